From an optimization exercise on the open Yosys and OpenROAD flow, aimed at small area, a short achievable clock period and few clock cycles; shortcuts taken in it are not production practice.
At most, simulation tests tie the RTL to the original design; equivalence was not proved.
The runs stand in the order in which they began. Some may have run side by side, so a run need not build on the results above it, and the first need not be the original design.
The series may have gaps, and a smaller design here may also do less where the tests do not look.
For runs 2 and 3, only the layout was checked, not whether the RTL still works.

<file path="design/flow/run.sh">
#!/bin/bash
# synth_recipe.tcl (not shown) runs the flow's synth.tcl, then flattens the netlist and writes it again
# the make line also repeats each setting of config.mk as NAME=value (left out here)
make -C /OpenROAD-flow-scripts/flow DESIGN_CONFIG=/design/flow/config.mk WORK_HOME=/design/flow/orfs CLKGATE_MAP_FILE= SYNTH_SCRIPT=/design/flow/synth_recipe.tcl finish
</file>
<file path="design/flow/config.mk">
export PLATFORM = sky130hd
export DESIGN_NAME = rs_dec_kes
export DESIGN_NICKNAME = rs_dec_kes
export VERILOG_FILES = /design/flow/design.v
export SDC_FILE = /design/flow/constraint.sdc
export NUM_CORES = 8
export LEC_CHECK = 0
export CAP_MARGIN = 35
export CORE_MARGIN = 2
export CORE_UTILIZATION = 40
export SLEW_MARGIN = 35
</file>
<file path="design/flow/constraint.sdc">
create_clock -name core_clock -period 9.0 [get_ports {clk}]
set_input_delay 1.8000 -clock core_clock [delete_from_list [all_inputs] [get_ports {clk}]]
set_output_delay 1.8000 -clock core_clock [all_outputs]
set_load 0.01 [all_outputs]
</file>
<file path="design/flow/design.v">
module gf_mul (
    input  logic [9:0] a,
    input  logic [9:0] b,
    output logic [9:0] y
);
    assign y[0] = (a[0] & b[0]) ^ (a[1] & b[9]) ^ (a[2] & b[8]) ^ (a[3] & b[7]) ^ (a[4] & b[6]) ^ (a[5] & b[5]) ^ (a[6] & b[4]) ^ (a[7] & b[3]) ^ (a[8] & b[2]) ^ (a[8] & b[9]) ^ (a[9] & b[1]) ^ (a[9] & b[8]);
    assign y[1] = (a[0] & b[1]) ^ (a[1] & b[0]) ^ (a[2] & b[9]) ^ (a[3] & b[8]) ^ (a[4] & b[7]) ^ (a[5] & b[6]) ^ (a[6] & b[5]) ^ (a[7] & b[4]) ^ (a[8] & b[3]) ^ (a[9] & b[2]) ^ (a[9] & b[9]);
    assign y[2] = (a[0] & b[2]) ^ (a[1] & b[1]) ^ (a[2] & b[0]) ^ (a[3] & b[9]) ^ (a[4] & b[8]) ^ (a[5] & b[7]) ^ (a[6] & b[6]) ^ (a[7] & b[5]) ^ (a[8] & b[4]) ^ (a[9] & b[3]);
    assign y[3] = (a[0] & b[3]) ^ (a[1] & b[2]) ^ (a[1] & b[9]) ^ (a[2] & b[1]) ^ (a[2] & b[8]) ^ (a[3] & b[0]) ^ (a[3] & b[7]) ^ (a[4] & b[6]) ^ (a[4] & b[9]) ^ (a[5] & b[5]) ^ (a[5] & b[8]) ^ (a[6] & b[4]) ^ (a[6] & b[7]) ^ (a[7] & b[3]) ^ (a[7] & b[6]) ^ (a[8] & b[2]) ^ (a[8] & b[5]) ^ (a[8] & b[9]) ^ (a[9] & b[1]) ^ (a[9] & b[4]) ^ (a[9] & b[8]);
    assign y[4] = (a[0] & b[4]) ^ (a[1] & b[3]) ^ (a[2] & b[2]) ^ (a[2] & b[9]) ^ (a[3] & b[1]) ^ (a[3] & b[8]) ^ (a[4] & b[0]) ^ (a[4] & b[7]) ^ (a[5] & b[6]) ^ (a[5] & b[9]) ^ (a[6] & b[5]) ^ (a[6] & b[8]) ^ (a[7] & b[4]) ^ (a[7] & b[7]) ^ (a[8] & b[3]) ^ (a[8] & b[6]) ^ (a[9] & b[2]) ^ (a[9] & b[5]) ^ (a[9] & b[9]);
    assign y[5] = (a[0] & b[5]) ^ (a[1] & b[4]) ^ (a[2] & b[3]) ^ (a[3] & b[2]) ^ (a[3] & b[9]) ^ (a[4] & b[1]) ^ (a[4] & b[8]) ^ (a[5] & b[0]) ^ (a[5] & b[7]) ^ (a[6] & b[6]) ^ (a[6] & b[9]) ^ (a[7] & b[5]) ^ (a[7] & b[8]) ^ (a[8] & b[4]) ^ (a[8] & b[7]) ^ (a[9] & b[3]) ^ (a[9] & b[6]);
    assign y[6] = (a[0] & b[6]) ^ (a[1] & b[5]) ^ (a[2] & b[4]) ^ (a[3] & b[3]) ^ (a[4] & b[2]) ^ (a[4] & b[9]) ^ (a[5] & b[1]) ^ (a[5] & b[8]) ^ (a[6] & b[0]) ^ (a[6] & b[7]) ^ (a[7] & b[6]) ^ (a[7] & b[9]) ^ (a[8] & b[5]) ^ (a[8] & b[8]) ^ (a[9] & b[4]) ^ (a[9] & b[7]);
    assign y[7] = (a[0] & b[7]) ^ (a[1] & b[6]) ^ (a[2] & b[5]) ^ (a[3] & b[4]) ^ (a[4] & b[3]) ^ (a[5] & b[2]) ^ (a[5] & b[9]) ^ (a[6] & b[1]) ^ (a[6] & b[8]) ^ (a[7] & b[0]) ^ (a[7] & b[7]) ^ (a[8] & b[6]) ^ (a[8] & b[9]) ^ (a[9] & b[5]) ^ (a[9] & b[8]);
    assign y[8] = (a[0] & b[8]) ^ (a[1] & b[7]) ^ (a[2] & b[6]) ^ (a[3] & b[5]) ^ (a[4] & b[4]) ^ (a[5] & b[3]) ^ (a[6] & b[2]) ^ (a[6] & b[9]) ^ (a[7] & b[1]) ^ (a[7] & b[8]) ^ (a[8] & b[0]) ^ (a[8] & b[7]) ^ (a[9] & b[6]) ^ (a[9] & b[9]);
    assign y[9] = (a[0] & b[9]) ^ (a[1] & b[8]) ^ (a[2] & b[7]) ^ (a[3] & b[6]) ^ (a[4] & b[5]) ^ (a[5] & b[4]) ^ (a[6] & b[3]) ^ (a[7] & b[2]) ^ (a[7] & b[9]) ^ (a[8] & b[1]) ^ (a[8] & b[8]) ^ (a[9] & b[0]) ^ (a[9] & b[7]);
endmodule
module rs_dec_kes (
    input  logic        clk,
    input  logic        rst_n,
    input  logic        start,
    input  logic [299:0] syndromes_in_flat,  
    output logic        done,
    output logic [159:0] lambda_flat,        
    output logic [159:0] omega_flat          
);
    logic [9:0]  syndromes_in [29:0];
    always_comb begin
        for (int n = 0; n < 30; n++) syndromes_in[n] = syndromes_in_flat[10*n +: 10];
    end
    localparam T = 15;
    localparam K_STEPS = 30;  
    typedef enum logic [1:0] {IDLE, CALC, FINISH} state_t;
    state_t state;
    logic [9:0] lam_reg [15:0];
    logic [9:0] b_reg   [15:0];
    logic [9:0] omg_reg [15:0];
    logic [9:0] a_reg   [15:0];
    logic [9:0] syn_shift   [29:0];    
    logic [9:0] syn_window  [15:0];
    logic [9:0] delta, gamma;
    logic [4:0] k_cnt;   
    logic [4:0] L;       
    logic [9:0] del_term [15:0];   
    logic [9:0] lam_term    [15:0];     
    logic [9:0] del_term_b  [15:0];     
    logic [9:0] lam_next    [15:0];
    logic [9:0] omg_term    [15:0];     
    logic [9:0] del_term_a  [15:0];     
    logic [9:0] omg_next    [15:0];
    always_comb begin
        syn_window[0] = syndromes_in[k_cnt]; 
        for (int j = 1; j <= T; j++) begin
            syn_window[j] = syn_shift[j-1];
        end
    end
    genvar i;
    generate
        for (i = 0; i <= T; i++) begin : gen_delta_mul
            gf_mul u_mul_delta (
                .a(lam_reg[i]), 
                .b(syn_window[i]), 
                .y(del_term[i])
            );
        end
    endgenerate
    always_comb begin
        delta = 10'd0;
        for (int j = 0; j <= T; j++) begin
            delta = delta ^ del_term[j];
        end
    end
    generate
        for (i = 0; i <= T; i++) begin : gen_update_mul
            gf_mul u_mul_g_lam (.a(gamma), .b(lam_reg[i]), .y(lam_term[i]));
            logic [9:0] b_val;
            assign b_val = (i == 0) ? 10'd0 : b_reg[i-1];
            gf_mul u_mul_d_b   (.a(delta), .b(b_val),      .y(del_term_b[i]));
            gf_mul u_mul_g_omg (.a(gamma), .b(omg_reg[i]), .y(omg_term[i]));
            logic [9:0] a_val;
            assign a_val = (i == 0) ? 10'd0 : a_reg[i-1];
            gf_mul u_mul_d_a   (.a(delta), .b(a_val),      .y(del_term_a[i]));
        end
    endgenerate
    always_comb begin
        for (int j = 0; j <= T; j++) begin
            lam_next[j] = lam_term[j] ^ del_term_b[j];
            omg_next[j] = omg_term[j] ^ del_term_a[j];
        end
    end
    always_ff @(posedge clk or negedge rst_n) begin
        if (!rst_n) begin
            state <= IDLE;
            k_cnt <= 5'd0;
            done  <= 1'b0;
            for (int j=0; j<=T; j++) begin
                lam_reg[j] <= 10'd0; b_reg[j] <= 10'd0;
                omg_reg[j] <= 10'd0; a_reg[j] <= 10'd0;
            end
        end
        else begin
            case (state)
                IDLE: begin
                    done <= 1'b0;
                    if (start) begin
                        state <= CALC;
                        k_cnt <= 5'd0;
                        L     <= 5'd0;
                        gamma <= 10'd1;  
                        for (int j=0; j<K_STEPS; j++) syn_shift[j] <= 10'd0;
                        lam_reg[0] <= 10'd1; b_reg[0] <= 10'd1;
                        omg_reg[0] <= 10'd1; a_reg[0] <= 10'd0;  
                        for (int j=1; j<=T; j++) begin
                            lam_reg[j] <= 10'd0; b_reg[j] <= 10'd0;
                            omg_reg[j] <= 10'd0; a_reg[j] <= 10'd0;
                        end
                    end
                end
                CALC: begin
                    logic [9:0] d_curr;
                    d_curr = delta; 
                    for (int j=0; j<=T; j++) begin
                        lam_reg[j] <= lam_next[j];
                        omg_reg[j] <= omg_next[j];
                    end
                    if (d_curr != 0 && (2*L <= k_cnt)) begin
                        for (int j=0; j<=T; j++) begin
                            b_reg[j] <= lam_reg[j];
                            a_reg[j] <= omg_reg[j];
                        end
                        L <= k_cnt + 1 - L;
                        gamma <= d_curr;
                    end
                    else begin
                        for (int j=T; j>0; j--) begin
                            b_reg[j] <= b_reg[j-1];
                            a_reg[j] <= a_reg[j-1];
                        end
                        b_reg[0] <= 10'd0;
                        a_reg[0] <= 10'd0;
                    end
                    syn_shift[0] <= syndromes_in[k_cnt];
                    for (int j=1; j<T; j++) syn_shift[j] <= syn_shift[j-1];
                    if (k_cnt == K_STEPS - 1) begin
                        state <= FINISH;
                    end else begin
                        k_cnt <= k_cnt + 1;
                    end
                end
                FINISH: begin
                    done <= 1'b1;
                    state <= IDLE;  
                end
            endcase
        end
    end
    always_comb begin
        for (int n = 0; n < 16; n++) begin
            lambda_flat[10*n +: 10] = lam_reg[n];
            omega_flat[10*n +: 10]  = omg_reg[n];
        end
    end
endmodule
</file>
==> results of run 1 <==
-- synthesized netlist by cell type, types with 82 or more instances --
cell and count:
o22ai_1 270, a22oi_1 413, o21ai_0 803, o21ai_1 228, buf_2 585, buf_1 376
mux2_2 263, nand3b_1 82, xnor2_1 5992, nand2b_1 138, edfxtp_1 165, clkbuf_1 1078
xor2_1 1403, dfrtp_1 628, a21oi_1 292, xnor3_1 151, and2_1 147, mux2i_1 363
nor2_1 414, inv_1 233, nand2_1 7267
-- tightest hold or removal path, stage by stage (launching register included) --
cell and delay, ns:
dfrtp_1 0.35, nand2_1 0.05, o21ai_0 0.06
-- area by class of cell --
type                    instances  area, um2  area share, %
clock inverters                62        870          0.513
clock buffers                 149       3190           1.88
repair buffers               1496      14300           8.42
diodes                        110        275          0.162
inverters                     236        886          0.522
flip-flops and latches        793      20700           12.2
well taps                    5038       6300           3.72
multi-input cells           18800     123000           72.6
-- logic make-up (layout without fill, tap and decap cells) --
logic type | count (synthesis) | after routing
simple gates | 8257 | 8257
xor+xnor | 7559 | 7559
buf+inv | 2418 | 1943
compound gates | 2363 | 2363
flops | 793 | 793
mux | 630 | 630
fa+ha+maj | 18 | 18
other cells | 0 | 110
-- through the flow --
step | hold slack (ns) | instance area (um2) | worst slack (ns) | utilization, %
2_1_floorplan | 0.501 | 154000 | 1.24 | -
3_3_place_gp | 0.467 | 164000 | 0.709 | 42.9
3_5_place_dp | 0.481 | 165000 | 0.733 | 43.0
4_1_cts | 0.494 | 169000 | 1.59 | 44.1
5_1_grt | 0.531 | 169000 | 1.14 | 44.3
6_report | 0.499 | 170000 | 0.886 | 44.3
-- final timing paths --
path,slack [ns],to,cells after the start
max,0.89,lam_reg[3][7],18
min,0.50,lam_reg[13][7],2
max reg2reg,0.89,lam_reg[3][7],18
min reg2reg,0.50,lam_reg[13][7],2
max in group asynchronous,5.75,lam_reg[13][0],4
min in group asynchronous,0.84,omg_reg[14][9],1
-- layer usage --
| layer | GRT usage, % | wire length [um] | up-vias |
|---|---|---|---|
| li1 | - | - | 68000 |
| met1 | 51.3 | 309000 | 77200 |
| met2 | 58.6 | 339000 | 13000 |
| met3 | 16.4 | 119000 | 3540 |
| met4 | 30.7 | 76700 | 78 |
| met5 | 2.35 | 1670 | - |
==> results.tsv, run 1 <==
metric	value	unit
status	finished clean	
Required @ worst endpoint	9.76	ns
CP peak stage delay	1.06	ns
vias in the first global route	145000	
die width	624	um
clock buffer depth	4	
# fillers	39000	
critical path peak fanout	20	
Post-Synth Simple-Gate Area	21.2	%
crit path from	syn_shift[4][7]	
Setup Skew	0.0952	ns
post-synthesis mux area share	4.33	%
worst slew pin tran	1.24	ns
CTS resizes	0	
slew margin rel.	17.6	%
Synth Area per Inst	6.98	um2
type of the tightest min-delay check	register to register	
DRC	0	
Final Max Tran Viols	0	
die height	624	um
hold_buf cts	0	
dominant cells by area after synthesis	xnor2_1, nand2_1, dfrtp_1	
via/cell ratio	6.06	
RSZ-0062 raised after global routing	false	
FF+latch count, synth	793	
Hold Violations, Final	0	
commonest non-fill, non-tap cell in the layout	nand2_1	
final worst path period share	90.2	%
global route total overflow	0	
Detail Route Antenna Nets	0	
pin count of the biggest net entering global routing	176	
EDFF count, synth	165	
die area	0.389	mm2
Synthesized Nets	22400	
Site Rows	227	
startpoint types	register	
FFs w/ async S/R, synth	79.2	%
Critical Path Most Common Cell	xnor2_1	
first-pass GRT wire length	1180000	um
core area	0.383	mm2
crit path time final	8.11	ns
RR Startpoint	syn_shift[4][7]	
starting DRC count in detailed routing	26000	
Placer Congestion	1.17	
Fmax	123	MHz
TritonCTS clock tree	yes	
CP Buf/Inv Count	2	
area delta synth->final	10.4	%
startpoint of the worst hold path	lam_reg[13][7]	
later-pin clock latency in the skew report	0.97	ns
fin nets	21800	
crit path kind	register to register	
GRT Util Overall	41.8	%
Syn Inst Count	22000	
top cell type's share of synthesized area	34.1	%
compound-cell area share of the yosys netlist	9.39	%
CP Data Arrival Time	8.88	ns
post-synthesis sequential area ratio	13.4	%
Netlist Area Pre-Place	0.154	mm2
Setup Buffers After CTS	0	
Post-Synth XOR/XNOR Area	44.5	%
largest family of logic cells by synthesized area	XOR/XNOR gates	
io pins	624	
TritonCTS Buffers	115	
wire per inst	31.7	um
Worst path slowest cell	edfxtp_1	
H-Tree Depth	3	
number of buffers added on ports	623	
most frequent cells in the layout	nand2_1, xnor2_1, xor2_1, o21ai_0, buf_4	
Initial Util	40.2	%
layout cells sized above 1	6.91	%
First-pass DRT Iterations	9	
# placed instances	26400	
synth unique cells	100	
Synth Flop Type	dfrtp_1	
total of max-cap violations	0	
final setup TNS	0	ns
crit path cell chain	nand2_1, xor2_1, xnor2_1, xnor2_2, xnor2_1, xnor3_1, xnor3_2, xnor2_1, xnor2_1, buf_4, xnor2_4, buf_12, nand2b_2, o21ai_0, a22oi_1, xnor2_1, xnor2_1, o21ai_1	
delay-heaviest family, CP	XOR/XNOR gates	
crit end category	register	
antenna violations before repair	122	
final setup fails	0	
DP HPWL	566000	um
Post-Route WL	846000	um
total clock sinks	793	
clock slew at reported path FFs	0.07	ns
Via Count	162000	
post-synth top area cell	xnor2_1	
final cell count without fillers	26700	
Synth Area in Adders	0.151	%
Root Buffer	clkbuf_16	
Ys Warns	24	
Testbench counts, summed over its fixed seeds: cycles 102,408.
Power of run 1 is not shown: default switching activity piles up to over one toggle a cycle in this logic, so the estimate is an artifact.
==> run 2, diff against run 1 <==
==> design/flow/design.v (replaced) <==
module gf_mul (
    input  logic [9:0] a,
    input  logic [9:0] b,
    output logic [9:0] y
);
    logic [9:0] ap [0:9];
    always_comb begin
        ap[0] = a;
        for (int j = 1; j < 10; j++)
            ap[j] = {ap[j-1][8:0], 1'b0} ^ (ap[j-1][9] ? 10'h009 : 10'h000);
        y = 10'd0;
        for (int j = 0; j < 10; j++)
            if (b[j]) y = y ^ ap[j];
    end
endmodule
module rs_dec_kes (
    input  logic        clk,
    input  logic        rst_n,
    input  logic        start,
    input  logic [299:0] syndromes_in_flat,
    output logic        done,
    output logic [159:0] lambda_flat,
    output logic [159:0] omega_flat
);
    localparam logic [1:0] IDLE = 2'd0, ITER = 2'd1, OMG = 2'd2, FIN = 2'd3;
    logic [9:0] S [0:29];
    always_comb for (int n = 0; n < 30; n++) S[n] = syndromes_in_flat[10*n +: 10];
    logic [1:0] st;
    logic [4:0] cnt;
    logic [4:0] L;
    logic [9:0] gam;
    logic [9:0] lam [0:15];
    logic [9:0] b   [0:14];    
    logic [9:0] w   [0:15];    
    logic [9:0] sg2, sg3;      
    wire om = st[1];           
    logic [9:0] p [0:15];
    logic [9:0] delta;
    for (genvar i = 0; i < 16; i++) begin : g1
        gf_mul u (.a(lam[i]), .b(w[i]), .y(p[i]));
    end
    always_comb begin
        delta = 10'd0;
        for (int i = 0; i < 16; i++) delta = delta ^ p[i];
    end
    wire [9:0] gsel = om ? sg2 : gam;
    wire [9:0] dsel = om ? sg3 : delta;
    logic [9:0] t2 [0:15];
    logic [9:0] t3 [0:15];
    logic [9:0] lnx [0:15];
    for (genvar i = 0; i < 16; i++) begin : g2
        gf_mul u (.a(gsel), .b(lam[i]), .y(t2[i]));
    end
    assign t3[0] = 10'd0;
    for (genvar i = 1; i < 16; i++) begin : g3
        wire [9:0] bs = om ? lam[i-1] : b[i-1];
        gf_mul u (.a(bs), .b(dsel), .y(t3[i]));
    end
    always_comb for (int i = 0; i < 16; i++) lnx[i] = t2[i] ^ t3[i];
    wire last_it = (st == ITER) && (cnt == 5'd29);
    wire upd = (delta != 10'd0) && ({L, 1'b0} <= {1'b0, cnt});
    logic [2:0] u;
    logic [9:0] r1, r2, r3;
    always_comb begin
        u = (st == ITER) ? 3'd0 : 3'(cnt[1:0] + 2'd1);
        case (u)
            3'd0: begin r1 = S[14]; r3 = S[13]; r2 = S[12]; end
            3'd1: begin r1 = S[11]; r3 = S[10]; r2 = S[9];  end
            3'd2: begin r1 = S[8];  r3 = S[7];  r2 = S[6];  end
            3'd3: begin r1 = S[5];  r3 = S[4];  r2 = S[3];  end
            default: begin r1 = S[2]; r3 = S[1]; r2 = S[0]; end
        endcase
    end
    wire [9:0] snext = S[cnt + 5'd1];
    wire s0nz = (S[0] != 10'd0);
    wire s1nz = (S[1] != 10'd0);
    always_ff @(posedge clk or negedge rst_n) begin
        if (!rst_n) begin
            st  <= IDLE;
            cnt <= 5'd0;
        end else begin
            case (st)
                ITER: begin
                    cnt <= last_it ? 5'd0 : cnt + 5'd1;
                    if (last_it) st <= OMG;
                end
                OMG: begin
                    cnt <= cnt + 5'd1;
                    if (cnt[1:0] == 2'd3) st <= FIN;
                end
                default: begin
                    if (start) begin st <= ITER; cnt <= 5'd2; end
                    else st <= IDLE;
                end
            endcase
        end
    end
    always_ff @(posedge clk) begin
        if (st == ITER) begin
            for (int i = 0; i < 16; i++) lam[i] <= lnx[i];
            if (upd) begin
                for (int i = 0; i < 15; i++) b[i] <= lam[i];
                gam <= delta;
                L   <= cnt + 5'd1 - L;
            end else begin
                b[0] <= 10'd0;
                for (int i = 1; i < 15; i++) b[i] <= b[i-1];
            end
        end else if (st == OMG) begin
            for (int j = 0; j < 15; j++)
                b[j] <= (j >= 3 ? b[j-3] : 10'd0) ^ (j >= 2 ? p[j-2] : 10'd0) ^ lnx[j];
        end else if (start) begin
            for (int i = 0; i < 16; i++) lam[i] <= 10'd0;
            for (int i = 0; i < 15; i++) b[i] <= 10'd0;
            lam[0] <= s0nz ? S[0] : 10'd1;
            lam[1] <= s0nz ? S[1] : 10'd0;
            lam[2] <= s0nz ? 10'd0 : S[1];
            b[0]   <= (!s0nz && s1nz) ? 10'd1 : 10'd0;
            b[1]   <= s0nz ? 10'd1 : 10'd0;
            b[2]   <= (!s0nz && !s1nz) ? 10'd1 : 10'd0;
            gam    <= s0nz ? S[0] : (s1nz ? S[1] : 10'd1);
            L      <= s0nz ? 5'd1 : (s1nz ? 5'd2 : 5'd0);
        end
        if ((st == IDLE || st == FIN) && start) begin
            w[0] <= S[2]; w[1] <= S[1]; w[2] <= S[0];
            for (int i = 3; i < 16; i++) w[i] <= 10'd0;
        end else if (st == ITER && !last_it) begin
            w[0] <= snext;
            for (int i = 1; i < 16; i++) w[i] <= w[i-1];
        end else begin
            for (int i = 0; i < 16; i++) w[i] <= r1;
        end
        sg2 <= r2;
        sg3 <= r3;
    end
    assign done = (st == FIN);
    always_comb begin
        for (int n = 0; n < 16; n++) lambda_flat[10*n +: 10] = lam[n];
        omega_flat[9:0] = lam[0];
        for (int j = 1; j < 16; j++)
            omega_flat[10*j +: 10] = lam[j] ^ lnx[j-1]
                                   ^ (j >= 3 ? p[j-3] : 10'd0)
                                   ^ (j >= 4 ? b[j-4] : 10'd0);
    end
endmodule
==> run 2 against run 1 <==
Net effect: the layout now fails its checks (negative setup slack); first-iteration DRC count down 34%; final area down 29%; sequential cell count down 281; clock skew down 0.031 ns; via count down 33%; worst setup slack worse by 0.98 ns; fmax down 11%; global-route usage up 1.5 points; highest routed layer unchanged.
==> results.tsv, run 2 <==
metric	value	unit	change
status	complete, but fails checks		
Layout Check Fails	negative setup slack		
top-count cell post-synth	xnor2_1		
met3 WL	79600	um	-33%
Via Count	109000		-33%
Met2 Wirelength	234000	um	-31%
GRT Util Overall	43.3	%	+1.5 points
Site Rows	183		-19%
die height	505	um	-19%
total clock sinks	512		-35%
Detail Route Antenna Nets	0		unchanged
layout cells sized above 1	11.6	%	+4.7 points
Final Cell Area	0.120	mm2	-29%
pin count of the biggest net entering global routing	131		-26%
final setup fails	8		+8
most frequent cells in the layout	xnor2_1, nand2_1, nor2_1, buf_4, xor2_1		
RSZ-0062 raised after global routing	true		
area delta synth->final	19.4	%	
Critical Path Most Common Cell	xnor2_1		
Hold Violations, Final	0		unchanged
vias in the first global route	98800		-32%
Netlist Area Pre-Place	0.100	mm2	-35%
dominant cells by area after synthesis	xnor2_1, nand2_1, edfxtp_1		
core area	0.249	mm2	-35%
via/cell ratio	6.06		+0.13%
hold_buf cts	0		unchanged
startpoint types	register		
commonest non-fill, non-tap cell in the layout	xnor2_1		
FFs w/ async S/R, synth	1.37	%	-78 points
R2R Setup Slk	2.66	ns	+1.77 ns
Initial Util	40.3	%	+0.14 points
CP Data Arrival Time	7.29	ns	-1.59 ns
total of max-cap violations	0		unchanged
Synth Flop Type	edfxtp_1		
crit path kind	register to output pin		
FF+latch count, synth	512		-35%
post-synth top area cell	xnor2_1		
starting DRC count in detailed routing	17100		-34%
First-pass DRT Iterations	16		+7
fin nets	14800		-32%
crit path time final	9.09	ns	+0.976 ns
EDFF count, synth	325		+97%
critical path peak fanout	42		+110%
Area after DPL	0.115	mm2	-30%
top cell type's share of synthesized area	31.0	%	-3.1 points
wire per inst	32.4	um	+2.3%
worst slew pin tran	1.14	ns	-0.0992 ns
worst setup margin	-0.0897	ns	-0.976 ns
clock buffer depth	3		-1
global route total overflow	0		unchanged
Post-Route WL	580000	um	-31%
WL met1	214000	um	-31%
Required @ worst endpoint	7.20	ns	-2.56 ns
final worst path period share	101	%	+11 points
io pins	624		unchanged
TritonCTS Buffers	76		-34%
Fmax	110	MHz	-11%
later-pin clock latency in the skew report	0.80	ns	-0.17 ns
type of the tightest min-delay check	register to register		
Placer Congestion	1.06		-9.9%
Root Buffer	clkbuf_16		
DP HPWL	425000	um	-25%
DRC	0		unchanged
post-synthesis sequential area ratio	13.5	%	+0.032 points
synth unique cells	79		-21%
H-Tree Depth	3		unchanged
number of buffers added on ports	623		unchanged
TritonCTS clock tree	yes		
Synthesized Nets	14200		-37%
slew margin rel.	24.2	%	+6.6 points
die area	0.255	mm2	-34%
crit end category	output pin		
die width	505	um	-19%
Worst path slowest cell	xnor3_1		
Ys Warns	17		-29%
antenna violations before repair	43		-65%
first-pass GRT wire length	795000	um	-32%
Final Max Tran Viols	0		unchanged
Post-synth top cells	xnor2_1, nand2_1, nor2_1		
CP peak stage delay	0.59	ns	-0.47 ns
# fillers	25300		-35%
crit path cell chain	buf_4, nand2_1, xnor3_1, xnor3_1, xnor3_1, xnor2_1, xnor2_1, xnor2_2, xnor2_1, o21ai_4, buf_12, mux2_2, o22ai_1, xnor2_1, xnor3_1, xnor2_1, buf_4, xnor2_2, xnor2_2, buf_4, clkdlybuf4s50_1		
Setup Skew	0.0645	ns	-0.0307 ns
clock slew at reported path FFs	0.06	ns	about the same
Synth Area per Inst	7.24	um2	+3.9%
Syn Inst Count	13900		-37%
top sig layer	met5		
==> run 2: cell count changes in the layout (fill, tap and decap cells not counted), moves of 212 or more <==
cell     delta
xor2_1    -620
buf_4     +330
nand2_1  -4059
dfrtp_1   -581
a22oi_1   -212
nor2_1   +1121
xnor2_1  -2491
o21ai_0   -554
o21ai_1   -224
==> run 2: area by class of cell <==
cell class                 count  area [um2]  share of cell area [%]
multi-input combinational  12000       83000                    69.2
timing repair buffer        1790       16100                    13.4
sequential                   512       13600                    11.3
tap                         3330        4170                    3.47
clock buffer                 104        2210                    1.85
inverter                     128         503                   0.419
clock inverter                37         288                   0.240
antenna                       34        85.1                  0.0709
==> run 2: worst paths after layout <==
kind | startpoint | endpoint | depth (start not counted)
max in group asynchronous | rst_n | st[1] | 1
min | w[1][5] | w[2][5] | 2
min reg2reg | w[1][5] | w[2][5] | 2
max reg2reg | lam[2][9] | b[4][3] | 21
max | lam[2][9] | omega_flat[44] | 21
min in group asynchronous | rst_n | st[1] | 1
==> run 2: timing repair <==
| item | in CTS | in global routing |
|---|---|---|
| resized for setup | 70 | 107 |
| pin swaps | 3 | 11 |
| buffers inserted | 105 | 109 |
| gates cloned | 1 | 1 |
| setup endpoints to repair | 139 | 109 |
| endpoints found under the hold margin | 0 | 0 |
==> run 2: worst max-delay path, delay by kind of cell (launching register included) <==
family / cells / cell delay [ns]
compound gates: 2 / 0.44
xor+xnor: 12 / 3.59
buf+inv: 5 / 1.52
flops: 1 / 0.49
mux: 1 / 0.37
simple gates: 1 / 0.08
==> run 2: through the flow <==
step | setup WS (ns) | utilization [%] | TNS (ns) | instances | hold slack [ns]
after global placement | -0.0990 | 45.9 | -0.0990 | 17500 | 0.465
after detailed placement | -0.0297 | 46.0 | -0.0297 | 17500 | 0.476
after CTS | -0.119 | 47.5 | -0.119 | 17800 | 0.485
final | -0.0897 | 48.1 | -0.352 | 17900 | 0.486
after global routing | -0.0836 | 48.1 | -0.111 | 17900 | 0.509
after floorplan | 1.05 | - | 0 | 13900 | 0.549
==> run 2: kinds of logic (layout without fill, tap and decap cells) <==
| family | count (synthesis) | in the layout | synth area share [%] |
|---|---|---|---|
| AND/OR/NAND/NOR | 5157 | 5157 | 20.2 |
| AO/OA/AOI/OAI | 1677 | 1677 | 11.0 |
| adder cells (fa/ha/maj) | 18 | 18 | 0.232 |
| multiplexers | 486 | 486 | 5.01 |
| other | 0 | 34 | 0 |
| flip-flops | 512 | 512 | 13.5 |
| buffers and inverters | 1375 | 2059 | 5.54 |
| XOR/XNOR | 4639 | 4639 | 44.5 |
==> run 2: metal layers <==
layer / up-vias / global-route usage, %
met5: - / 0
met4: 26 / 32.3
met3: 2035 / 13.4
met2: 8661 / 61.6
met1: 51900 / 54.7
li1: 46000 / -
Power of run 2 is left out for the same reason.
==> run 3, diff against run 2 <==
==> design/flow/design.v (replaced) <==
module gf_mul (
    input  logic [9:0] a,
    input  logic [9:0] b,
    output logic [9:0] y
);
    logic [9:0] ap [0:9];
    always_comb begin
        ap[0] = a;
        for (int j = 1; j < 10; j++)
            ap[j] = {ap[j-1][8:0], 1'b0} ^ (ap[j-1][9] ? 10'h009 : 10'h000);
        y = 10'd0;
        for (int j = 0; j < 10; j++)
            if (b[j]) y = y ^ ap[j];
    end
endmodule
module rs_dec_kes (
    input  logic        clk,
    input  logic        rst_n,
    input  logic        start,
    input  logic [299:0] syndromes_in_flat,
    output logic        done,
    output logic [159:0] lambda_flat,
    output logic [159:0] omega_flat
);
    localparam logic [1:0] IDLE = 2'd0, RUN = 2'd1, OMG = 2'd2, FIN = 2'd3;
    logic [9:0] S [0:29];
    always_comb for (int n = 0; n < 30; n++) S[n] = syndromes_in_flat[10*n +: 10];
    logic [1:0] st;
    logic       ph;            
    logic [4:0] cnt;           
    logic [4:0] L;
    logic [9:0] gam;           
    logic [9:0] dreg;          
    logic [9:0] lam [0:15];
    logic [9:0] b   [0:14];    
    logic [9:0] t   [0:7];     
    logic [9:0] w   [0:15];    
    wire pb = (st == RUN) && ph;    
    logic [9:0] pp [0:15];
    logic [9:0] qq [0:7];
    for (genvar i = 0; i < 16; i++) begin : gp
        logic [9:0] xa, yb;
        if (i == 0) begin : c0
            assign xa = lam[0];
            assign yb = w[0];
        end else if (i < 8) begin : c1
            assign xa = pb ? b[i-1] : lam[i];
            assign yb = pb ? dreg   : w[i];
        end else begin : c2
            assign xa = lam[i];
            assign yb = pb ? gam : w[i];
        end
        gf_mul u (.a(xa), .b(yb), .y(pp[i]));
    end
    wire [9:0] qa = pb ? dreg : gam;
    for (genvar m = 0; m < 8; m++) begin : gq
        wire [9:0] qb = pb ? b[m+7] : lam[m];
        gf_mul u (.a(qa), .b(qb), .y(qq[m]));
    end
    logic [9:0] delta;
    always_comb begin
        delta = 10'd0;
        for (int i = 0; i < 16; i++) delta = delta ^ pp[i];
    end
    logic [9:0] lnx [0:15];
    always_comb begin
        lnx[0] = t[0];
        for (int i = 1; i < 8; i++) lnx[i] = t[i] ^ pp[i];
        for (int i = 8; i < 16; i++) lnx[i] = pp[i] ^ qq[i-8];
    end
    wire last_k = (cnt == 5'd29);
    wire upd = (dreg != 10'd0) && ({L, 1'b0} <= {1'b0, cnt});
    wire om0 = (st == OMG) && (cnt[2:0] == 3'd0);
    logic [9:0] rp, rq;
    always_comb begin
        case (st == OMG ? cnt[2:0] : 3'd7)
            3'd0: begin rp = S[6]; rq = S[14]; end
            3'd1: begin rp = S[5]; rq = S[13]; end
            3'd2: begin rp = S[4]; rq = S[12]; end
            3'd3: begin rp = S[3]; rq = S[11]; end
            3'd4: begin rp = S[2]; rq = S[10]; end
            3'd5: begin rp = S[1]; rq = S[9];  end
            3'd6: begin rp = S[0]; rq = S[8];  end
            default: begin rp = S[7]; rq = 10'd0; end
        endcase
    end
    wire [9:0] snext = S[cnt + 5'd1];
    wire s0nz = (S[0] != 10'd0);
    wire s1nz = (S[1] != 10'd0);
    always_ff @(posedge clk or negedge rst_n) begin
        if (!rst_n) begin
            st  <= IDLE;
            ph  <= 1'b0;
            cnt <= 5'd0;
        end else begin
            case (st)
                RUN: begin
                    ph <= ~ph;
                    if (ph) begin
                        cnt <= last_k ? 5'd0 : cnt + 5'd1;
                        if (last_k) st <= OMG;
                    end
                end
                OMG: begin
                    cnt <= cnt + 5'd1;
                    if (cnt[2:0] == 3'd7) st <= FIN;
                end
                default: begin
                    ph <= 1'b0;
                    if (start) begin st <= RUN; cnt <= 5'd2; end
                    else st <= IDLE;
                end
            endcase
        end
    end
    always_ff @(posedge clk) begin
        case (st)
            RUN: begin
                if (!ph) begin
                    dreg <= delta;
                    for (int m = 0; m < 8; m++) t[m] <= qq[m];
                    if (last_k) for (int i = 0; i < 16; i++) w[i] <= S[7];
                    else begin
                        w[0] <= snext;
                        for (int i = 1; i < 16; i++) w[i] <= w[i-1];
                    end
                end else begin
                    for (int i = 0; i < 16; i++) lam[i] <= lnx[i];
                    if (upd) begin
                        for (int i = 0; i < 15; i++) b[i] <= lam[i];
                        L <= cnt + 5'd1 - L;
                    end else begin
                        b[0] <= 10'd0;
                        for (int i = 1; i < 15; i++) b[i] <= b[i-1];
                    end
                    if (last_k) gam <= 10'd0;
                    else if (upd) gam <= dreg;
                end
            end
            OMG: begin
                for (int i = 0; i < 15; i++)
                    b[i] <= ((i > 0 && !om0) ? b[i-1] : 10'd0) ^ pp[i];
                for (int m = 0; m < 7; m++)
                    t[m] <= (m > 0 ? t[m-1] : 10'd0) ^ qq[m];
                for (int i = 0; i < 16; i++) w[i] <= rp;
                gam <= rq;
            end
            default: begin
                if (start) begin
                    for (int i = 0; i < 16; i++) lam[i] <= 10'd0;
                    for (int i = 0; i < 15; i++) b[i] <= 10'd0;
                    lam[0] <= s0nz ? S[0] : 10'd1;
                    lam[1] <= s0nz ? S[1] : 10'd0;
                    lam[2] <= s0nz ? 10'd0 : S[1];
                    b[0]   <= (!s0nz && s1nz) ? 10'd1 : 10'd0;
                    b[1]   <= s0nz ? 10'd1 : 10'd0;
                    b[2]   <= (!s0nz && !s1nz) ? 10'd1 : 10'd0;
                    gam    <= s0nz ? S[0] : (s1nz ? S[1] : 10'd1);
                    L      <= s0nz ? 5'd1 : (s1nz ? 5'd2 : 5'd0);
                    w[0] <= S[2]; w[1] <= S[1]; w[2] <= S[0];
                    for (int i = 3; i < 16; i++) w[i] <= 10'd0;
                end
            end
        endcase
    end
    assign done = (st == FIN);
    always_comb begin
        for (int n = 0; n < 16; n++) lambda_flat[10*n +: 10] = lam[n];
        omega_flat[9:0] = lam[0];
        for (int j = 1; j < 16; j++)
            omega_flat[10*j +: 10] = lam[j] ^ b[j-1] ^ (j >= 9 ? t[j-9] : 10'd0);
    end
endmodule
==> run 3 against run 2 <==
Net effect: fmax increased by 41%; die area down 22%; synthesized cell count down 29%; routed wire length fell by 19%; final area down 25%; critical path depth is 9 lower; sequential share of layout area up 8.2 points; now clean on timing, DRC and antenna; via count fell by 23%.
==> results.tsv, run 3 <==
metric	value	unit	change
status	finished clean		
antenna violations before repair	30		-30%
Syn Inst Count	9788		-29%
final setup fails	0		-8
clock buffer depth	3		unchanged
die width	446	um	-12%
Netlist Area Pre-Place	0.0782	mm2	-22%
final worst path period share	71.5	%	-30 points
Setup Buffers After CTS	0		-100%
wire per inst	37.3	um	+15%
top-count cell post-synth	xnor2_1		
crit end category	register		
top sig layer	met5		
most frequent cells in the layout	xnor2_1, nor2_1, nand2_1, o21ai_0, xor2_1		
TritonCTS Buffers	78		+2.6%
Post-Route WL	469000	um	-19%
Final Max Tran Viols	0		unchanged
die height	446	um	-12%
worst slew pin tran	1.09	ns	-0.0433 ns
clock slew at reported path FFs	0.06	ns	about the same
vias in the first global route	74900		-24%
total clock sinks	583		+14%
Hold Violations, Final	0		unchanged
EDFF count, synth	575		+77%
number of buffers added on ports	623		unchanged
startpoint types	register		
first-pass GRT wire length	633000	um	-20%
GRT Util Overall	45.1	%	+1.8 points
DP HPWL	343000	um	-19%
via/cell ratio	6.63		+9.3%
Final Cell Area	0.0897	mm2	-25%
Fmax	155	MHz	+41%
critical path peak fanout	107		+150%
Met2 Wirelength	184000	um	-21%
CTS resizes	0		-100%
Synth Flop Type	edfxtp_1		
post-synth top area cell	edfxtp_1		
H-Tree Depth	3		unchanged
Synthesized Nets	10100		-29%
final setup TNS	0	ns	+0.352 ns
top cell type's share of synthesized area	22.1	%	-8.9 points
post-synthesis sequential area ratio	22.3	%	+8.8 points
Required @ worst endpoint	9.47	ns	+2.27 ns
Root Buffer	clkbuf_16		
Detail Route Antenna Nets	0		unchanged
hold_buf cts	0		unchanged
CP Data Arrival Time	6.91	ns	-0.38 ns
Site Rows	162		-11%
DRC	0		unchanged
layout cells sized above 1	8.55	%	-3.1 points
Post-synth top cells	xnor2_1, nor2_1, nand2_1		
type of the tightest min-delay check	register to register		
Placer Congestion	1.05		-0.45%
fin nets	10300		-31%
Critical Path Most Common Cell	xnor3_1		
commonest non-fill, non-tap cell in the layout	xnor2_1		
crit path cell chain	inv_1, ha_4, buf_12, nand3_1, a2111oi_0, a21o_1, a22oi_1, xnor2_1, xnor3_1, xnor3_1, xnor3_1, xnor3_1		
Synth Area per Inst	7.99	um2	+10%
die area	0.199	mm2	-22%
slew margin rel.	27.1	%	+2.9 points
crit path time final	6.43	ns	-2.66 ns
final cell count without fillers	12600		-30%
starting DRC count in detailed routing	14900		-13%
io pins	624		unchanged
Core Util, Final	46.1	%	-2.0 points
dominant cells by area after synthesis	edfxtp_1, xnor2_1, xor2_1		
First-pass DRT Iterations	10		-6
delay-heaviest family, CP	XOR/XNOR gates		
later-pin clock latency in the skew report	0.76	ns	-0.04 ns
Worst path slowest cell	xnor3_1		
CP Buf/Inv Count	2		-3
Area after DPL	0.0869	mm2	-24%
core area	0.195	mm2	-22%
Ys Warns	17		unchanged
Initial Util	40.2	%	-0.11 points
TritonCTS clock tree	yes		
FF+latch count, synth	583		+14%
total of max-cap violations	0		unchanged
WL met1	178000	um	-17%
global route total overflow	0		unchanged
# placed instances	12400		-29%
Setup Skew	0.0475	ns	-0.0170 ns
pin count of the biggest net entering global routing	151		+15%
Via Count	83400		-23%
synth unique cells	87		+10%
FFs w/ async S/R, synth	1.37	%	+0.0050 points
met3 WL	69800	um	-12%
RSZ-0062 raised after global routing	false		
crit path kind	register to register		
CP peak stage delay	0.95	ns	+0.36 ns
area delta synth->final	14.7	%	
run 3: changes by cell type after synthesis, moves of 118 or more:
cell / previous run / this run
nand2_1: 3204 / 1012
xnor2_1: 3555 / 1688
o21ai_0: 254 / 886
nor2_1: 1536 / 1153
mux2i_1: 360 / 108
edfxtp_1: 325 / 575
buf_1: 271 / 61
o22ai_1: 364 / 162
dfxtp_1: 180 / 0
clkbuf_1: 731 / 613
run 3: path summary, 6_finish.rpt:
| check | cells after the start | startpoint | slack, ns | end |
|---|---|---|---|---|
| max in group asynchronous | 1 | rst_n | 6.98 | ph |
| min in group asynchronous | 1 | rst_n | 1.47 | cnt[0] |
| max reg2reg | 12 | st[1] | 2.57 | dreg[5] |
| min reg2reg | 2 | cnt[3] | 0.55 | cnt[3] |
| min | 2 | cnt[3] | 0.55 | cnt[3] |
| max | 12 | st[1] | 2.57 | dreg[5] |
run 3: routing by layer:
| metal | vias to the layer above | GRT usage [%] |
|---|---|---|
| li1 | 34100 | - |
| met1 | 40800 | 59.7 |
| met2 | 7105 | 61.8 |
| met3 | 1377 | 16.1 |
| met4 | 16 | 28.5 |
| met5 | - | 0.0733 |
run 3: through the flow:
stage                     hold slack [ns]  setup slack, ns
after floorplan                     0.494             1.46
after global placement              0.520             2.69
after detailed placement            0.539             2.76
after CTS                           0.553             2.68
after global routing                0.615             2.57
final                               0.555             2.57
run 3: kinds of logic after synthesis:
family                   share of synthesized area, %
XOR/XNOR                                         33.4
adder cells (fa/ha/maj)                         0.313
buffers and inverters                            5.94
AND/OR/NAND/NOR                                  15.9
multiplexers                                     2.40
flip-flops                                       22.3
AO/OA/AOI/OAI                                    19.7
run 3: worst register-to-register path, cell delays in order, from the launching register on:
cell       delay [ns]
dfrtp_1          0.44
inv_1            0.12
ha_4             0.52
buf_12           0.49
nand3_1          0.95
a2111oi_0        0.74
a21o_1           0.14
a22oi_1          0.08
xnor2_1          0.19
xnor3_1          0.95
xnor3_1          0.66
xnor3_1          0.48
xnor3_1          0.38
run 3: layout make-up:
class / instances / area, um2
Multi-Input combinational cell: 8178 / 56800
Clock inverter: 48 / 544
Inverter: 124 / 470
Timing Repair Buffer: 979 / 9140
Sequential cell: 583 / 17500
Fill cell: 19100 / 105000
Clock buffer: 91 / 2010
Tap cell: 2542 / 3180
Antenna cell: 36 / 90.1
Power of run 3 is left out for the same reason.
==> run 4, diff against run 3 <==
==> design/flow/design.v (replaced) <==
module gf_mul (
    input  logic [9:0] a,
    input  logic [9:0] b,
    output logic [9:0] y
);
    logic [9:0] ap [0:9];
    always_comb begin
        ap[0] = a;
        for (int j = 1; j < 10; j++)
            ap[j] = {ap[j-1][8:0], 1'b0} ^ (ap[j-1][9] ? 10'h009 : 10'h000);
        y = 10'd0;
        for (int j = 0; j < 10; j++)
            if (b[j]) y = y ^ ap[j];
    end
endmodule
module rs_dec_kes (
    input  logic        clk,
    input  logic        rst_n,
    input  logic        start,
    input  logic [299:0] syndromes_in_flat,
    output logic        done,
    output logic [159:0] lambda_flat,
    output logic [159:0] omega_flat
);
    localparam logic [1:0] IDLE = 2'd0, ITER = 2'd1, OMG = 2'd2, FIN = 2'd3;
    logic [9:0] S [0:29];
    always_comb for (int n = 0; n < 30; n++) S[n] = syndromes_in_flat[10*n +: 10];
    logic [1:0] st;
    logic [4:0] cnt;
    logic [4:0] L;
    logic [9:0] gam;
    logic [9:0] lam [0:15];
    logic [9:0] b   [0:14];    
    logic [9:0] w   [0:15];    
    logic [9:0] sg2, sg3;      
    logic om;                  
    logic [9:0] p [0:15];
    logic [9:0] delta;
    for (genvar i = 0; i < 16; i++) begin : g1
        gf_mul u (.a(lam[i]), .b(w[i]), .y(p[i]));
    end
    always_comb begin
        delta = 10'd0;
        for (int i = 0; i < 16; i++) delta = delta ^ p[i];
    end
    wire [9:0] gsel = om ? sg2 : gam;
    wire [9:0] dsel = om ? sg3 : delta;
    logic [9:0] t2 [0:15];
    logic [9:0] t3 [0:15];
    logic [9:0] lnx [0:15];
    for (genvar i = 0; i < 16; i++) begin : g2
        gf_mul u (.a(gsel), .b(lam[i]), .y(t2[i]));
    end
    assign t3[0] = 10'd0;
    for (genvar i = 1; i < 16; i++) begin : g3
        wire [9:0] bs = om ? lam[i-1] : b[i-1];
        gf_mul u (.a(bs), .b(dsel), .y(t3[i]));
    end
    always_comb for (int i = 0; i < 16; i++) lnx[i] = t2[i] ^ t3[i];
    wire last_it = (st == ITER) && (cnt == 5'd29);
    wire upd = (delta != 10'd0) && ({L, 1'b0} <= {1'b0, cnt});
    logic [2:0] u;
    logic [9:0] r1, r2, r3;
    always_comb begin
        u = (st == ITER) ? 3'd0 : cnt[2:0] + 3'd1;
        case (u)
            3'd0: begin r1 = S[14]; r3 = S[13]; r2 = S[12]; end
            3'd1: begin r1 = S[11]; r3 = S[10]; r2 = S[9];  end
            3'd2: begin r1 = S[8];  r3 = S[7];  r2 = S[6];  end
            3'd3: begin r1 = S[5];  r3 = S[4];  r2 = S[3];  end
            default: begin r1 = S[2]; r3 = S[1]; r2 = S[0]; end
        endcase
    end
    wire [9:0] snext = S[cnt + 5'd1];
    wire s0nz = (S[0] != 10'd0);
    wire s1nz = (S[1] != 10'd0);
    always_ff @(posedge clk or negedge rst_n) begin
        if (!rst_n) begin
            st  <= IDLE;
            cnt <= 5'd0;
            om  <= 1'b0;
        end else begin
            case (st)
                ITER: begin
                    cnt <= last_it ? 5'd0 : cnt + 5'd1;
                    if (last_it) begin st <= OMG; om <= 1'b1; end
                end
                OMG: begin
                    cnt <= cnt + 5'd1;
                    if (cnt[2:0] == 3'd4) begin st <= FIN; om <= 1'b0; end
                end
                default: begin
                    if (start) begin st <= ITER; cnt <= 5'd2; end
                    else st <= IDLE;
                end
            endcase
        end
    end
    always_ff @(posedge clk) begin
        if (st == ITER) begin
            for (int i = 0; i < 16; i++) lam[i] <= lnx[i];
            if (upd) begin
                for (int i = 0; i < 15; i++) b[i] <= lam[i];
                gam <= delta;
                L   <= cnt + 5'd1 - L;
            end else begin
                b[0] <= 10'd0;
                for (int i = 1; i < 15; i++) b[i] <= b[i-1];
            end
        end else if (st == OMG) begin
            for (int j = 0; j < 15; j++)
                b[j] <= (j >= 3 ? b[j-3] : 10'd0) ^ (j >= 2 ? p[j-2] : 10'd0) ^ lnx[j];
        end else if (start) begin
            for (int i = 0; i < 16; i++) lam[i] <= 10'd0;
            for (int i = 0; i < 15; i++) b[i] <= 10'd0;
            lam[0] <= s0nz ? S[0] : 10'd1;
            lam[1] <= s0nz ? S[1] : 10'd0;
            lam[2] <= s0nz ? 10'd0 : S[1];
            b[0]   <= (!s0nz && s1nz) ? 10'd1 : 10'd0;
            b[1]   <= s0nz ? 10'd1 : 10'd0;
            b[2]   <= (!s0nz && !s1nz) ? 10'd1 : 10'd0;
            gam    <= s0nz ? S[0] : (s1nz ? S[1] : 10'd1);
            L      <= s0nz ? 5'd1 : (s1nz ? 5'd2 : 5'd0);
        end
        if ((st == IDLE || st == FIN) && start) begin
            w[0] <= S[2]; w[1] <= S[1]; w[2] <= S[0];
            for (int i = 3; i < 16; i++) w[i] <= 10'd0;
        end else if (st == ITER && !last_it) begin
            w[0] <= snext;
            for (int i = 1; i < 16; i++) w[i] <= w[i-1];
        end else begin
            for (int i = 0; i < 16; i++) w[i] <= r1;
        end
        sg2 <= r2;
        sg3 <= r3;
    end
    assign done = (st == FIN);
    always_comb begin
        for (int n = 0; n < 16; n++) lambda_flat[10*n +: 10] = lam[n];
        omega_flat[9:0] = lam[0];
        for (int j = 1; j < 16; j++)
            omega_flat[10*j +: 10] = lam[j] ^ b[j-1];
    end
endmodule
--- a/design/flow/config.mk
+++ b/design/flow/config.mk
@@ -8,4 +8,5 @@
 export CAP_MARGIN = 35
 export CORE_MARGIN = 2
-export CORE_UTILIZATION = 40
+export CORE_UTILIZATION = 70
+export SETUP_SLACK_MARGIN = 3.5
 export SLEW_MARGIN = 35
==> run 4 against run 3 <==
Net effect: the flow now stops in 5_1_grt; synthesized cell count increased by 42%; synthesized area up 29%.
==> results.tsv, run 4 <==
metric	value	unit	change
status	did not finish		
failing step	5_1_grt		
Error	[ERROR GRT-0232] Routing congestion too high. Check the congestion heatmap in the GUI.		
global route total overflow	2		
die height	384	um	-14%
Ys Warns	17		unchanged
Synth Area per Inst	7.25	um2	-9.3%
Post-synth top cells	nand2_1, xnor2_1, nor2_1		
FFs w/ async S/R, synth	1.56	%	+0.19 points
clock buffer depth	3		unchanged
TritonCTS Buffers	70		-10%
post-synth top area cell	xnor2_1		
Synthesized Nets	14200		+41%
synth unique cells	79		-9.2%
Root Buffer	clkbuf_16		
Initial Util	70.4	%	+30 points
GRT Util Overall	81.6	%	
dominant cells by area after synthesis	xnor2_1, nand2_1, edfxtp_1		
Site Rows	139		-14%
hold_buf cts	0		unchanged
Placer Congestion	1.16		+10%
Syn Inst Count	13900		+42%
total clock sinks	513		-12%
EDFF count, synth	325		-43%
DP HPWL	353000	um	+2.9%
FF+latch count, synth	513		-12%
H-Tree Depth	3		unchanged
Netlist Area Pre-Place	0.101	mm2	+29%
io pins	624		unchanged
pin count of the biggest net entering global routing	126		
top cell type's share of synthesized area	28.7	%	+6.6 points
top-count cell post-synth	nand2_1		
number of buffers added on ports	623		unchanged
post-synthesis sequential area ratio	13.4	%	-8.9 points
pre-CTS setup slack	1.96	ns	-0.800 ns
die width	384	um	-14%
Synth Flop Type	edfxtp_1		
## run 4: cell count changes after synthesis, moves of 144 or more
| cell | change |
|---|---|
| nand2_1 | +2530 |
| xnor2_1 | +1614 |
| o21ai_0 | -616 |
| edfxtp_1 | -250 |
| buf_1 | +215 |
| mux2i_1 | +189 |
| dfxtp_1 | +180 |
| xor2_1 | +144 |
## run 4: how the worst max path moves through the flow
stage                           from         to  slack (ns)  cells after the start
after floorplan           lam[12][8]    b[8][6]        3.94                     18
after global placement     lam[0][6]  lam[5][4]        2.02                     17
after detailed placement   lam[0][1]    b[1][3]        1.96                     17
after CTS                  lam[5][9]    b[4][8]        3.47                     21
## run 4: per-layer routing
| layer | GRT overflow | global-route usage [%] |
|---|---|---|
| met1 | 1 | 81.3 |
| met2 | 0 | 94.9 |
| met3 | 0 | 70.4 |
| met4 | 0 | 80.4 |
| met5 | 1 | 43.9 |
## run 4: repair_timing
action | 4_1_cts
gates cloned | 27
setup endpoints to repair | 315
resized for setup | 343
pin swaps | 42
buffers inserted | 279
## run 4: stage by stage
stage,area [um2],cells
after CTS,116000,16000
after floorplan,101000,13900
after global placement,108000,15600
after detailed placement,108000,15600
## run 4: cells by family after synthesis
logic type | count (synthesis) | share of synthesized area (%)
AO/OA/AOI/OAI | 1691 | 10.8
XOR/XNOR | 4583 | 44.5
adder cells (fa/ha/maj) | 19 | 0.243
buffers and inverters | 1359 | 5.59
flip-flops | 513 | 13.4
multiplexers | 445 | 4.61
AND/OR/NAND/NOR | 5300 | 20.9
Testbench counts for the RTL of run 4, summed over its fixed seeds: cycles 108,808.
==> run 5, diff against run 4 <==
==> design/flow/design.v (replaced) <==
module gf_mul (
    input  logic [9:0] a,
    input  logic [9:0] b,
    output logic [9:0] y
);
    logic [9:0] ap [0:9];
    always_comb begin
        ap[0] = a;
        for (int j = 1; j < 10; j++)
            ap[j] = {ap[j-1][8:0], 1'b0} ^ (ap[j-1][9] ? 10'h009 : 10'h000);
        y = 10'd0;
        for (int j = 0; j < 10; j++)
            if (b[j]) y = y ^ ap[j];
    end
endmodule
module rs_dec_kes (
    input  logic        clk,
    input  logic        rst_n,
    input  logic        start,
    input  logic [299:0] syndromes_in_flat,
    output logic        done,
    output logic [159:0] lambda_flat,
    output logic [159:0] omega_flat
);
    localparam logic [2:0] IDLE = 3'd0, ITER = 3'd1, OMG = 3'd2, VER = 3'd3,
                           SCL  = 3'd4, FIN  = 3'd5, RST = 3'd6;
    localparam logic [4:0] KMAX = 5'd20;
    logic [9:0] S [0:29];
    always_comb for (int n = 0; n < 30; n++) S[n] = syndromes_in_flat[10*n +: 10];
    logic [2:0] st;
    logic       om;            
    logic       sc;            
    logic       omx;           
    logic       nobet;         
    logic       fail;          
    logic [4:0] cnt;           
    logic [4:0] L;
    logic [4:0] kp1;           
    logic [4:0] ex;            
    logic [9:0] gam;
    logic [9:0] cpow;          
    logic [9:0] lam [0:15];
    logic [9:0] b   [0:14];    
    logic [9:0] w   [0:15];    
    logic [9:0] sg2, sg3;      
    logic [9:0] p [0:15];
    logic [9:0] delta;
    for (genvar i = 0; i < 16; i++) begin : g1
        gf_mul u (.a(lam[i]), .b(w[i]), .y(p[i]));
    end
    always_comb begin
        delta = 10'd0;
        for (int i = 0; i < 16; i++) delta = delta ^ p[i];
    end
    wire [9:0] gsel = omx ? (sc ? cpow : sg2) : gam;
    wire [9:0] dsel = omx ? (sc ? cpow : sg3) : delta;
    logic [9:0] t2 [0:15];
    logic [9:0] t3 [0:15];
    logic [9:0] lnx [0:15];
    for (genvar i = 0; i < 16; i++) begin : g2
        gf_mul u (.a(gsel), .b(lam[i]), .y(t2[i]));
    end
    assign t3[0] = 10'd0;
    for (genvar i = 1; i < 16; i++) begin : g3
        wire [9:0] bs = om ? lam[i-1] : b[i-1];
        gf_mul u (.a(bs), .b(dsel), .y(t3[i]));
    end
    always_comb for (int i = 0; i < 16; i++) lnx[i] = t2[i] ^ t3[i];
    function automatic logic [9:0] gsq(input logic [9:0] a);
        logic [9:0] r;
        r = 10'd0;
        for (int i = 9; i >= 0; i--) begin
            r = {r[8:0], 1'b0} ^ (r[9] ? 10'h009 : 10'h000);
            if (a[i]) r = r ^ a;
        end
        gsq = r;
    endfunction
    logic [9:0] csq, cmul;
    assign csq = gsq(cpow);
    gf_mul u_cp (.a(csq), .b(gam), .y(cmul));
    wire in_it = (st == ITER);
    wire last_it = in_it && (cnt == 5'd29);
    wire dnz = (delta != 10'd0);
    wire lok = ({L, 1'b0} <= {1'b0, cnt});
    wire upd = dnz && lok;
    wire bet = in_it && !dnz && lok && (cnt <= KMAX) && !nobet;
    logic [3:0] ua;
    logic [9:0] r1a, r2a, r3a, r1, r2, r3;
    always_comb begin
        ua = cnt[3:0] - 4'd1;
        case (ua)
            4'd9: begin r1a = S[29]; r3a = S[28]; r2a = S[27]; end
            4'd8: begin r1a = S[26]; r3a = S[25]; r2a = S[24]; end
            4'd7: begin r1a = S[23]; r3a = S[22]; r2a = S[21]; end
            4'd6: begin r1a = S[20]; r3a = S[19]; r2a = S[18]; end
            4'd5: begin r1a = S[17]; r3a = S[16]; r2a = S[15]; end
            4'd4: begin r1a = S[14]; r3a = S[13]; r2a = S[12]; end
            4'd3: begin r1a = S[11]; r3a = S[10]; r2a = S[9];  end
            4'd2: begin r1a = S[8];  r3a = S[7];  r2a = S[6];  end
            4'd1: begin r1a = S[5];  r3a = S[4];  r2a = S[3];  end
            default: begin r1a = S[2]; r3a = S[1]; r2a = S[0]; end
        endcase
        r1 = in_it ? S[14] : r1a;
        r2 = in_it ? (bet ? S[27] : S[12]) : r2a;
        r3 = in_it ? (bet ? S[28] : S[13]) : r3a;
    end
    wire [9:0] snext = S[cnt + 5'd1];
    logic vbad, sbad;
    logic [5:0] cq;
    always_comb begin
        vbad = 1'b0;
        cq = 6'd0;
        for (int q = 12; q < 15; q++) begin
            cq = 6'(q + 3) + 6'(3 * cnt[3:0]);
            if (cq >= {1'b0, kp1} && cq <= 6'd29 && b[q] != 10'd0) vbad = 1'b1;
        end
        sbad = 1'b0;
        for (int q = 0; q < 15; q++)
            if (5'(q) >= kp1 && b[q] != 10'd0) sbad = 1'b1;
    end
    wire s0nz = (S[0] != 10'd0);
    wire s1nz = (S[1] != 10'd0);
    wire allz = (syndromes_in_flat == 300'd0);
    wire init = ((st == IDLE || st == FIN) && start) || (st == RST);
    always_ff @(posedge clk or negedge rst_n) begin
        if (!rst_n) begin
            st    <= IDLE;
            cnt   <= 5'd0;
            om    <= 1'b0;
            sc    <= 1'b0;
            omx   <= 1'b0;
            nobet <= 1'b0;
        end else begin
            case (st)
                ITER: begin
                    if (bet) begin
                        st <= VER; om <= 1'b1; omx <= 1'b1; cnt <= 5'd9;
                    end else if (last_it) begin
                        st <= OMG; om <= 1'b1; omx <= 1'b1; cnt <= 5'd4;
                    end else cnt <= cnt + 5'd1;
                end
                OMG: begin
                    cnt <= cnt - 5'd1;
                    if (cnt[3:0] == 4'd0) begin st <= FIN; om <= 1'b0; omx <= 1'b0; end
                end
                VER: begin
                    cnt <= cnt - 5'd1;
                    if (cnt[3:0] == 4'd0) begin st <= SCL; om <= 1'b0; sc <= 1'b1; end
                end
                SCL: begin
                    sc <= 1'b0;
                    omx <= 1'b0;
                    st <= (fail || sbad) ? RST : FIN;
                end
                RST: begin
                    st <= ITER; cnt <= 5'd2; nobet <= 1'b1;
                end
                default: begin
                    if (start) begin
                        st    <= allz ? FIN : ITER;
                        cnt   <= 5'd2;
                        nobet <= 1'b0;
                    end else st <= IDLE;
                end
            endcase
        end
    end
    always_ff @(posedge clk) begin
        if (init) begin
            for (int i = 0; i < 16; i++) lam[i] <= 10'd0;
            for (int i = 0; i < 15; i++) b[i] <= 10'd0;
            lam[0] <= s0nz ? S[0] : 10'd1;
            lam[1] <= s0nz ? S[1] : 10'd0;
            lam[2] <= s0nz ? 10'd0 : S[1];
            b[0]   <= (!s0nz && s1nz) ? 10'd1 : 10'd0;
            b[1]   <= s0nz ? 10'd1 : 10'd0;
            b[2]   <= (!s0nz && !s1nz && !allz) ? 10'd1 : 10'd0;
            gam    <= s0nz ? S[0] : (s1nz ? S[1] : 10'd1);
            L      <= s0nz ? 5'd1 : (s1nz ? 5'd2 : 5'd0);
        end else if (in_it) begin
            for (int i = 0; i < 16; i++) lam[i] <= lnx[i];
            if (upd) begin
                for (int i = 0; i < 15; i++) b[i] <= lam[i];
                gam <= delta;
                L   <= cnt + 5'd1 - L;
            end else begin
                b[0] <= 10'd0;
                for (int i = 1; i < 15; i++) b[i] <= b[i-1];
            end
        end else if (om) begin
            for (int j = 0; j < 15; j++)
                b[j] <= (j >= 3 ? b[j-3] : 10'd0) ^ (j >= 2 ? p[j-2] : 10'd0) ^ lnx[j];
        end else if (sc) begin
            for (int i = 0; i < 16; i++) lam[i] <= t2[i];
            for (int j = 0; j < 15; j++) b[j] <= t3[j+1];
        end
        if (bet) begin
            kp1  <= cnt + 5'd1;
            ex   <= 5'd29 - cnt;
            cpow <= 10'd1;
            fail <= 1'b0;
        end else if (st == VER) begin
            if (vbad) fail <= 1'b1;
            if (cnt[3:0] >= 4'd5) cpow <= ex[cnt[3:0] - 4'd5] ? cmul : csq;
        end
        if (init) begin
            w[0] <= S[2]; w[1] <= S[1]; w[2] <= S[0];
            for (int i = 3; i < 16; i++) w[i] <= 10'd0;
        end else if (in_it && !last_it) begin
            w[0] <= bet ? S[29] : snext;
            for (int i = 1; i < 16; i++) w[i] <= w[i-1];
        end else begin
            for (int i = 0; i < 16; i++) w[i] <= r1;
        end
        sg2 <= r2;
        sg3 <= r3;
    end
    assign done = (st == FIN);
    always_comb begin
        for (int n = 0; n < 16; n++) lambda_flat[10*n +: 10] = lam[n];
        omega_flat[9:0] = lam[0];
        for (int j = 1; j < 16; j++)
            omega_flat[10*j +: 10] = lam[j] ^ b[j-1];
    end
endmodule
==> design/flow/config.mk (replaced) <==
export PLATFORM = sky130hd
export DESIGN_NAME = rs_dec_kes
export DESIGN_NICKNAME = rs_dec_kes
export VERILOG_FILES = /design/flow/design.v
export SDC_FILE = /design/flow/constraint.sdc
export NUM_CORES = 8
export LEC_CHECK = 0
export CAP_MARGIN = 20
export CORE_MARGIN = 2
export CORE_UTILIZATION = 45
export SETUP_SLACK_MARGIN = 3.0
export SLEW_MARGIN = 20
==> run 5 against run 4 <==
Net effect: now clean on timing, DRC and antenna; synthesized cell count up 18%; synthesized area up 9.7%.
==> results.tsv, run 5 <==
metric	value	unit	change
status	finished clean		
total clock sinks	537		+4.7%
Hold Violations, Final	0		
worst r2r dst	lam[11][1]		
Post-Route WL	701000	um	
Initial Util	45.1	%	-25 points
fin nets	16800		
Required @ worst endpoint	9.69	ns	
die width	500	um	+30%
most frequent cells in the layout	nand2_1, xnor2_1, nor2_1, xor2_1, a21oi_1		
Setup Skew	0.0678	ns	
# fillers	24100		
io pins	624		unchanged
core area	0.245	mm2	
post-synth top area cell	xnor2_1		
die height	500	um	+30%
Placer Congestion	1.14		-1.8%
number of buffers added on ports	623		unchanged
crit path from	lam[9][5]		
crit path to	lam[11][1]		
final setup TNS	0	ns	
Synthesized Nets	16700		+18%
H-Tree Depth	3		unchanged
final cell count without fillers	19800		
via/cell ratio	6.68		
area delta synth->final	17.8	%	
CP Data Arrival Time	6.95	ns	
final setup fails	0		
total of max-cap violations	0		
global route total overflow	0		
FFs w/ async S/R, synth	2.23	%	+0.68 points
dominant cells by area after synthesis	xnor2_1, nand2_1, xor2_1		
Sequential cell area	0.0120	mm2	
critical path peak fanout	30		
Detail Route Antenna Nets	0		
antenna violations before repair	78		
top cell type's share of synthesized area	26.0	%	-2.6 points
hold_buf cts	0		unchanged
first-pass GRT wire length	935000	um	
die area	0.250	mm2	
DRC	0		
slew margin rel.	5.42	%	
synth unique cells	95		+20%
pre-CTS setup slack	1.45	ns	-0.513 ns
Netlist Area Pre-Place	0.111	mm2	+9.7%
EDFF count, synth	84		-74%
Ys Warns	17		unchanged
vias in the first global route	113000		
Root Buffer	clkbuf_16		
Synth Flop Type	dfxtp_1		
wire per inst	35.4	um	
crit path time final	6.26	ns	
DP HPWL	479000	um	+36%
Site Rows	182		+31%
later-pin clock latency in the skew report	0.82	ns	
Post-synth top cells	nand2_1, xnor2_1, nor2_1		
pin count of the biggest net entering global routing	133		
final worst path period share	69.5	%	
layout cells sized above 1	11.6	%	
Final Cell Area	0.130	mm2	
Via Count	132000		
worst setup margin	2.74	ns	
GRT Util Overall	52.2	%	
commonest non-fill, non-tap cell in the layout	nand2_1		
crit end category	register		
TritonCTS Buffers	81		+16%
post-synthesis sequential area ratio	10.5	%	-2.9 points
First-pass DRT Iterations	15		
starting DRC count in detailed routing	24100		
clock buffer depth	3		unchanged
worst reg-to-reg path cell count	21		
Fmax	160	MHz	
startpoint types	register		
Multi-input gate area	0.0956	mm2	
FF+latch count, synth	537		+4.7%
RR Startpoint	lam[9][5]		
Area after DPL	0.120	mm2	+11%
TritonCTS clock tree	yes		
RSZ-0062 raised after global routing	true		
Syn Inst Count	16400		+18%
Synth Area per Inst	6.74	um2	-7.0%
Final Max Tran Viols	0		
top-count cell post-synth	nand2_1		
type of the tightest min-delay check	register to register		
crit path kind	register to register		
R2R Setup Slk	2.74	ns	
# placed instances	19300		+24%
clock slew at reported path FFs	0.06	ns	
worst slew pin tran	1.42	ns	
[run 5: cell count changes after synthesis, moves of 106 or more]
cell	before	now
a21oi_1	479	954
a22oi_1	144	258
clkbuf_1	671	934
dfxtp_1	180	441
edfxtp_1	325	84
nand2_1	3542	4017
o21ai_0	270	546
o221ai_1	32	138
xnor3_1	315	166
xor2_1	937	1155
[run 5: layer usage]
layer  share of wire [%]  global-route usage (%)  vias to the layer above
met4                  11                    42.3                       44
met2                  37                    68.2                    12500
met1                  35                    63.3                    62000
met5                0.13                   0.367                        -
li1                    -                       -                    54300
met3                  17                    25.9                     3663
[run 5: layout make-up]
class                      count  share of cell area, %
inverter                     119                  0.364
multi-input combinational  14200                   73.3
timing repair buffer        1521                   11.5
sequential                   537                   9.21
tap                         3220                   3.09
clock inverter                52                  0.576
antenna                      105                  0.202
clock buffer                  99                   1.66
[run 5: metrics by stage]
step | utilization (%) | hold WS [ns]
floorplan | - | 0.435
global placement | 48.9 | 0.445
detailed placement | 49.0 | 0.452
CTS | 51.3 | 0.466
global route | 53.0 | 0.476
finish | 53.1 | 0.464
[run 5: cells by family (layout without fill, tap and decap cells)]
logic type / Yosys count / count (layout) / synth area share, %
adder cells (fa/ha/maj): 43 / 43 / 0.498
AND/OR/NAND/NOR: 6098 / 6099 / 22.4
XOR/XNOR: 4629 / 4629 / 38.9
multiplexers: 517 / 517 / 4.90
AO/OA/AOI/OAI: 2875 / 2881 / 16.5
other: 0 / 105 / 0
buffers and inverters: 1703 / 1791 / 6.30
flip-flops: 537 / 537 / 10.5
[run 5: worst max-delay path, stage by stage, from the launching register on]
cell	delay, ns
dfxtp_1	0.37
buf_6	0.37
xor2_1	0.34
nand2_1	0.11
xor2_1	0.27
xnor2_1	0.19
xnor2_2	0.40
xnor2_1	0.20
xnor2_1	0.15
xnor2_2	0.48
xnor2_4	0.25
buf_4	0.21
o21ai_4	0.31
buf_4	0.26
buf_6	0.50
nor2_1	0.13
xnor2_1	0.25
xnor2_1	0.12
xnor2_1	0.59
xor2_1	0.27
nand2_1	0.09
a21oi_1	0.25
[run 5: worst min-delay path by stage]
stage | startpoint | end | slack [ns] | depth (start not counted)
after floorplan | fail | fail | 0.44 | 1
after global routing | fail | fail | 0.48 | 1
final | fail | fail | 0.46 | 1
after detailed placement | fail | fail | 0.45 | 1
after CTS | fail | fail | 0.47 | 1
after global placement | fail | fail | 0.44 | 1
[run 5: what timing repair did]
item                       in CTS  in global routing
resized for setup             328                495
buffers inserted              112                143
gates cloned                   15                 24
setup endpoints to repair     374                341
pin swaps                      25                 84
Testbench counts for the RTL of run 5, summed over its fixed seeds: cycles 79,665.
Power of run 5 is left out for the same reason.
==> run 6, diff against run 5 <==
--- a/design/flow/design.v
+++ b/design/flow/design.v
@@ -25,5 +25,5 @@
     localparam logic [2:0] IDLE = 3'd0, ITER = 3'd1, OMG = 3'd2, VER = 3'd3,
                            SCL  = 3'd4, FIN  = 3'd5, RST = 3'd6;
-    localparam logic [4:0] KMAX = 5'd20;
+    localparam logic [4:0] KMAX = 5'd22;
     logic [9:0] S [0:29];
     always_comb for (int n = 0; n < 30; n++) S[n] = syndromes_in_flat[10*n +: 10];
@@ -102,6 +102,6 @@
         endcase
         r1 = in_it ? S[14] : r1a;
-        r2 = in_it ? (bet ? S[27] : S[12]) : r2a;
-        r3 = in_it ? (bet ? S[28] : S[13]) : r3a;
+        r2 = (in_it || init) ? ((in_it ? bet : bets) ? S[27] : S[12]) : r2a;
+        r3 = (in_it || init) ? ((in_it ? bet : bets) ? S[28] : S[13]) : r3a;
     end
     wire [9:0] snext = S[cnt + 5'd1];
@@ -123,4 +123,14 @@
     wire allz = (syndromes_in_flat == 300'd0);
     wire init = ((st == IDLE || st == FIN) && start) || (st == RST);
+    logic [9:0] m01, m02, sq0, sq1, d2;
+    gf_mul u_s01 (.a(S[0]), .b(S[1]), .y(m01));
+    gf_mul u_s02 (.a(S[0]), .b(S[2]), .y(m02));
+    assign sq0 = gsq(S[0]);
+    assign sq1 = gsq(S[1]);
+    assign d2  = s0nz ? (m02 ^ sq1) : S[2];         
+    wire d2nz = (d2 != 10'd0);
+    wire lok2 = s0nz || !s1nz;                      
+    wire upd2 = d2nz && lok2;
+    wire bets = !d2nz && lok2 && !allz && (st != RST);    
     always_ff @(posedge clk or negedge rst_n) begin
         if (!rst_n) begin
@@ -154,11 +164,15 @@
                 end
                 RST: begin
-                    st <= ITER; cnt <= 5'd2; nobet <= 1'b1;
+                    st <= ITER; cnt <= 5'd3; nobet <= 1'b1;
                 end
                 default: begin
                     if (start) begin
-                        st    <= allz ? FIN : ITER;
-                        cnt   <= 5'd2;
                         nobet <= 1'b0;
+                        if (allz) st <= FIN;
+                        else if (bets) begin
+                            st <= VER; om <= 1'b1; omx <= 1'b1; cnt <= 5'd9;
+                        end else begin
+                            st <= ITER; cnt <= 5'd3;
+                        end
                     end else st <= IDLE;
                 end
@@ -170,12 +184,22 @@
             for (int i = 0; i < 16; i++) lam[i] <= 10'd0;
             for (int i = 0; i < 15; i++) b[i] <= 10'd0;
-            lam[0] <= s0nz ? S[0] : 10'd1;
-            lam[1] <= s0nz ? S[1] : 10'd0;
-            lam[2] <= s0nz ? 10'd0 : S[1];
-            b[0]   <= (!s0nz && s1nz) ? 10'd1 : 10'd0;
-            b[1]   <= s0nz ? 10'd1 : 10'd0;
-            b[2]   <= (!s0nz && !s1nz && !allz) ? 10'd1 : 10'd0;
-            gam    <= s0nz ? S[0] : (s1nz ? S[1] : 10'd1);
-            L      <= s0nz ? 5'd1 : (s1nz ? 5'd2 : 5'd0);
+            if (s0nz) begin
+                lam[0] <= sq0; lam[1] <= m01; lam[2] <= d2;
+                if (upd2) begin b[0] <= S[0]; b[1] <= S[1]; end
+                else b[2] <= 10'd1;
+                gam <= upd2 ? d2 : S[0];
+                L   <= upd2 ? 5'd2 : 5'd1;
+            end else if (s1nz) begin
+                lam[0] <= S[1]; lam[1] <= S[2]; lam[2] <= sq1;
+                b[1] <= 10'd1;
+                gam <= S[1];
+                L   <= 5'd2;
+            end else begin
+                lam[0] <= 10'd1; lam[3] <= S[2];
+                if (upd2) b[0] <= 10'd1;
+                else if (!allz) b[3] <= 10'd1;
+                gam <= upd2 ? S[2] : 10'd1;
+                L   <= upd2 ? 5'd3 : 5'd0;
+            end
         end else if (in_it) begin
             for (int i = 0; i < 16; i++) lam[i] <= lnx[i];
@@ -195,7 +219,7 @@
             for (int j = 0; j < 15; j++) b[j] <= t3[j+1];
         end
-        if (bet) begin
-            kp1  <= cnt + 5'd1;
-            ex   <= 5'd29 - cnt;
+        if (bet || init) begin
+            kp1  <= in_it ? cnt + 5'd1 : 5'd3;
+            ex   <= in_it ? 5'd29 - cnt : 5'd27;
             cpow <= 10'd1;
             fail <= 1'b0;
@@ -205,6 +229,7 @@
         end
         if (init) begin
-            w[0] <= S[2]; w[1] <= S[1]; w[2] <= S[0];
-            for (int i = 3; i < 16; i++) w[i] <= 10'd0;
+            w[0] <= bets ? S[29] : S[3];
+            w[1] <= S[2]; w[2] <= S[1]; w[3] <= S[0];
+            for (int i = 4; i < 16; i++) w[i] <= 10'd0;
         end else if (in_it && !last_it) begin
             w[0] <= bet ? S[29] : snext;
==> run 6 against run 5 <==
Net effect: still clean on timing, DRC and antenna; global-route usage fell by 0.84 points; cell count grew 2.4%; worst setup slack better by 0.089 ns; routed wire length up 2.7%; sequential cell count unchanged; synthesized area rose by 5.6%; first-iteration DRC count grew 1.3%; critical path type unchanged.
==> results.tsv, run 6 <==
metric	value	unit	change
Sequential cell area	0.0122	mm2	+1.3%
Syn Inst Count	16800		+2.6%
fin nets	17100		+1.9%
crit path time final	6.17	ns	-0.0894 ns
Worst path slowest cell	dfrtp_2		
Synth Area per Inst	6.94	um2	+2.9%
First-pass DRT Iterations	22		+7
Synthesized Nets	17200		+2.6%
startpoint types	register		
Via Count	136000		+2.3%
global route total overflow	0		unchanged
antenna violations before repair	70		-10%
H-Tree Depth	3		unchanged
vias in the first global route	118000		+4.1%
synth unique cells	102		+7.4%
FFs w/ async S/R, synth	2.23	%	unchanged
type of the tightest min-delay check	register to register		
slew margin rel.	10.7	%	+5.3 points
die width	513	um	+2.7%
RSZ-0062 raised after global routing	true		
io pins	624		unchanged
Detail Route Antenna Nets	0		unchanged
# fillers	25600		+6.3%
crit path cell chain	buf_4, mux2i_1, a21oi_4, buf_4, nand2b_2, buf_4, nand2_4, buf_12, nand2_1, xnor2_1, xnor2_1, xnor2_1, xnor2_1, xnor2_1, xnor2_1, nand2_1, o21ai_0, a221oi_1		
Initial Util	45.1	%	about the same
worst slew pin tran	1.34	ns	-0.0787 ns
layout cells sized above 1	11.0	%	-0.59 points
DP HPWL	489000	um	+2.0%
starting DRC count in detailed routing	24400		+1.3%
critical path peak fanout	65		+120%
Critical Path Most Common Cell	xnor2_1		
EDFF count, synth	104		+24%
post-synthesis sequential area ratio	10.1	%	-0.39 points
top cell type's share of synthesized area	24.2	%	-1.9 points
Root Buffer	clkbuf_16		
crit path kind	register to register		
Ys Warns	17		unchanged
Post-Route WL	719000	um	+2.7%
CP Data Arrival Time	6.81	ns	-0.14 ns
delay-heaviest family, CP	buffers and inverters		
TritonCTS clock tree	yes		
# placed instances	19800		+2.8%
Required @ worst endpoint	9.64	ns	-0.05 ns
final worst path period share	68.5	%	-0.99 points
CP Buf/Inv Count	4		unchanged
DRC	0		unchanged
Setup Skew	0.0773	ns	+0.00947 ns
GRT Util Overall	51.4	%	-0.84 points
number of buffers added on ports	623		unchanged
clock slew at reported path FFs	0.06	ns	about the same
Site Rows	187		+2.7%
Hold Violations, Final	0		unchanged
dominant cells by area after synthesis	xnor2_1, nand2_1, xor2_1		
Fmax	162	MHz	+1.4%
CP peak stage delay	0.73	ns	+0.14 ns
FF+latch count, synth	537		unchanged
core area	0.259	mm2	+5.5%
most frequent cells in the layout	nand2_1, xnor2_1, nor2_1, xor2_1, a21oi_1		
Netlist Area Pre-Place	0.117	mm2	+5.6%
final setup TNS	0	ns	unchanged
Final Max Tran Viols	0		unchanged
final cell count without fillers	20300		+2.4%
TritonCTS Buffers	77		-4.9%
Post-synth top cells	nand2_1, xnor2_1, nor2_1		
first-pass GRT wire length	972000	um	+3.9%
wire per inst	35.4	um	+0.25%
hold_buf cts	0		unchanged
Synth Flop Type	dfxtp_1		
total clock sinks	537		unchanged
Placer Congestion	1.10		-3.3%
pin count of the biggest net entering global routing	145		+9.0%
post-synth top area cell	xnor2_1		
top-count cell post-synth	nand2_1		
via/cell ratio	6.68		-0.10%
die height	513	um	+2.7%
area delta synth->final	15.5	%	
crit end category	register		
status	finished clean		
total of max-cap violations	0		unchanged
die area	0.264	mm2	+5.5%
clock buffer depth	3		unchanged
later-pin clock latency in the skew report	0.82	ns	about the same
final setup fails	0		unchanged
commonest non-fill, non-tap cell in the layout	nand2_1		
Multi-input gate area	0.101	mm2	+5.2%
## run 6: cell count changes in the layout (fill, tap and decap cells not counted), sizes merged, moves of 28 or more
cell,previous run,this run
a211oi,131,78
a22oi,258,316
a32oi,12,40
buf,870,837
mux2i,334,388
nand2,4018,4096
nor2,1191,1290
nor2b,137,45
o211ai,74,139
o21ai,561,620
xnor2,3294,3245
xnor3,167,339
xor2,1164,1069
## run 6: metal layers
metal	GRT usage [%]	share of wire, %	wire length (um)
met5	3.18	0.23	1640
met4	37.4	9.4	67300
met3	25.7	17	125000
met2	67.0	37	266000
met1	63.7	36	259000
## run 6: worst paths after layout
| kind | startpoint | to | slack [ns] | cells past startpoint |
|---|---|---|---|---|
| hold reg to reg | fail | fail | 0.49 | 2 |
| setup / recovery | sc | b[13][5] | 2.83 | 18 |
| max in group asynchronous | rst_n | om | 7.14 | 1 |
| setup reg to reg | sc | b[13][5] | 2.83 | 18 |
| min in group asynchronous | rst_n | omx | 1.41 | 1 |
| hold / removal | fail | fail | 0.49 | 2 |
## run 6: final cells by class
class | count | share of cell area (%)
Antenna cell | 86 | 0.159
Clock buffer | 97 | 1.61
Clock inverter | 45 | 0.422
Inverter | 119 | 0.334
Multi-Input combinational cell | 14500 | 74.5
Sequential cell | 537 | 9.01
Tap cell | 3402 | 3.15
Timing Repair Buffer | 1477 | 10.8
## run 6: kinds of logic (layout without fill, tap and decap cells)
logic type / after synthesis / after routing / share of synthesized area (%)
flops: 537 / 537 / 10.1
simple gates: 6170 / 6170 / 21.2
buf+inv: 1765 / 1738 / 6.60
other cells: 0 / 86 / 0
compound gates: 3064 / 3074 / 16.8
fa+ha+maj: 49 / 49 / 0.533
xor+xnor: 4676 / 4676 / 39.6
mux: 564 / 567 / 5.03
## run 6: repair_timing
| item | CTS | global route |
|---|---|---|
| buffers inserted | 134 | 82 |
| setup endpoints to repair | 373 | 295 |
| pin swaps | 34 | 63 |
| resized for setup | 362 | 339 |
| gates cloned | 20 | 14 |
## run 6: worst register-to-register path, cell delays in order (launching register included)
cell and delay, ns:
dfrtp_2 0.73, buf_4 0.59, mux2i_1 0.22, a21oi_4 0.28, buf_4 0.53, nand2b_2 0.24, buf_4 0.45, nand2_4 0.37
buf_12 0.34, nand2_1 0.39, xnor2_1 0.14, xnor2_1 0.15, xnor2_1 0.11, xnor2_1 0.47, xnor2_1 0.26, xnor2_1 0.23
nand2_1 0.10, o21ai_0 0.10, a221oi_1 0.34
## run 6: metrics by stage
step           utilization (%)  setup slack, ns  hold slack [ns]  cell area [um2]
2_1_floorplan                -             3.07            0.438           117000
3_3_place_gp              48.6             1.44            0.449           126000
3_5_place_dp              48.7             1.53            0.472           126000
4_1_cts                   51.0             2.99            0.488           132000
5_1_grt                   52.1             2.93            0.522           135000
6_report                  52.1             2.83            0.486           135000
Testbench counts for the RTL of run 6, summed over its fixed seeds: cycles 76,522.
Power of run 6 is left out for the same reason.
==> run 7, diff against run 6 <==
==> design/flow/flow/run.sh (new file) <==
#!/bin/bash
# The standard layout (standard.sh, unchanged synthesis and steps),
# with the port buffers inserted by buffer_ports made of
# sky130_fd_sc_hd__buf_2 instead of the default cell.
set -euo pipefail
export BUFFER_PORTS_ARGS="-buffer_cell sky130_fd_sc_hd__buf_2"
bash standard.sh "BUFFER_PORTS_ARGS=-buffer_cell sky130_fd_sc_hd__buf_2" finish > standard_flow.log 2>&1
==> design/flow/standard.sh (new file) <==
#!/bin/bash
# synth_recipe.tcl (not shown) runs the flow's synth.tcl, then flattens the netlist and writes it again
# the make line also repeats each setting of config.mk as NAME=value (left out here)
make -C /OpenROAD-flow-scripts/flow DESIGN_CONFIG=/design/flow/config.mk WORK_HOME=/design/flow/orfs CLKGATE_MAP_FILE= SYNTH_SCRIPT=/design/flow/synth_recipe.tcl "${@:-finish}"
removed: design/flow/run.sh
==> run 7 against run 6 <==
Net effect: count of clock-buffer cells in the layout rose by 18; final area fell by 2.9%; worst setup slack got worse by 0.14 ns; die area did not move; fmax fell by 2.2%; core utilization fell by 1.5 points; sequential share of layout area rose by 0.28 points; critical path depth rose by 1.
==> results.tsv, run 7 <==
metric	value	unit	change
critical path peak fanout	17		-74%
io pins	624		unchanged
crit path from	lam[3][5]		
DRC	0		unchanged
TritonCTS Buffers	77		unchanged
wire per inst	34.9	um	-1.4%
type of the tightest min-delay check	register to register		
Placer Congestion	1.09		-0.39%
CP Data Arrival Time	6.90	ns	+0.09 ns
top cell type's share of synthesized area	24.2	%	unchanged
Critical Path Most Common Cell	buf_4		
Synth Area per Inst	6.94	um2	unchanged
largest family of logic cells by synthesized area	XOR/XNOR gates		
worst r2r dst	b[3][0]		
Post-Route WL	707000	um	-1.8%
compound-cell area share of the yosys netlist	16.8	%	unchanged
crit path kind	register to register		
EDFF count, synth	104		unchanged
core area	0.259	mm2	unchanged
most frequent cells in the layout	nand2_1, xnor2_1, nor2_1, xor2_1, a21oi_1		
Hold Violations, Final	0		unchanged
delay-heaviest family, CP	XOR/XNOR gates		
starting DRC count in detailed routing	24500		+0.41%
Ys Warns	17		unchanged
final cell count without fillers	20200		-0.37%
crit end category	register		
final setup fails	0		unchanged
die height	513	um	unchanged
commonest non-fill, non-tap cell in the layout	nand2_1		
Synth Flop Type	dfxtp_1		
RSZ-0062 raised after global routing	true		
worst slew pin tran	1.35	ns	+0.00884 ns
GRT Util Overall	50.6	%	-0.74 points
RR Startpoint	lam[3][5]		
die width	513	um	unchanged
Netlist Area Pre-Place	0.117	mm2	unchanged
post-synthesis sequential area ratio	10.1	%	unchanged
CP peak stage delay	0.65	ns	-0.08 ns
worst reg-to-reg path cell count	19		+1
vias in the first global route	117000		-0.47%
Detail Route Antenna Nets	0		unchanged
final worst path period share	70.0	%	+1.5 points
Required @ worst endpoint	9.60	ns	-0.04 ns
FF+latch count, synth	537		unchanged
R2R Setup Slk	2.70	ns	-0.14 ns
die area	0.264	mm2	unchanged
via/cell ratio	6.68		about the same
Final Max Tran Viols	0		unchanged
area delta synth->final	12.1	%	
CP Buf/Inv Count	5		+1
H-Tree Depth	3		unchanged
TritonCTS clock tree	yes		
Syn Inst Count	16800		unchanged
post-synth top area cell	xnor2_1		
fin nets	17000		-0.40%
Post-Synth XOR/XNOR Area	39.6	%	unchanged
# placed instances	19800		-0.24%
layout cells sized above 1	14.3	%	+3.3 points
Setup Skew	0.0525	ns	-0.0248 ns
clock slew at reported path FFs	0.06	ns	about the same
crit path cell chain	buf_4, inv_1, o22ai_1, a2111oi_1, xnor3_1, xnor2_4, xnor2_4, xnor3_2, xnor3_2, a21oi_4, buf_4, buf_4, bufbuf_16, nand2_1, xnor2_1, xnor3_1, a221oi_1, o21ai_0, o41ai_1		
top-count cell post-synth	nand2_1		
clock buffer depth	3		unchanged
crit path time final	6.30	ns	+0.136 ns
dominant cells by area after synthesis	xnor2_1, nand2_1, xor2_1		
antenna violations before repair	64		-8.6%
Worst path slowest cell	a2111oi_1		
total clock sinks	537		unchanged
Via Count	135000		-0.37%
Synth Area in Adders	0.533	%	unchanged
later-pin clock latency in the skew report	0.81	ns	about the same
first-pass GRT wire length	959000	um	-1.3%
final setup TNS	0	ns	unchanged
Root Buffer	clkbuf_16		
Site Rows	187		unchanged
DP HPWL	484000	um	-0.94%
startpoint types	register		
synth unique cells	102		unchanged
global route total overflow	0		unchanged
First-pass DRT Iterations	10		-55%
status	finished clean		
number of buffers added on ports	623		unchanged
crit path to	b[3][0]		
post-synthesis mux area share	5.03	%	unchanged
pin count of the biggest net entering global routing	145		unchanged
Synthesized Nets	17200		unchanged
FFs w/ async S/R, synth	2.23	%	unchanged
total of max-cap violations	0		unchanged
Fmax	159	MHz	-2.2%
Post-synth top cells	nand2_1, xnor2_1, nor2_1		
Post-Synth Simple-Gate Area	21.2	%	unchanged
slew margin rel.	9.47	%	-1.2 points
Initial Util	45.1	%	unchanged
Crit path depth	19		+1
[run 7: cell counts after synthesis]
No cell type changed its count.
[run 7: worst min-delay path, stage by stage (launching register included)]
cell and delay [ns]:
dfxtp_1 0.34, a31oi_1 0.05, nor2_1 0.08
[run 7: kinds of logic after synthesis]
| logic type | Yosys count |
|---|---|
| buffers and inverters | 1765 |
| adder cells (fa/ha/maj) | 49 |
| AO/OA/AOI/OAI | 3064 |
| multiplexers | 564 |
| flip-flops | 537 |
| AND/OR/NAND/NOR | 6170 |
| XOR/XNOR | 4676 |
[run 7: area by class of cell]
cell class	instances	area (um2)
antenna	78	195
clock buffer	115	2350
tap	3402	4260
inverter	119	447
timing repair buffer	1412	10700
fill	25900	128000
multi-input combinational	14500	101000
sequential	537	12200
clock inverter	27	344
[run 7: metrics by stage]
step	util (%)	instance area, um2	hold slack [ns]	worst slack (ns)
after global placement	47.2	122000	0.467	1.57
after global routing	50.6	131000	0.531	2.91
after detailed placement	47.3	122000	0.474	1.61
after floorplan	-	117000	0.438	3.07
final	50.6	131000	0.502	2.70
after CTS	49.5	128000	0.499	3.00
[run 7: worst min path at each step]
stage          endpoint  depth (start not counted)  from  slack [ns]
2_1_floorplan      fail                          2  fail        0.44
6_report           fail                          2  fail        0.50
5_1_grt            fail                          2  fail        0.53
3_3_place_gp       fail                          2  fail        0.47
4_1_cts            fail                          2  fail        0.50
3_5_place_dp       fail                          2  fail        0.47
[run 7: per-layer routing]
| metal | vias to the layer above | wire (um) | GRT usage (%) |
|---|---|---|---|
| li1 | 55700 | - | - |
| met1 | 63700 | 254000 | 61.9 |
| met2 | 12500 | 265000 | 66.9 |
| met3 | 3077 | 122000 | 25.8 |
| met4 | 45 | 64900 | 36.6 |
| met5 | - | 1140 | 1.50 |
[run 7: timing repair]
item / CTS / global route
gates cloned: 19 / 8
pin swaps: 30 / 55
hold buffers: 0 / 0
resized for setup: 307 / 386
hold endpoints to repair: 0 / 0
buffers inserted: 128 / 77
setup endpoints to repair: 374 / 282
Power of run 7 is left out for the same reason.
==> run 8, diff against run 7 <==
--- a/design/flow/config.mk
+++ b/design/flow/config.mk
@@ -8,5 +8,5 @@
 export CAP_MARGIN = 20
 export CORE_MARGIN = 2
-export CORE_UTILIZATION = 45
+export CORE_UTILIZATION = 50
 export SETUP_SLACK_MARGIN = 3.0
 export SLEW_MARGIN = 20
==> run 8 against run 7 <==
Net effect: sequential share of layout area hardly changed; global-route usage is 6.1 points higher; highest routed layer unchanged; routed wire length barely moved; sequential cell count unchanged; fmax up 1.1%; critical path type unchanged; hold slack better by 0.029 ns; still clean; non-clock buffer count grew 8; core utilization up 5.6 points.
==> results.tsv, run 8 <==
metric	value	unit	change
status	finished clean		
Synthesized Nets	17200		unchanged
Via Count	135000		+0.18%
total of max-cap violations	0		unchanged
post-synthesis sequential area ratio	10.1	%	unchanged
Min-Delay Path Depth	2		unchanged
worst slew pin tran	1.30	ns	-0.0467 ns
Synth Flop Type	dfxtp_1		
# fillers	22600		-13%
Post-Route WL	707000	um	about the same
Fmax	160	MHz	+1.1%
Hold Violations, Final	0		unchanged
core area	0.233	mm2	-10%
clock buffer depth	3		unchanged
Multi-input gate area	0.101	mm2	+0.12%
worst r2r dst	lam[5][4]		
Required @ worst endpoint	9.67	ns	+0.07 ns
R2R Setup Slk	2.77	ns	+0.07 ns
crit end category	register		
Sequential cell area	0.0122	mm2	about the same
top-count cell post-synth	nand2_1		
antenna violations before repair	79		+23%
critical path peak fanout	57		+40
clock slew at reported path FFs	0.07	ns	about the same
final setup TNS	0	ns	unchanged
TritonCTS Buffers	80		+3.9%
top cell type's share of synthesized area	24.2	%	unchanged
Root Buffer	clkbuf_16		
pin count of the biggest net entering global routing	136		-6.2%
First-pass DRT Iterations	11		+1
type of the tightest min-delay check	register to register		
GRT Util Overall	56.7	%	+6.1 points
RR Startpoint	omx		
startpoint types	register		
global route total overflow	0		unchanged
crit path kind	register to register		
crit path time final	6.23	ns	-0.0688 ns
hold_buf cts	0		unchanged
FF+latch count, synth	537		unchanged
io pins	624		unchanged
EDFF count, synth	104		unchanged
most frequent cells in the layout	nand2_1, xnor2_1, nor2_1, xor2_1, a21oi_1		
die area	0.237	mm2	-9.9%
wire per inst	35.5	um	+1.7%
RSZ-0062 raised after global routing	true		
TritonCTS clock tree	yes		
synth unique cells	102		unchanged
DRC	0		unchanged
Placer Congestion	1.08		-1.0%
fin nets	17000		+0.065%
total clock sinks	537		unchanged
first-pass GRT wire length	965000	um	+0.58%
dominant cells by area after synthesis	xnor2_1, nand2_1, xor2_1		
Syn Inst Count	16800		unchanged
commonest non-fill, non-tap cell in the layout	nand2_1		
via/cell ratio	6.80		+1.8%
layout cells sized above 1	14.5	%	+0.18 points
starting DRC count in detailed routing	23500		-4.3%
number of buffers added on ports	623		unchanged
Site Rows	177		-5.3%
CP Data Arrival Time	6.90	ns	about the same
Ys Warns	17		unchanged
post-synth top area cell	xnor2_1		
die width	487	um	-5.1%
vias in the first global route	118000		+0.31%
Initial Util	50.2	%	+5.1 points
later-pin clock latency in the skew report	0.80	ns	about the same
DP HPWL	483000	um	-0.29%
Post-synth top cells	nand2_1, xnor2_1, nor2_1		
slew margin rel.	12.8	%	+3.3 points
FFs w/ async S/R, synth	2.23	%	unchanged
Netlist Area Pre-Place	0.117	mm2	unchanged
final setup fails	0		unchanged
Setup Skew	0.0613	ns	+0.00880 ns
die height	487	um	-5.1%
worst reg-to-reg path cell count	12		-7
area delta synth->final	11.9	%	
Final Max Tran Viols	0		unchanged
Detail Route Antenna Nets	0		unchanged
Hold EP	fail		
final worst path period share	69.3	%	-0.76 points
H-Tree Depth	3		unchanged
Synth Area per Inst	6.94	um2	unchanged
startpoint of the worst hold path	fail		
## run 8: critical path, cell delays in order, from the launching register on
cell	delay (ns)
dfrtp_4	1.00
nor2_1	0.18
a21oi_4	0.17
buf_4	0.66
nand2b_2	0.29
buf_4	0.61
nand3_1	1.02
o21ai_1	0.84
a22oi_1	0.17
xnor2_1	0.52
o211a_1	0.24
o21ai_1	0.12
and2_1	0.19
## run 8: kinds of logic (layout without fill, tap and decap cells)
kind of cell               after synthesis  in the layout  synth area share (%)
and+or+nand+nor                       6170           6170                  21.2
xor gates and xnor gates              4676           4676                  39.6
AOI/OAI and AO/OA                     3064           3071                  16.8
buffers and inverters                 1765           1682                  6.60
muxes                                  564            567                  5.03
DFF                                    537            537                  10.1
adders and majority gates               49             49                 0.533
other                                    0            108                     0
## run 8: worst max path at each step
stage,startpoint,end,slack [ns],cells past startpoint
after detailed placement,syndromes_in_flat[8],sg3[4],1.66,21
final,omx,lam[5][4],2.77,12
after global routing,lam[12][3],b[10][7],2.85,22
after floorplan,syndromes_in_flat[2],w[0][0],3.07,18
after global placement,w[5][5],b[2][6],1.48,18
after CTS,lam[15][1],b[2][6],3.00,18
## run 8: routing by layer
layer / GRT usage (%) / vias to the layer above / routed length [um]
met1: 68.6 / 63400 / 249000
met2: 74.1 / 12700 / 266000
met5: 0.857 / - / 570
li1: - / 55800 / -
met3: 29.0 / 3364 / 123000
met4: 45.3 / 55 / 69400
## run 8: metrics by stage
| step | hold WS (ns) | utilization [%] | setup WS (ns) | instances | instance area, um2 |
|---|---|---|---|---|---|
| after floorplan | 0.438 | - | 3.07 | 16800 | 117000 |
| after global placement | 0.510 | 52.4 | 1.48 | 19400 | 122000 |
| after detailed placement | 0.514 | 52.5 | 1.66 | 19400 | 122000 |
| after CTS | 0.527 | 55.0 | 3.00 | 19700 | 128000 |
| after global routing | 0.572 | 56.1 | 2.85 | 19800 | 131000 |
| final | 0.531 | 56.2 | 2.77 | 19900 | 131000 |
## run 8: what timing repair did
item / in CTS / in global routing
resized for setup: 377 / 361
setup endpoints to repair: 375 / 291
hold endpoints to repair: 0 / 0
buffers inserted: 140 / 72
cloned: 16 / 6
pin swaps: 38 / 70
## run 8: area by class of cell
cell class | count | area share [%]
diodes | 108 | 0.207
clock buffers | 113 | 1.76
clock inverters | 30 | 0.245
inverters | 119 | 0.342
multi-input cells | 14500 | 77.0
flip-flops and latches | 537 | 9.31
well taps | 3043 | 2.91
repair buffers | 1420 | 8.23
Power of run 8 is left out for the same reason.
==> run 9, diff against run 8 <==
--- a/design/flow/design.v
+++ b/design/flow/design.v
@@ -85,25 +85,26 @@
     wire upd = dnz && lok;
     wire bet = in_it && !dnz && lok && (cnt <= KMAX) && !nobet;
+    wire [4:0] sidx = in_it ? cnt + 5'd1 : 5'(3 * cnt) - 5'd1;
+    wire [9:0] snext = S[sidx];
     logic [3:0] ua;
-    logic [9:0] r1a, r2a, r3a, r1, r2, r3;
+    logic [9:0] r2a, r3a, r1, r2, r3;
     always_comb begin
         ua = cnt[3:0] - 4'd1;
         case (ua)
-            4'd9: begin r1a = S[29]; r3a = S[28]; r2a = S[27]; end
-            4'd8: begin r1a = S[26]; r3a = S[25]; r2a = S[24]; end
-            4'd7: begin r1a = S[23]; r3a = S[22]; r2a = S[21]; end
-            4'd6: begin r1a = S[20]; r3a = S[19]; r2a = S[18]; end
-            4'd5: begin r1a = S[17]; r3a = S[16]; r2a = S[15]; end
-            4'd4: begin r1a = S[14]; r3a = S[13]; r2a = S[12]; end
-            4'd3: begin r1a = S[11]; r3a = S[10]; r2a = S[9];  end
-            4'd2: begin r1a = S[8];  r3a = S[7];  r2a = S[6];  end
-            4'd1: begin r1a = S[5];  r3a = S[4];  r2a = S[3];  end
-            default: begin r1a = S[2]; r3a = S[1]; r2a = S[0]; end
+            4'd9: begin r3a = S[28]; r2a = S[27]; end
+            4'd8: begin r3a = S[25]; r2a = S[24]; end
+            4'd7: begin r3a = S[22]; r2a = S[21]; end
+            4'd6: begin r3a = S[19]; r2a = S[18]; end
+            4'd5: begin r3a = S[16]; r2a = S[15]; end
+            4'd4: begin r3a = S[13]; r2a = S[12]; end
+            4'd3: begin r3a = S[10]; r2a = S[9];  end
+            4'd2: begin  r3a = S[7];  r2a = S[6];  end
+            4'd1: begin  r3a = S[4];  r2a = S[3];  end
+            default: begin r3a = S[1]; r2a = S[0]; end
         endcase
-        r1 = in_it ? S[14] : r1a;
+        r1 = in_it ? S[14] : snext;     
         r2 = (in_it || init) ? ((in_it ? bet : bets) ? S[27] : S[12]) : r2a;
         r3 = (in_it || init) ? ((in_it ? bet : bets) ? S[28] : S[13]) : r3a;
     end
-    wire [9:0] snext = S[cnt + 5'd1];
     logic vbad, sbad;
     logic [5:0] cq;
--- a/design/flow/config.mk
+++ b/design/flow/config.mk
@@ -6,7 +6,7 @@
 export NUM_CORES = 8
 export LEC_CHECK = 0
-export CAP_MARGIN = 20
+export CAP_MARGIN = 35
 export CORE_MARGIN = 2
 export CORE_UTILIZATION = 50
 export SETUP_SLACK_MARGIN = 3.0
-export SLEW_MARGIN = 20
+export SLEW_MARGIN = 35
==> run 9 against run 8 <==
Net effect: non-clock buffer count fell by 76; clock skew increased by 0.017 ns; core utilization decreased by 0.077 points; die area down 1.7%; critical endpoint is now lam[13][5].
==> results.tsv, run 9 <==
metric	value	unit	change
status	finished clean		
slew margin rel.	20.1	%	+7.3 points
antenna violations before repair	85		+7.6%
TritonCTS Buffers	77		-3.8%
synth unique cells	92		-9.8%
first-pass GRT wire length	916000	um	-5.0%
most frequent cells in the layout	nand2_1, xnor2_1, a21oi_1, xor2_1, nor2_1		
area delta synth->final	11.4	%	
Critical Path Most Common Cell	xnor2_1		
post-synth top area cell	xnor2_1		
Synth Flop Type	dfxtp_1		
CP Data Arrival Time	6.86	ns	-0.04 ns
Final Max Tran Viols	0		unchanged
worst setup margin	2.80	ns	+0.0304 ns
Initial Util	50.4	%	+0.18 points
die height	483	um	-0.86%
Placer Congestion	1.08		-0.33%
Detail Route Antenna Nets	0		unchanged
WHS	0.512	ns	-0.0193 ns
Required @ worst endpoint	9.66	ns	about the same
global route total overflow	0		unchanged
CP peak stage delay	0.64	ns	-0.38 ns
TritonCTS clock tree	yes		
Ys Warns	17		unchanged
pin count of the biggest net entering global routing	139		+2.2%
RSZ-0062 raised after global routing	true		
crit path time final	6.20	ns	-0.0304 ns
startpoint types	register		
crit path cell chain	mux2i_1, a21o_4, buf_4, nand2_2, nand2_4, buf_4, nand2_1, xnor2_1, xnor2_1, xnor2_1, xnor2_1, xnor2_1, o221ai_1, and2_2		
Fmax	161	MHz	+0.49%
FF+latch count, synth	537		unchanged
DRC	0		unchanged
crit end category	register		
later-pin clock latency in the skew report	0.83	ns	+0.03 ns
fin nets	17100		+0.60%
Syn Inst Count	17000		+1.0%
Via Count	132000		-2.3%
wire per inst	33.4	um	-6.1%
hold_buf cts	0		unchanged
Synthesized Nets	17400		+1.0%
top cell type's share of synthesized area	27.2	%	+3.0 points
core area	0.228	mm2	-2.1%
Root Buffer	clkbuf_16		
FFs w/ async S/R, synth	2.23	%	unchanged
layout cells sized above 1	13.6	%	-0.93 points
total of max-cap violations	0		unchanged
Post-synth top cells	nand2_1, xnor2_1, a21oi_1		
First-pass DRT Iterations	9		-2
Worst path slowest cell	xnor2_1		
GRT Util Overall	53.7	%	-3.0 points
final setup fails	0		unchanged
critical path peak fanout	31		-46%
final worst path period share	68.9	%	-0.34 points
final setup TNS	0	ns	unchanged
pre-CTS setup slack	1.27	ns	-0.391 ns
Site Rows	175		-1.1%
crit path kind	register to register		
post-synthesis sequential area ratio	10.3	%	+0.18 points
top-count cell post-synth	nand2_1		
DP HPWL	465000	um	-3.7%
via/cell ratio	6.62		-2.6%
worst slew pin tran	1.19	ns	-0.113 ns
type of the tightest min-delay check	register to register		
die width	483	um	-0.86%
vias in the first global route	115000		-2.4%
starting DRC count in detailed routing	21900		-6.4%
dominant cells by area after synthesis	xnor2_1, nand2_1, xor2_1		
clock slew at reported path FFs	0.07	ns	about the same
number of buffers added on ports	623		unchanged
total clock sinks	537		unchanged
H-Tree Depth	3		unchanged
commonest non-fill, non-tap cell in the layout	nand2_1		
Netlist Area Pre-Place	0.115	mm2	-1.7%
EDFF count, synth	104		unchanged
Hold Violations, Final	0		unchanged
Post-Route WL	667000	um	-5.7%
Synth Area per Inst	6.75	um2	-2.7%
clock buffer depth	3		unchanged
Setup Skew	0.0785	ns	+0.0172 ns
io pins	624		unchanged
die area	0.233	mm2	-1.7%
## run 9: cell count changes after synthesis, moves of 37 or more
| cell | change |
|---|---|
| nand2b_1 | +37 |
| nor2b_1 | +42 |
| o211ai_1 | -86 |
| and2_1 | +62 |
| xor2_1 | +45 |
| o21ai_0 | +48 |
| nand2_1 | +277 |
| xnor2_1 | +341 |
| a21oi_1 | +171 |
| o32ai_1 | -72 |
| a22oi_1 | -58 |
| nor2_1 | -398 |
| xnor3_1 | -182 |
## run 9: layout make-up
cell class	instances	area [um2]
flip-flops and latches	537	12100
multi-input cells	14700	98800
diodes	118	295
inverters	103	394
fillers	22400	99900
repair buffers	1344	9830
clock inverters	33	350
clock buffers	108	2340
well taps	3009	3760
## run 9: layer usage
metal  part of all wire [%]  track usage (%)  vias to the layer above  wire [um]
met2                     39             72.6                    11900     258000
met4                    9.4             41.7                       34      62700
met3                     16             21.7                     2931     105000
li1                       -                -                    55500          -
met5                  0.039                0                        -        263
met1                     36             67.1                    61700     240000
## run 9: what timing repair did
item | in CTS | in global routing
gates resized for setup | 281 | 309
setup buffers | 94 | 52
pin swaps | 23 | 38
cloned | 15 | 9
endpoints found under the setup margin | 490 | 433
## run 9: worst paths after layout
kind / slack, ns / cells past startpoint / end / start
setup reg to reg: 2.80 / 14 / lam[13][5] / sc
max in group asynchronous: 7.77 / 1 / omx / rst_n
setup / recovery: 2.80 / 14 / lam[13][5] / sc
hold reg to reg: 0.51 / 2 / fail / fail
hold / removal: 0.51 / 2 / fail / fail
min in group asynchronous: 0.89 / 1 / cnt[2] / rst_n
## run 9: logic make-up after synthesis
| kind of cell | after synthesis | synth area share, % |
|---|---|---|
| AO/OA/AOI/OAI | 3063 | 16.4 |
| XOR/XNOR | 4855 | 39.2 |
| adder cells (fa/ha/maj) | 53 | 0.589 |
| buffers and inverters | 1752 | 6.45 |
| flip-flops | 537 | 10.3 |
| multiplexers | 538 | 4.91 |
| AND/OR/NAND/NOR | 6202 | 22.1 |
## run 9: per-stage QoR
stage	utilization, %	instances	cell area [um2]
after floorplan	-	17000	115000
after global placement	52.6	19500	120000
after detailed placement	52.8	19500	120000
after CTS	55.0	19800	125000
after global routing	56.0	19900	128000
final	56.1	20000	128000
## run 9: worst max-delay path, delay by kind of cell (launching register included)
family / cells / cell delay [ns]
AND/OR/NAND/NOR: 4 / 1.74
multiplexers: 1 / 0.50
XOR/XNOR: 5 / 1.33
AO/OA/AOI/OAI: 2 / 0.62
flip-flops: 1 / 0.57
buffers and inverters: 2 / 1.17
Testbench counts for the RTL of run 9, summed over its fixed seeds: cycles 76,522.
Power of run 9 is left out for the same reason.
==> run 10, diff against run 9 <==
--- a/design/flow/config.mk
+++ b/design/flow/config.mk
@@ -9,4 +9,4 @@
 export CORE_MARGIN = 2
 export CORE_UTILIZATION = 50
-export SETUP_SLACK_MARGIN = 3.0
+export SETUP_SLACK_MARGIN = 3.3
 export SLEW_MARGIN = 35
==> run 10 against run 9 <==
Net effect: worst setup slack better by 0.31 ns; cell count is 1.4% higher; first-iteration DRC count is 9.4% higher; still clean on timing, DRC and antenna; register-to-register slack better by 0.31 ns; global-route usage is 0.90 points higher; via count is 2.2% higher; synthesized cell count stayed put; die area stayed put.
==> results.tsv, run 10 <==
metric	value	unit	change
Worst path slowest cell	nand2_4		
DRC	0		unchanged
H-Tree Depth	3		unchanged
Setup Skew	0.0747	ns	-0.00384 ns
post-synthesis sequential area ratio	10.3	%	unchanged
fin nets	17400		+1.7%
Core Util, Final	58.6	%	+2.4 points
core area	0.228	mm2	unchanged
Min-Delay Path Depth	2		unchanged
antenna violations before repair	88		+3.5%
Site Rows	175		unchanged
Ys Warns	17		unchanged
hold_buf cts	0		unchanged
First-pass DRT Iterations	14		+5
area delta synth->final	16.2	%	
RR Startpoint	sc		
die height	483	um	unchanged
Syn Inst Count	17000		unchanged
total of max-cap violations	0		unchanged
io pins	624		unchanged
RSZ-0062 raised after global routing	true		
Final Max Tran Viols	0		unchanged
worst slew pin tran	1.23	ns	+0.0482 ns
CP peak stage delay	0.67	ns	+0.03 ns
EDFF count, synth	104		unchanged
crit end category	register		
worst reg-to-reg path cell count	16		+2
die width	483	um	unchanged
final setup TNS	0	ns	unchanged
slew margin rel.	17.2	%	-2.9 points
Synth Flop Type	dfxtp_1		
critical path peak fanout	27		-13%
TritonCTS Buffers	79		+2.6%
number of buffers added on ports	623		unchanged
Post-Route WL	689000	um	+3.3%
Detail Route Antenna Nets	0		unchanged
CP Data Arrival Time	6.54	ns	-0.32 ns
Post-synth top cells	nand2_1, xnor2_1, a21oi_1		
dominant cells by area after synthesis	xnor2_1, nand2_1, xor2_1		
via/cell ratio	6.67		+0.81%
startpoint of the worst hold path	fail		
clock slew at reported path FFs	0.06	ns	about the same
crit path time final	5.89	ns	-0.314 ns
later-pin clock latency in the skew report	0.81	ns	-0.02 ns
first-pass GRT wire length	928000	um	+1.3%
top-count cell post-synth	nand2_1		
R2R Setup Slk	3.11	ns	+0.31 ns
global route total overflow	0		unchanged
Synth Area per Inst	6.75	um2	unchanged
clock buffer depth	3		unchanged
type of the tightest min-delay check	register to register		
wire per inst	34.0	um	+1.9%
crit path kind	register to register		
Via Count	135000		+2.2%
worst r2r dst	b[14][5]		
Sequential cell area	0.0123	mm2	+1.6%
vias in the first global route	116000		+0.56%
FFs w/ async S/R, synth	2.23	%	unchanged
Initial Util	50.4	%	unchanged
crit path cell chain	buf_6, nand2_1, a21boi_0, a21o_1, buf_4, nand2_1, nand2_4, buf_6, nand2_1, xnor2_1, xnor2_1, xnor2_1, xnor2_1, xnor2_1, xnor2_1, a221oi_1		
GRT Util Overall	54.6	%	+0.90 points
Root Buffer	clkbuf_16		
FF+latch count, synth	537		unchanged
final worst path period share	65.4	%	-3.5 points
starting DRC count in detailed routing	24000		+9.4%
Netlist Area Pre-Place	0.115	mm2	unchanged
Hold EP	fail		
total clock sinks	537		unchanged
Fmax	170	MHz	+5.3%
# fillers	21700		-3.0%
Required @ worst endpoint	9.66	ns	about the same
startpoint types	register		
Synthesized Nets	17400		unchanged
die area	0.233	mm2	unchanged
Placer Congestion	1.09		+1.4%
top cell type's share of synthesized area	27.2	%	unchanged
synth unique cells	92		unchanged
final setup fails	0		unchanged
Multi-input gate area	0.100	mm2	+1.7%
pin count of the biggest net entering global routing	122		-12%
post-synth top area cell	xnor2_1		
status	finished clean		
layout cells sized above 1	16.7	%	+3.1 points
DP HPWL	466000	um	+0.39%
commonest non-fill, non-tap cell in the layout	nand2_1		
TritonCTS clock tree	yes		
most frequent cells in the layout	nand2_1, xnor2_1, a21oi_1, xor2_1, nor2_1		
Hold Violations, Final	0		unchanged
Critical Path Most Common Cell	xnor2_1		
-- run 10: cell counts after synthesis --
Identical to the previous run, type by type.
-- run 10: critical path: cells and delay by family (launching register included) --
kind                   cells  cell delay [ns]
buffers and inverters      3             1.27
AO/OA/AOI/OAI              3             1.01
flip-flops                 1             0.57
AND/OR/NAND/NOR            4             1.51
XOR/XNOR                   6             1.32
-- run 10: kinds of logic after synthesis --
group	synth area share (%)
adder cells (fa/ha/maj)	0.589
buffers and inverters	6.45
AND/OR/NAND/NOR	22.1
XOR/XNOR	39.2
flip-flops	10.3
multiplexers	4.91
AO/OA/AOI/OAI	16.4
-- run 10: layout make-up --
class	count	area share, %
timing repair buffer	1631	10.2
clock inverter	36	0.309
multi-input combinational	14700	75.3
inverter	103	0.304
antenna	106	0.199
tap	3009	2.82
clock buffer	107	1.70
sequential	537	9.20
-- run 10: worst max-delay path by stage --
| stage | startpoint | endpoint |
|---|---|---|
| 4_1_cts | lam[13][1] | b[13][7] |
| 5_1_grt | lam[10][9] | b[12][5] |
| 3_3_place_gp | syndromes_in_flat[2] | sg2[0] |
| 2_1_floorplan | syndromes_in_flat[2] | sg2[4] |
| 3_5_place_dp | syndromes_in_flat[2] | sg2[0] |
| 6_report | sc | b[14][5] |
-- run 10: what timing repair did --
item                       in CTS  in global routing
pin swaps                      54                189
resized for setup             507                588
setup endpoints to repair     509                444
setup buffers                 176                232
gates cloned                   20                 39
-- run 10: routing by layer --
layer | vias up | routed length, um | GRT usage, %
met3 | 3387 | 115000 | 23.6
met1 | 63000 | 242000 | 67.2
li1 | 56100 | - | -
met2 | 12500 | 262000 | 73.4
met5 | - | 542 | 1.08
met4 | 56 | 69600 | 43.4
-- run 10: stage by stage --
step / worst slack, ns / hold slack (ns) / cell area [um2] / cells
after floorplan: 3.37 / 0.432 / 115000 / 17000
after global placement: 1.20 / 0.450 / 120000 / 19500
after detailed placement: 1.23 / 0.458 / 120000 / 19500
after CTS: 3.20 / 0.471 / 127000 / 19900
after global routing: 3.18 / 0.513 / 133000 / 20200
final: 3.11 / 0.475 / 133000 / 20300
Power of run 10 is left out for the same reason.
==> run 11, diff against run 10 <==
--- a/design/flow/config.mk
+++ b/design/flow/config.mk
@@ -9,4 +9,4 @@
 export CORE_MARGIN = 2
 export CORE_UTILIZATION = 50
-export SETUP_SLACK_MARGIN = 3.3
+export SETUP_SLACK_MARGIN = 2.7
 export SLEW_MARGIN = 35
==> run 11 against run 10 <==
Net effect: core utilization down 3.3 points; cell count down 1.8%; count of clock-buffer cells in the layout up 2; die area unchanged; routed wire length down 3.5%; critical endpoint is now lam[8][5].
==> results.tsv, run 11 <==
metric	value	unit	change
WL met1	237000	um	-1.8%
crit path time final	6.35	ns	+0.460 ns
Synth Flop Type	dfxtp_1		
post-synthesis mux area share	4.91	%	unchanged
slew margin rel.	27.3	%	+10 points
type of the tightest min-delay check	register to register		
post-synth top area cell	xnor2_1		
synth unique cells	92		unchanged
Initial Util	50.4	%	unchanged
crit path from	lam[3][2]		
first-pass GRT wire length	913000	um	-1.7%
number of buffers added on ports	623		unchanged
io pins	624		unchanged
commonest non-fill, non-tap cell in the layout	nand2_1		
critical path peak fanout	40		+48%
dominant cells by area after synthesis	xnor2_1, nand2_1, xor2_1		
H-Tree Depth	3		unchanged
antenna violations before repair	72		-18%
most frequent cells in the layout	nand2_1, xnor2_1, a21oi_1, xor2_1, nor2_1		
Synth Area per Inst	6.75	um2	unchanged
global route total overflow	0		unchanged
Post-Synth Simple-Gate Area	22.1	%	unchanged
total clock sinks	537		unchanged
CP peak stage delay	0.56	ns	-0.11 ns
die height	483	um	unchanged
Post-Route WL	664000	um	-3.5%
via/cell ratio	6.60		-1.0%
Critical Path Most Common Cell	xnor3_1		
CP Data Arrival Time	6.94	ns	+0.40 ns
R2R Setup Slk	2.65	ns	-0.46 ns
Met2 Wirelength	257000	um	-1.9%
Crit path depth	20		+4
final setup fails	0		unchanged
clock slew at reported path FFs	0.07	ns	about the same
met3 WL	106000	um	-7.6%
# fillers	22800		+5.0%
# placed instances	19500		-0.010%
Placer Congestion	1.09		-0.79%
crit path cell chain	buf_4, buf_4, xor2_4, nand2_1, xnor3_1, xnor3_1, xnor2_1, xnor3_1, xnor3_1, xnor3_1, o21ai_4, buf_4, buf_6, a21oi_1, o22ai_1, xnor2_1, xnor2_1, xnor2_1, mux2i_1, o22ai_1		
top cell type's share of synthesized area	27.2	%	unchanged
Post-Synth XOR/XNOR Area	39.2	%	unchanged
Worst path slowest cell	xnor3_1		
CP Buf/Inv Count	4		+1
DRC	0		unchanged
Hold Violations, Final	0		unchanged
worst reg-to-reg path cell count	20		+4
compound-cell area share of the yosys netlist	16.4	%	unchanged
Setup Skew	0.0432	ns	-0.0315 ns
crit path to	lam[8][5]		
largest family of logic cells by synthesized area	XOR/XNOR gates		
TritonCTS Buffers	78		-1.3%
EDFF count, synth	104		unchanged
Synth Area in Adders	0.589	%	unchanged
pin count of the biggest net entering global routing	135		+11%
die area	0.233	mm2	unchanged
layout cells sized above 1	12.3	%	-4.4 points
top sig layer	met5		
Synthesized Nets	17400		unchanged
delay-heaviest family, CP	XOR/XNOR gates		
startpoint types	register		
Site Rows	175		unchanged
Final Max Tran Viols	0		unchanged
Fmax	158	MHz	-7.2%
worst r2r dst	lam[8][5]		
status	finished clean		
top-count cell post-synth	nand2_1		
core area	0.228	mm2	unchanged
First-pass DRT Iterations	9		-5
fin nets	17100		-2.1%
FF+latch count, synth	537		unchanged
Via Count	131000		-2.8%
crit end category	register		
FFs w/ async S/R, synth	2.23	%	unchanged
hold_buf cts	0		unchanged
final cell count without fillers	19900		-1.8%
later-pin clock latency in the skew report	0.78	ns	-0.03 ns
wire per inst	33.4	um	-1.8%
post-synthesis sequential area ratio	10.3	%	unchanged
Root Buffer	clkbuf_16		
GRT Util Overall	53.6	%	-1.0 points
final worst path period share	70.5	%	+5.1 points
RSZ-0062 raised after global routing	true		
Post-synth top cells	nand2_1, xnor2_1, a21oi_1		
total of max-cap violations	0		unchanged
RR Startpoint	lam[3][2]		
DP HPWL	461000	um	-1.2%
Detail Route Antenna Nets	0		unchanged
Netlist Area Pre-Place	0.115	mm2	unchanged
clock buffer depth	3		unchanged
crit path kind	register to register		
worst slew pin tran	1.09	ns	-0.148 ns
WHS	0.497	ns	+0.0215 ns
final setup TNS	0	ns	unchanged
Syn Inst Count	17000		unchanged
Required @ worst endpoint	9.59	ns	-0.07 ns
area delta synth->final	9.59	%	
starting DRC count in detailed routing	22300		-7.0%
Ys Warns	17		unchanged
TritonCTS clock tree	yes		
vias in the first global route	115000		-0.85%
die width	483	um	unchanged
==> run 11: changes by cell type in the layout (fill, tap and decap cells not counted), moves of 44 or more <==
cell,before,now
buf_4,747,560
xnor2_1,3306,3440
dfxtp_1,220,346
xnor2_2,223,115
dfxtp_2,138,70
buf_12,99,40
dfxtp_4,63,5
xnor3_1,90,142
xnor3_2,61,11
buf_6,78,32
xor2_1,1009,1053
==> run 11: worst reg2reg max path, delay by kind of cell, from the launching register on <==
kind / cells / cell delay (ns)
and+or+nand+nor: 1 / 0.12
muxes: 1 / 0.15
AOI/OAI and AO/OA: 4 / 1.06
xor gates and xnor gates: 10 / 3.37
buffers and inverters: 4 / 1.15
DFF: 1 / 0.34
==> run 11: metal layers <==
metal	global-route usage (%)	vias up
met5	0.408	-
met4	43.2	40
met3	22.0	2961
met2	72.5	11800
met1	66.0	61300
li1	-	55300
==> run 11: layout make-up <==
cell class                 instances  area (um2)  share of cell area (%)
clock buffer                     109        2270                    1.81
antenna                          122         305                   0.243
tap                             3009        3760                    2.99
sequential                       537       12000                    9.51
multi-input combinational      14700       97900                    77.9
inverter                         103         398                   0.316
timing repair buffer            1265        8740                    6.95
clock inverter                    30         409                   0.325
==> run 11: cell families after synthesis <==
logic type	Yosys count
simple gates	6202
flops	537
xor+xnor	4855
fa+ha+maj	53
buf+inv	1752
mux	538
compound gates	3063
==> run 11: how the worst min path moves through the flow <==
stage,from,to,cells after the start
finish,fail,fail,2
global route,fail,fail,2
CTS,fail,fail,2
detailed placement,fail,fail,2
global placement,fail,fail,2
floorplan,fail,fail,2
==> run 11: repair_timing <==
action | 4_1_cts | 5_1_grt
gates resized for setup | 143 | 169
endpoints found under the setup margin | 365 | 431
cloned | 6 | 10
setup buffers | 56 | 24
pin swaps | 6 | 20
==> run 11: through the flow <==
| stage | cell area, um2 | utilization (%) | setup slack [ns] |
|---|---|---|---|
| after floorplan | 115000 | - | 2.89 |
| after global placement | 120000 | 52.6 | 0.929 |
| after detailed placement | 120000 | 52.8 | 1.36 |
| after CTS | 124000 | 54.5 | 2.70 |
| after global routing | 126000 | 55.1 | 2.68 |
| final | 126000 | 55.2 | 2.65 |
Power of run 11 is left out for the same reason.

-- port drivers added, routing unchanged --
No port has a modelled driver above. Below, the same layouts with a new extraction and two added sets of constraints. Step 1: set_driving_cell puts a clkbuf_16 on clk and a buf_2 on each other input, an assumption about the parent block. Step 2 times the ports against the registers' clock, not the clock port: input delays grow and output delays shrink by t, the midpoint of the rising clock arrivals with the driver on. Three values: ideal ports, drivers, drivers and shift; two values: the first two.
run | t, ns | slack for setup (ns) | latest minus earliest clock arrival (ns) | worst register clock-pin slew, ns | cell pins on the clock port's net
run 1 | 1.035 | 0.886 / 0.886 / 0.369 | 0.095 / 0.095 | 0.07 / 0.07 | 1
run 2 | 0.863 | -0.090 / -0.185 / 0.678 | 0.065 / 0.065 | 0.07 / 0.07 | 1
run 3 | 0.841 | 2.566 / 2.566 / 2.566 | 0.048 / 0.048 | 0.08 / 0.08 | 1
run 5 | 0.887 | 2.745 / 2.745 / 2.745 | 0.068 / 0.068 | 0.08 / 0.08 | 1
run 6 | 0.893 | 2.834 / 2.834 / 2.244 | 0.077 / 0.077 | 0.09 / 0.09 | 1
run 7 | 0.894 | 2.698 / 2.698 / 2.211 | 0.052 / 0.052 | 0.07 / 0.07 | 1
run 8 | 0.877 | 2.767 / 2.767 / 2.382 | 0.061 / 0.061 | 0.07 / 0.07 | 1
run 9 | 0.895 | 2.797 / 2.797 / 2.262 | 0.079 / 0.078 | 0.08 / 0.08 | 1
run 10 | 0.881 | 3.112 / 3.112 / 2.448 | 0.074 / 0.075 | 0.07 / 0.07 | 1
run 11 | 0.867 | 2.652 / 2.652 / 1.966 | 0.043 / 0.043 | 0.08 / 0.08 | 1
The setup slack of run 11, which loses most, moves by 0.000 ns with the drivers and by -0.686 ns with both steps.
